This design comes from an exercise in tuning for small area and a short achievable clock period on the open sky130 flow, not from production work. The RTL was checked by simulation tests, not by an equivalence proof against the original design. The runs stand in the order in which they began. Some may have run side by side, so a run need not build on the results above it, and the first need not be the original design. Some runs may be left out. An edit can pass the tests and still lose a function that they never use. Power and IR drop assume default switching activity.

==> flow/design.v <==
module arm_datapath(
	input CLK,
	input CLR,
	input [18:0] Ctrl,           
	input [31:0] MemDataOut,     
	output [31:0] MemAddress,    
	output [31:0] MemDataIn,     
	output [31:0] IR,            
	output [3:0] FlagsOut,       
	output Cond                  
);
wire FRLD  = Ctrl[18];
wire RFLD  = Ctrl[17];
wire IRLD  = Ctrl[16];
wire MARLD = Ctrl[15];
wire MDRLD = Ctrl[14];
wire [1:0] MA = Ctrl[11:10];
wire [1:0] MB = Ctrl[9:8];
wire MC = Ctrl[7];
wire MD = Ctrl[6];
wire ME = Ctrl[5];
wire [4:0] OPcu = Ctrl[4:0];
reg [31:0] IRq, MAR, MDR;
reg Zf, Nf, Cf, Vf;
assign IR = IRq;
assign MemAddress = MAR;
assign MemDataIn = MDR;
assign FlagsOut = {Zf, Nf, Cf, Vf};
wire [31:0] rq [0:15];
wire [31:0] res;
wire [31:0] resg = CLR ? 32'h00000000 : res;
wire [3:0] waddr = MC ? 4'hF : IRq[15:12];
wire [15:0] wdec = 16'h0001 << waddr;
wire [15:0] wen = CLR ? 16'hFFFF : (RFLD ? wdec : 16'h0000);
genvar g;
generate
	for (g = 0; g < 16; g = g + 1) begin : rf
		reg [31:0] q;
		always @(posedge CLK)
			if (wen[g]) q <= resg;
		assign rq[g] = q;
	end
endgenerate
wire [15:0] dRn = 16'h0001 << IRq[19:16];
wire [15:0] dRd = 16'h0001 << IRq[15:12];
wire [15:0] dRm = 16'h0001 << IRq[3:0];
wire [15:0] sel1 = ({16{MA == 2'd0}} & dRn) | ({16{MA == 2'd1}} & dRd) | ({16{MA == 2'd2}} & 16'h8000) | ({16{MA == 2'd3}} & 16'h0001);
reg [31:0] PA, PB;
integer i;
always @(*) begin
	PA = 32'h00000000;
	PB = 32'h00000000;
	for (i = 0; i < 16; i = i + 1) begin
		PA = PA | ({32{sel1[i]}} & rq[i]);
		PB = PB | ({32{dRm[i]}} & rq[i]);
	end
end
wire [2:0] cls = IRq[27:25];
wire isImmRot = (cls == 3'b001);
wire isShift  = (cls == 3'b000) && !IRq[4];
wire isBr     = (cls == 3'b101);
wire [4:0] sh = IRq[11:7];
wire [1:0] st = IRq[6:5];
wire [4:0] ramt = (st == 2'b00) ? (5'd0 - sh) : sh;
wire [31:0] r0 = PB;
wire [31:0] r1 = ramt[0] ? {r0[0],    r0[31:1]}  : r0;
wire [31:0] r2 = ramt[1] ? {r1[1:0],  r1[31:2]}  : r1;
wire [31:0] r3 = ramt[2] ? {r2[3:0],  r2[31:4]}  : r2;
wire [31:0] r4 = ramt[3] ? {r3[7:0],  r3[31:8]}  : r3;
wire [31:0] r5 = ramt[4] ? {r4[15:0], r4[31:16]} : r4;
reg [31:0] lomask, himask;
integer j;
always @(*) begin
	for (j = 0; j < 32; j = j + 1) begin
		lomask[j] = (j < sh);
		himask[31 - j] = (j < sh);
	end
end
wire [31:0] mzero = (st == 2'b00) ? lomask : (st == 2'b01) ? himask : 32'h00000000;
wire [31:0] mone  = (st == 2'b10) ? himask : 32'h00000000;
wire [31:0] shifted = (r5 & ~mzero) | mone;
wire [31:0] imm32 = {24'h000000, IRq[7:0]};
wire [3:0] rotimm = {IRq[10:8], 1'b0};
wire [31:0] immrot = (imm32 >> rotimm) | (imm32 << (6'd32 - {2'b00, rotimm}));
wire [31:0] K = isImmRot ? immrot :
                isBr ? {{6{IRq[23]}}, IRq[23:0], 2'b00} :
                {20'h00000, IRq[11:0]};
wire [31:0] SO = isShift ? shifted : K;
wire [31:0] A = PA;
wire [31:0] B = (MB == 2'd0) ? PB : (MB == 2'd1) ? SO : (MB == 2'd2) ? MDR : 32'h00000000;
wire [4:0] op = MD ? OPcu : {1'b0, IRq[24:21]};
wire Cin = Cf;
reg [31:0] Q;
reg ci, invS, cinv, arith;
reg [31:0] lres;
always @(*) begin
	Q = B; ci = 1'b0; invS = 1'b0; cinv = 1'b0; arith = 1'b0; lres = 32'h00000000;
	case (op)
		5'd0, 5'd8:          lres = A & B;
		5'd1, 5'd9:          lres = A ^ B;
		5'd2, 5'd10: begin Q = ~B; ci = 1'b1; cinv = 1'b1; arith = 1'b1; end
		5'd3:        begin Q = ~B; ci = 1'b0; invS = 1'b1; arith = 1'b1; end
		5'd4, 5'd11, 5'd18: begin arith = 1'b1; end
		5'd5:        begin ci = Cin; arith = 1'b1; end
		5'd6:        begin Q = ~B; ci = Cin; cinv = 1'b1; arith = 1'b1; end
		5'd7:        begin Q = ~B; ci = ~Cin; invS = 1'b1; arith = 1'b1; end
		5'd12:               lres = A | B;
		5'd13:               lres = B;
		5'd14:               lres = A & ~B;
		5'd15:               lres = ~B;
		5'd16:               lres = A;
		5'd17:       begin Q = 32'h00000004; arith = 1'b1; end
		default: ;
	endcase
end
wire [32:0] s = {1'b0, A} + {1'b0, Q} + {32'h00000000, ci};
assign res = arith ? (s[31:0] ^ {32{invS}}) : lres;
wire Cnew = arith & (s[32] ^ cinv);
wire Nnew = res[31];
wire Znew = (res == 32'h00000000);
wire Vnew = Cin ^ Cnew;
always @(posedge CLK) begin
	if (CLR | FRLD) begin
		Zf <= ~CLR & Znew;
		Nf <= ~CLR & Nnew;
		Cf <= ~CLR & Cnew;
		Vf <= ~CLR & Vnew;
	end
	if (CLR | IRLD)  IRq <= CLR ? 32'h00000000 : MemDataOut;
	if (CLR | MARLD) MAR <= resg;
	if (CLR | MDRLD) MDR <= CLR ? 32'h00000000 : (ME ? res : MemDataOut);
end
reg c;
always @(*) begin
	case (IRq[31:28])
		4'b0000: c = Zf;
		4'b0001: c = ~Zf;
		4'b0010: c = Cf;
		4'b0011: c = ~Cf;
		4'b0100: c = Nf;
		4'b0101: c = ~Nf;
		4'b0110: c = Vf;
		4'b0111: c = ~Vf;
		4'b1000: c = Cf & ~Zf;
		4'b1001: c = ~Cf | Zf;
		4'b1010: c = (Nf == Vf);
		4'b1011: c = (Nf != Vf);
		4'b1100: c = ~Zf & (Nf == Vf);
		4'b1101: c = Zf | (Nf != Vf);
		4'b1110: c = 1'b1;
		default: c = 1'b0;
	endcase
end
assign Cond = c;
endmodule
==> flow/run.sh <==
#!/bin/bash
# synth_recipe.tcl (not shown) runs the flow's synth.tcl, then flattens the netlist and writes it again
# the make line also repeats each setting of config.mk as NAME=value (left out here)
make -C /OpenROAD-flow-scripts/flow DESIGN_CONFIG=/design/flow/config.mk WORK_HOME=/design/flow/orfs CLKGATE_MAP_FILE= SYNTH_SCRIPT=/design/flow/synth_recipe.tcl finish
==> flow/config.mk <==
export PLATFORM = sky130hd
export DESIGN_NAME = arm_datapath
export DESIGN_NICKNAME = arm_datapath
export VERILOG_FILES = /design/flow/design.v
export SDC_FILE = /design/flow/constraint.sdc
export NUM_CORES = 4
export LEC_CHECK = 0
export CAP_MARGIN = 20
export CORE_MARGIN = 2
export CORE_UTILIZATION = 30
export SLEW_MARGIN = 20
==> flow/constraint.sdc <==
create_clock -name core_clock -period 12.0 [get_ports {CLK}]
set_input_delay 2.4000 -clock core_clock [delete_from_list [all_inputs] [get_ports {CLK}]]
set_output_delay 2.4000 -clock core_clock [all_outputs]
set_load 0.01 [all_outputs]
==> out/metrics.cfg, run 1 <==
[floorplanning]
dieArea_um2 = 125000
chipHeight_um = 354
initial_core_util = 0.302
floorplan.core_area_um2 = 122000
rows = 128
floorplan.die.width_um = 354
io-pin-count = 154

[power_and_ir_drop]
p_clk_frac = 0.260
total_power_w = 0.00892
power.sequential.fraction = 0.376
internal_power_w = 0.00545
power.share.combinational = 0.364
cellPowerDensity_nw_per_um2 = 207
irDropWorstVdd_mv = 0.107
net-switching-power_w = 0.00347
sw_frac_of_total = 0.389
pleak_nw = 15.2

[yosys]
synth.cells.most_frequent = edfxtp_1 (612), nor2_1 (220), mux2i_1 (216)
yosys.area.top_type_share = 0.501
synth.area.top_cells = edfxtp_1 (50%), mux2i_1 (5.9%), a22oi_1 (3.4%)
synth_cells = 3311
post_synth_instance_area_um2 = 36700
synth.ff_latch_count = 612
post-synth-top-count-cell = edfxtp_1
yosys_most_used_dff = edfxtp_1
avgSynthCellArea_um2 = 11.1
synth-edff-count = 612
syn_nets = 3438
ys.warnings.count = 1
asyncSetResetFlopFracSynth = 0
yosys.cell_types.count = 99
synth_seq_area_share = 0.501
synth_top_area_cell = edfxtp_1

[route]
route.final.wire_length_um = 173000
ant_nets = 0
vias = 33300
routed_via_density = 6.54
iteration_count_of_the_initial_detailed_routing_pass = 10
drt_first_iter_violations = 6364
dr.max_layer_used = met5
route.layer.met1.wl_um = 65200
drc = 0
route.detailed.wl_per_inst_um = 34.1
routed-wl-met3_um = 24200
met2_length_um = 72700

[status]
run_status = complete, no violations

[place]
dpl_worst_slack_ns = 1.73
dp_hpwl_um = 117000
placement.io_buffers = 151
routabilityCongestion = 1.00

[worst_setup_path]
category_of_the_critical_setup_timing_path = flip-flop to flip-flop
worstSetupStartpoint = IRq[1]$_SDFFCE_PP0P_
worstPathArrival_ns = 11.09
critical_path_peak_fanout = 22
crit_path_end_kind = flip-flop
cp.required_ns = 12.48
cp_slowest_cell = edfxtp_1
critPathLaunchType = flip-flop
cpPeakStageDelay_ns = 1.13
critical_path.reg2reg.startpoint = IRq[1]$_SDFFCE_PP0P_

[grt]
grt-ovfl-total = 0
grt_start_max_net_pins = 56
number_of_antenna_violations_at_the_first_check_in_global_routing = 7
grt_pass1_vias = 30900
global_route.usage.total = 0.266
grt_first_pass_wirelength_um = 240000

[final_layout]
drive_gt1_frac = 0.112
num-nets-final = 3536
area.growth.synth_to_final_pct = 17.4

[timing]
slew-limit-headroom = 0.213
post-route-period-util = 0.884
slew_viol_final = 0
final_hold_viol_count = 0
finalSetupViolCount = 0
worst-slew-pin-transition_ns = 1.18
tns_ns = 0
final.setup.worst_slack_ns = 1.39
timing.hold.ws_ns = 0.843
skew_ns = 0.0346
rsz0062_at_grt = no
finalWorstPathRequiredPeriod_ns = 10.61
fmax_ghz = 0.0943

[worst_hold_path]
min_from = Cf$_DFFE_PP_
min-delay-path-class = flip-flop to flip-flop

[clocking]
tritoncts_num_sinks = 612
clk-insertion-delay-late_ns = 0.66
ctsResizeCount = 0
cts_made_buffers = 71
cts_setup_buffers = 0
htreeDepth = 3
cts_hold_buffers = 0
register_clock_pin_slew_on_the_reported_worst_setup_and_hold_paths_ns = 0.06
cts.path.max_buffers = 3
cts_root_buffer = clkbuf_16
cts_tree = yes

[flow_run]
max_cap_violations = 0

-- layout by cell type, fill, tap and decap left out, types with 59 or more instances in the layout --
cell and instances:
clkdlybuf4s50_1 149, a221oi_1 94, a22oi_1 167, o22ai_1 78, a21oi_1 169, buf_4 137
ha_1 72, a22o_1 70, mux2i_1 215, nand2_1 148, edfxtp_1 612, a222oi_1 65
nand3_1 108, inv_1 59, a211oi_1 73, nor3_1 64, o21ai_0 133, clkbuf_16 72
nor2_1 207
-- state kept, by name, indices dropped and copies added (netlist names) --
name	cells
rf.q	512
IRq	32
MAR	32
MDR	32
Cf	1
Nf	1
Vf	1
Zf	1
-- cells by family after synthesis --
| logic type | after synthesis | synth area share |
|---|---|---|
| compound gates | 1176 | 0.235 |
| buf+inv | 330 | 0.0390 |
| mux | 244 | 0.0724 |
| fa+ha+maj | 74 | 0.0256 |
| xor+xnor | 68 | 0.0162 |
| simple gates | 807 | 0.111 |
| flops | 612 | 0.501 |
-- power groups by stage --
stage               sequential, W  clock, W  combinational (W)
finish                    0.00335   0.00232            0.00324
global placement          0.00338         0            0.00306
detailed placement        0.00338         0            0.00307
CTS                       0.00334   0.00233            0.00309
global route              0.00339   0.00242            0.00336
floorplan                 0.00326         0            0.00178
-- through the flow --
stage | util | std cells | area, µm²
finish | 0.354 | 5091 | 43100
global route | 0.354 | 5090 | 43100
CTS | 0.354 | 5086 | 43000
detailed placement | 0.334 | 4959 | 40500
global placement | 0.333 | 4959 | 40500
floorplan | - | 3311 | 36700
-- path summary, 6_finish.rpt --
check / to / depth (start not counted) / slack, ns
worst max-delay path: Zf$_DFFE_PP_ / 28 / 1.39
worst min-delay path: Vf$_DFFE_PP_ / 2 / 0.84
worst max register to register: Zf$_DFFE_PP_ / 28 / 1.39
worst min register to register: Vf$_DFFE_PP_ / 2 / 0.84
-- per-layer routing --
metal,up-vias,track usage
met5,-,0.00981
met1,16400,0.345
li1,13600,-
met4,6,0.144
met2,2710,0.390
met3,570,0.0880
-- final cells by class --
type / instances / area (µm²)
clock buffer: 80 / 1830
fill: 12000 / 78500
antenna: 3 / 7.51
clock inverter: 47 / 647
tap: 1625 / 2030
sequential: 612 / 18400
timing repair buffer: 294 / 2650
inverter: 61 / 229
multi-input combinational: 2369 / 17300
-- critical path: cells and delay by family (launching register included) --
family | cells | cell delay, ns
AND/OR/NAND/NOR | 11 | 3.91
XOR/XNOR | 1 | 0.11
buffers and inverters | 2 | 0.81
flip-flops | 1 | 1.13
AO/OA/AOI/OAI | 10 | 2.76
adder cells (fa/ha/maj) | 2 | 0.96
multiplexers | 2 | 0.77
==> inputs of run 2 (changes only) <==
--- a/flow/config.mk
+++ b/flow/config.mk
@@ -8,4 +8,5 @@
 export CAP_MARGIN = 20
 export CORE_MARGIN = 2
-export CORE_UTILIZATION = 30
+export CORE_UTILIZATION = 40
+export SETUP_SLACK_MARGIN = 5
 export SLEW_MARGIN = 20
==> out/metrics.cfg, run 2 <==
[floorplanning]
initial_core_util = 0.402  ; +0.100
rows = 111  ; -13%
floorplan.core_area_um2 = 91200  ; -25%
dieArea_um2 = 94200  ; -25%
io-pin-count = 154  ; unchanged
floorplan.die.width_um = 307  ; -13%
chipHeight_um = 307  ; -13%

[timing]
post-route-period-util = 0.633  ; -0.251
tns_ns = 0  ; unchanged
slew-limit-headroom = 0.266  ; +0.0534
timing.hold.ws_ns = 0.840  ; -0.00353 ns
rsz0062_at_grt = yes
finalWorstPathRequiredPeriod_ns = 7.59  ; -3.02 ns
slew_viol_final = 0  ; unchanged
skew_ns = 0.0452  ; +0.0106 ns
worst-slew-pin-transition_ns = 1.10  ; -0.0830 ns
final_hold_viol_count = 0  ; unchanged
fmax_ghz = 0.132  ; +40%
finalSetupViolCount = 0  ; unchanged

[yosys]
yosys.cell_types.count = 99  ; unchanged
synth-edff-count = 612  ; unchanged
avgSynthCellArea_um2 = 11.1  ; unchanged
synth_top_area_cell = edfxtp_1
synth.area.top_cells = edfxtp_1 (50%), mux2i_1 (5.9%), a22oi_1 (3.4%)
synth_seq_area_share = 0.501  ; unchanged
asyncSetResetFlopFracSynth = 0  ; unchanged
synth.ff_latch_count = 612  ; unchanged
ys.warnings.count = 1  ; unchanged
synth.cells.most_frequent = edfxtp_1 (612), nor2_1 (220), mux2i_1 (216)
yosys.area.top_type_share = 0.501  ; unchanged
post-synth-top-count-cell = edfxtp_1
synth_cells = 3311  ; unchanged
yosys_most_used_dff = edfxtp_1
syn_nets = 3438  ; unchanged
post_synth_instance_area_um2 = 36700  ; unchanged

[worst_setup_path]
r2r-end = Zf$_DFFE_PP_
critPathLaunchType = flip-flop
critical_path.reg2reg.startpoint = IRq[0]$_SDFFCE_PP0P_
reg2regPathDepth = 30  ; +7.1%
cpPeakStageDelay_ns = 0.57  ; -0.56 ns
critical_path_peak_fanout = 6  ; -73%
worstPathArrival_ns = 8.09  ; -3.00 ns
timing.reg2reg.setup_slack_ns = 4.41  ; +3.02 ns
cp_slowest_cell = mux4_2
crit_path_end_kind = flip-flop
critPathMostFrequentCell = buf_12
category_of_the_critical_setup_timing_path = flip-flop to flip-flop
cp.required_ns = 12.50  ; +0.02 ns

[power_and_ir_drop]
pleak_nw = 16.4  ; +8.3%
cellPowerDensity_nw_per_um2 = 203  ; -1.8%
irDropWorstVdd_mv = 0.0894  ; -17%

[route]
routed_via_density = 7.20  ; +10%
iteration_count_of_the_initial_detailed_routing_pass = 8  ; -2
route.final.wire_length_um = 179000  ; +3.0%
route.detailed.wl_per_inst_um = 37.2  ; +9.3%
drt_first_iter_violations = 5890  ; -7.4%
drc = 0  ; unchanged
vias = 34500  ; +3.7%
ant_nets = 0  ; unchanged

[grt]
grt_pass1_vias = 31800  ; +3.0%
global_route.usage.total = 0.367  ; +0.100
number_of_antenna_violations_at_the_first_check_in_global_routing = 2  ; -5
grt_first_pass_wirelength_um = 245000  ; +2.1%
grt_start_max_net_pins = 56  ; unchanged
grt-ovfl-total = 0  ; unchanged

[final_layout]
area.growth.synth_to_final_pct = 24.9
register_with_the_highest_flop_count = rf.q
finalCoreUtilization = 0.502  ; +0.148
largest_register_ffs = 512  ; unchanged
num-nets-final = 3683  ; +4.2%
layout_commonest_cell = edfxtp_1
layout.cells.most_common_list = edfxtp_1 (612), buf_4 (206), mux2i_1 (204)
drive_gt1_frac = 0.211  ; +0.0986

[clocking]
register_clock_pin_slew_on_the_reported_worst_setup_and_hold_paths_ns = 0.07  ; about the same
tritoncts_num_sinks = 612  ; unchanged
cts_root_buffer = clkbuf_16
htreeDepth = 3  ; unchanged
cts_made_buffers = 68  ; -4.2%
clk-insertion-delay-late_ns = 0.66  ; about the same
cts_hold_buffers = 0  ; unchanged
cts.path.max_buffers = 3  ; unchanged
cts_tree = yes

[status]
run_status = complete, no violations

[worst_hold_path]
min-delay-path-class = flip-flop to flip-flop
min_from = Cf$_DFFE_PP_
worstHoldEndpoint = Vf$_DFFE_PP_
worst_hold_path.num_cells = 2  ; unchanged

[place]
placement.io_buffers = 151  ; unchanged
dp_hpwl_um = 114000  ; -2.0%
routabilityCongestion = 1.04  ; +3.9%

[flow_run]
max_cap_violations = 0  ; unchanged

## run 2: cell counts after synthesis
Identical to the previous run, type by type.
## run 2: cells by family after synthesis
family | after synthesis | synth area share
compound gates | 1176 | 0.235
xor+xnor | 68 | 0.0162
fa+ha+maj | 74 | 0.0256
buf+inv | 330 | 0.0390
flops | 612 | 0.501
mux | 244 | 0.0724
simple gates | 807 | 0.111
## run 2: stage by stage
| step | setup slack (ns) | std cells | power, W | cell area [µm²] |
|---|---|---|---|---|
| 6_report | 4.41 | 4796 | 0.00932 | 45800 |
| 5_1_grt | 4.29 | 4793 | 0.00957 | 45800 |
| 4_1_cts | 4.55 | 4739 | 0.00890 | 44800 |
| 3_5_place_dp | 2.17 | 4500 | 0.00642 | 40000 |
| 3_3_place_gp | 2.27 | 4500 | 0.00642 | 39900 |
| 2_1_floorplan | 4.52 | 3311 | 0.00507 | 37000 |
## run 2: metal layers
metal	vias up	part of all wire	GRT usage
met3	703	0.14	0.105
met5	-	0.00031	0.00413
met1	16900	0.36	0.469
met4	2	0.080	0.242
li1	13900	-	-
met2	2926	0.42	0.540
## run 2: final cells by class
type	count	area, µm²
Sequential cell	612	18400
Tap cell	1186	1480
Antenna cell	3	7.51
Timing Repair Buffer	440	4550
Fill cell	8167	45400
Clock inverter	37	428
Clock buffer	84	1760
Inverter	61	236
Multi-Input combinational cell	2373	19000
## run 2: critical path, delay by kind of cell (launching register included)
| family | cells | cell delay (ns) |
|---|---|---|
| mux | 4 | 1.58 |
| buf+inv | 6 | 0.84 |
| flops | 1 | 0.35 |
| fa+ha+maj | 1 | 0.24 |
| xor+xnor | 1 | 0.09 |
| simple gates | 8 | 1.81 |
| compound gates | 10 | 2.48 |
## run 2: worst max-delay path by stage
stage / startpoint / slack [ns] / to / depth (start not counted)
floorplan: Ctrl[6] / 4.52 / Zf$_DFFE_PP_ / 28
global placement: Ctrl[11] / 2.27 / Zf$_DFFE_PP_ / 24
detailed placement: Ctrl[11] / 2.17 / Zf$_DFFE_PP_ / 24
CTS: IRq[0]$_SDFFCE_PP0P_ / 4.55 / Zf$_DFFE_PP_ / 28
global route: IRq[0]$_SDFFCE_PP0P_ / 4.29 / Zf$_DFFE_PP_ / 30
finish: IRq[0]$_SDFFCE_PP0P_ / 4.41 / Zf$_DFFE_PP_ / 30
## run 2: power breakdown
group          internal [W]  switching (W)  leakage, nW  total [W]
Clock               0.00119       0.000922         1.05    0.00211
Sequential          0.00303       0.000306         6.36    0.00334
Combinational       0.00144        0.00244         9.03    0.00387
## run 2: repair_timing
item                       CTS  global route
gates resized for setup    324            90
setup endpoints to repair  573           411
setup buffers              105            49
pin swaps                   79            52
cloned                      13             4
==> inputs of run 3 (changes only) <==
--- a/flow/design.v
+++ b/flow/design.v
@@ -62,6 +62,7 @@
 wire [4:0] sh = IRq[11:7];
 wire [1:0] st = IRq[6:5];
-wire [4:0] ramt = (st == 2'b00) ? (5'd0 - sh) : sh;
-wire [31:0] r0 = PB;
+wire [4:0] ramt = isImmRot ? {1'b0, IRq[10:8], 1'b0} :
+                  (st == 2'b00) ? (5'd0 - sh) : sh;
+wire [31:0] r0 = isImmRot ? {24'h000000, IRq[7:0]} : PB;
 wire [31:0] r1 = ramt[0] ? {r0[0],    r0[31:1]}  : r0;
 wire [31:0] r2 = ramt[1] ? {r1[1:0],  r1[31:2]}  : r1;
@@ -69,52 +70,52 @@
 wire [31:0] r4 = ramt[3] ? {r3[7:0],  r3[31:8]}  : r3;
 wire [31:0] r5 = ramt[4] ? {r4[15:0], r4[31:16]} : r4;
-reg [31:0] lomask, himask;
-integer j;
-always @(*) begin
-	for (j = 0; j < 32; j = j + 1) begin
-		lomask[j] = (j < sh);
-		himask[31 - j] = (j < sh);
-	end
-end
+wire [31:0] lomask = ~(32'hFFFFFFFF << sh);    
+wire [31:0] himask = ~(32'hFFFFFFFF >> sh);    
 wire [31:0] mzero = (st == 2'b00) ? lomask : (st == 2'b01) ? himask : 32'h00000000;
 wire [31:0] mone  = (st == 2'b10) ? himask : 32'h00000000;
-wire [31:0] shifted = (r5 & ~mzero) | mone;
-wire [31:0] imm32 = {24'h000000, IRq[7:0]};
-wire [3:0] rotimm = {IRq[10:8], 1'b0};
-wire [31:0] immrot = (imm32 >> rotimm) | (imm32 << (6'd32 - {2'b00, rotimm}));
-wire [31:0] K = isImmRot ? immrot :
-                isBr ? {{6{IRq[23]}}, IRq[23:0], 2'b00} :
-                {20'h00000, IRq[11:0]};
-wire [31:0] SO = isShift ? shifted : K;
+wire [31:0] K2 = isBr ? {{6{IRq[23]}}, IRq[23:0], 2'b00} : {20'h00000, IRq[11:0]};
+wire [31:0] keepv  = isShift ? ~mzero : {32{isImmRot}};
+wire [31:0] fillv = isShift ? mone : (isImmRot ? 32'h00000000 : K2);
+wire [31:0] SO = (r5 & keepv) | fillv;
 wire [31:0] A = PA;
-wire [31:0] B = (MB == 2'd0) ? PB : (MB == 2'd1) ? SO : (MB == 2'd2) ? MDR : 32'h00000000;
 wire [4:0] op = MD ? OPcu : {1'b0, IRq[24:21]};
 wire Cin = Cf;
-reg [31:0] Q;
-reg ci, invS, cinv, arith;
-reg [31:0] lres;
+reg invB, ci, invS, cinv, four;
+reg s_sum, s_and, s_xor, s_or, s_q, s_a;
 always @(*) begin
-	Q = B; ci = 1'b0; invS = 1'b0; cinv = 1'b0; arith = 1'b0; lres = 32'h00000000;
+	invB = 1'b0; ci = 1'b0; invS = 1'b0; cinv = 1'b0; four = 1'b0;
+	s_sum = 1'b0; s_and = 1'b0; s_xor = 1'b0; s_or = 1'b0; s_q = 1'b0; s_a = 1'b0;
 	case (op)
-		5'd0, 5'd8:          lres = A & B;
-		5'd1, 5'd9:          lres = A ^ B;
-		5'd2, 5'd10: begin Q = ~B; ci = 1'b1; cinv = 1'b1; arith = 1'b1; end
-		5'd3:        begin Q = ~B; ci = 1'b0; invS = 1'b1; arith = 1'b1; end
-		5'd4, 5'd11, 5'd18: begin arith = 1'b1; end
-		5'd5:        begin ci = Cin; arith = 1'b1; end
-		5'd6:        begin Q = ~B; ci = Cin; cinv = 1'b1; arith = 1'b1; end
-		5'd7:        begin Q = ~B; ci = ~Cin; invS = 1'b1; arith = 1'b1; end
-		5'd12:               lres = A | B;
-		5'd13:               lres = B;
-		5'd14:               lres = A & ~B;
-		5'd15:               lres = ~B;
-		5'd16:               lres = A;
-		5'd17:       begin Q = 32'h00000004; arith = 1'b1; end
+		5'd0, 5'd8:          s_and = 1'b1;
+		5'd1, 5'd9:          s_xor = 1'b1;
+		5'd2, 5'd10: begin invB = 1'b1; ci = 1'b1; cinv = 1'b1; s_sum = 1'b1; end
+		5'd3:        begin invB = 1'b1; ci = 1'b0; invS = 1'b1; s_sum = 1'b1; end
+		5'd4, 5'd11, 5'd18:  s_sum = 1'b1;
+		5'd5:        begin ci = Cin; s_sum = 1'b1; end
+		5'd6:        begin invB = 1'b1; ci = Cin; cinv = 1'b1; s_sum = 1'b1; end
+		5'd7:        begin invB = 1'b1; ci = ~Cin; invS = 1'b1; s_sum = 1'b1; end
+		5'd12:               s_or = 1'b1;
+		5'd13:               s_q = 1'b1;
+		5'd14:       begin invB = 1'b1; s_and = 1'b1; end
+		5'd15:       begin invB = 1'b1; s_q = 1'b1; end
+		5'd16:               s_a = 1'b1;
+		5'd17:       begin four = 1'b1; s_sum = 1'b1; end
 		default: ;
 	endcase
 end
-wire [32:0] s = {1'b0, A} + {1'b0, Q} + {32'h00000000, ci};
-assign res = arith ? (s[31:0] ^ {32{invS}}) : lres;
-wire Cnew = arith & (s[32] ^ cinv);
+wire m0 = (MB == 2'd0) & ~four;
+wire m1 = (MB == 2'd1) & ~four;
+wire m2 = (MB == 2'd2) & ~four;
+wire [31:0] Bsel = ({32{m0}} & PB) | ({32{m1}} & SO) | ({32{m2}} & MDR);
+wire [31:0] Q = (Bsel ^ {32{invB}}) | {29'h0, four, 2'b00};
+wire [33:0] s2 = {1'b0, A, 1'b1} + {1'b0, Q, ci};
+wire [31:0] sum = s2[32:1];
+assign res = ({32{s_sum}} & (sum ^ {32{invS}})) |
+             ({32{s_and}} & (A & Q)) |
+             ({32{s_xor}} & (A ^ Q)) |
+             ({32{s_or}}  & (A | Q)) |
+             ({32{s_q}}   & Q) |
+             ({32{s_a}}   & A);
+wire Cnew = s_sum & (s2[33] ^ cinv);
 wire Nnew = res[31];
 wire Znew = (res == 32'h00000000);
==> flow/flow/run.sh (new file) <==
#!/bin/bash
# Own flow: the standard layout, with one change in synthesis: ABC maps
# with flow/abc_map.script instead of ORFS's abc_speed.script. Everything else
# (Yosys passes, flattening, renaming, floorplan to finish) is the standard flow.
set -euo pipefail
W=$(pwd)
# ORFS synth.tcl with the ABC script swapped right after its preamble
sed "s#^source \$::env(SCRIPTS_DIR)/synth_preamble.tcl\$#&\nset abc_args [lreplace \$abc_args 1 1 $W/flow/abc_map.script]#" \
  "$FLOW_HOME/scripts/synth.tcl" > "$W/synth_mod.tcl"
grep -q "abc_map.script" "$W/synth_mod.tcl"
# synth_recipe.tcl sourcing the modified synth.tcl
sed "s#^source \$::env(SCRIPTS_DIR)/synth.tcl\$#source $W/synth_mod.tcl#" \
  "$W/synth_recipe.tcl" > "$W/own_synth.tcl"
grep -q "synth_mod.tcl" "$W/own_synth.tcl"
# standard.sh with the synthesis script replaced
sed "s#$W/synth_recipe.tcl#$W/own_synth.tcl#g" "$W/standard.sh" > "$W/own_standard.sh"
grep -q "own_synth.tcl" "$W/own_standard.sh"
bash "$W/own_standard.sh" > "$W/flow_make.log" 2>&1
==> flow/flow/abc_map.script (new file) <==
strash
&get -n
&st
&dch
&nf -a
&put
topo
stime -c
==> flow/standard.sh (new file) <==
#!/bin/bash
# synth_recipe.tcl (not shown) runs the flow's synth.tcl, then flattens the netlist and writes it again
# the make line also repeats each setting of config.mk as NAME=value (left out here)
make -C /OpenROAD-flow-scripts/flow DESIGN_CONFIG=/design/flow/config.mk WORK_HOME=/design/flow/orfs CLKGATE_MAP_FILE= SYNTH_SCRIPT=/design/flow/synth_recipe.tcl "${@:-finish}"
removed: flow/run.sh
==> out/metrics.cfg, run 3 <==
[status]
run_status = complete, no violations

[clocking]
htreeDepth = 3  ; unchanged
clk-insertion-delay-late_ns = 0.66  ; about the same
cts_tree = yes
cts.path.max_buffers = 3  ; unchanged
register_clock_pin_slew_on_the_reported_worst_setup_and_hold_paths_ns = 0.07  ; about the same
cts_root_buffer = clkbuf_16
cts_made_buffers = 67  ; -1.5%
tritoncts_num_sinks = 612  ; unchanged

[place]
routabilityCongestion = 1.03  ; -1.3%
dpl_worst_slack_ns = 2.02  ; -0.143 ns
placedCellCount = 4103  ; -8.8%
placement.io_buffers = 151  ; unchanged
dp_hpwl_um = 101000  ; -12%
dpl-instance-area_um2 = 36800  ; -7.9%

[route]
drc = 0  ; unchanged
routed_via_density = 7.17  ; -0.30%
route.detailed.wl_per_inst_um = 37.6  ; +0.95%
ant_nets = 0  ; unchanged
drt_first_iter_violations = 6667  ; +13%
route.final.wire_length_um = 170000  ; -4.6%
iteration_count_of_the_initial_detailed_routing_pass = 13  ; +5
vias = 32500  ; -5.8%

[floorplanning]
dieArea_um2 = 83000  ; -12%
chipHeight_um = 288  ; -6.1%
rows = 104  ; -6.3%
floorplan.core_area_um2 = 80200  ; -12%
io-pin-count = 154  ; unchanged
initial_core_util = 0.403  ; +0.000448
floorplan.die.width_um = 288  ; -6.1%

[final_layout]
area.growth.synth_to_final_pct = 39.3
register_with_the_highest_flop_count = rf.q
largest_register_ffs = 512  ; unchanged
drive_gt1_frac = 0.284  ; +0.0727
final_design_area_no_fill_um2 = 45000  ; -1.9%
layout_commonest_cell = edfxtp_1
num-nets-final = 3540  ; -3.9%
layout.cells.most_common_list = edfxtp_1 (612), a22oi_1 (315), buf_4 (297)
fin_cells = 4531  ; -5.5%
fillers = 6730  ; -18%

[worst_hold_path]
worstHoldEndpoint = Vf$_DFFE_PP_
worst_hold_path.num_cells = 2  ; unchanged
min_from = Cf$_DFFE_PP_
min-delay-path-class = flip-flop to flip-flop

[timing]
rsz0062_at_grt = yes
final.setup.worst_slack_ns = 4.16  ; -0.243 ns
final_hold_viol_count = 0  ; unchanged
tns_ns = 0  ; unchanged
post-route-period-util = 0.653  ; +0.0203
finalSetupViolCount = 0  ; unchanged
skew_ns = 0.0492  ; +0.00399 ns
worst-slew-pin-transition_ns = 1.21  ; +0.113 ns
finalWorstPathRequiredPeriod_ns = 7.84  ; +0.243 ns
fmax_ghz = 0.128  ; -3.1%
slew-limit-headroom = 0.191  ; -0.0755
slew_viol_final = 0  ; unchanged

[yosys]
ys.warnings.count = 1  ; unchanged
yosys.cell_types.count = 61  ; -38%
synth_top_area_cell = edfxtp_1
yosys_most_used_dff = edfxtp_1
syn_nets = 2902  ; -16%
avgSynthCellArea_um2 = 11.6  ; +4.7%
synth-edff-count = 612  ; unchanged
asyncSetResetFlopFracSynth = 0  ; unchanged
synth_cells = 2780  ; -16%
yosys.area.top_type_share = 0.569  ; +0.0686
synth_seq_area_share = 0.569  ; +0.0686
post_synth_instance_area_um2 = 32300  ; -12%
post-synth-top-count-cell = edfxtp_1
synth.ff_latch_count = 612  ; unchanged
synth.area.top_cells = edfxtp_1 (57%), a22oi_1 (7.7%), a21oi_1 (2.9%)
synth.cells.most_frequent = edfxtp_1 (612), a22oi_1 (333), nand2_1 (228)

[power_and_ir_drop]
cellPowerDensity_nw_per_um2 = 199  ; -2.0%
p_clk_frac = 0.234  ; +0.007
power.share.combinational = 0.400  ; -0.016
net-switching-power_w = 0.00349  ; -4.6%
pleak_nw = 15.2  ; -7.4%
internal_power_w = 0.00547  ; -3.4%
irDropWorstVdd_mv = 0.0963  ; +7.6%
sw_frac_of_total = 0.390  ; -0.00313
power.sequential.fraction = 0.366  ; +0.008

[worst_setup_path]
reg2regPathDepth = 36  ; +20%
cp.required_ns = 12.51  ; about the same
path_buf_inv = 6  ; unchanged
cp_slowest_cell = edfxtp_1
category_of_the_critical_setup_timing_path = flip-flop to flip-flop
critical_path.reg2reg.startpoint = IRq[2]$_SDFFCE_PP0P_
r2r-end = Zf$_DFFE_PP_
timing.reg2reg.setup_slack_ns = 4.16  ; -0.24 ns
worstPathArrival_ns = 8.34  ; +0.25 ns
critPathLaunchType = flip-flop
crit_path_end_kind = flip-flop
critical_path_s_top_delay_family = compound AO/OA/AOI/OAI gates
critical_path_peak_fanout = 8  ; +2
cpPeakStageDelay_ns = 0.53  ; -0.04 ns

[grt]
grt_start_max_net_pins = 73  ; +30%
grt_first_pass_wirelength_um = 229000  ; -6.8%
global_route.usage.total = 0.391  ; +0.0241
number_of_antenna_violations_at_the_first_check_in_global_routing = 5  ; +3
grt_pass1_vias = 30400  ; -4.5%
grt-ovfl-total = 0  ; unchanged

[flow_run]
max_cap_violations = 0  ; unchanged

==> run 3: changes by cell type after synthesis, sizes merged, moves of 60 or more <==
cell / change
inv: -60
nand2: +80
clkbuf: -178
mux2i: -211
nand4: +62
nand3: -69
o22ai: -75
clkinv: +72
a22oi: +166
buf: -87
==> run 3: how the worst max path moves through the flow <==
stage / start / cells past startpoint / slack (ns) / endpoint
6_report: IRq[2]$_SDFFCE_PP0P_ / 36 / 4.16 / Zf$_DFFE_PP_
5_1_grt: IRq[2]$_SDFFCE_PP0P_ / 34 / 4.07 / Zf$_DFFE_PP_
4_1_cts: IRq[2]$_SDFFCE_PP0P_ / 37 / 4.54 / Zf$_DFFE_PP_
3_5_place_dp: Ctrl[6] / 25 / 2.02 / Zf$_DFFE_PP_
3_3_place_gp: Ctrl[6] / 25 / 2.08 / Zf$_DFFE_PP_
2_1_floorplan: Ctrl[6] / 22 / 4.43 / Zf$_DFFE_PP_
==> run 3: power by group through the flow <==
stage / logic [W] / clock network, W / registers [W]
floorplan: 0.00141 / 0 / 0.00323
global placement: 0.00251 / 0 / 0.00328
detailed placement: 0.00254 / 0 / 0.00329
CTS: 0.00299 / 0.00211 / 0.00325
global route: 0.00370 / 0.00219 / 0.00331
finish: 0.00358 / 0.00210 / 0.00328
==> run 3: worst reg2reg max path: cells and delay by family (launching register included) <==
family / cells / cell delay [ns]
adders and majority gates: 1 / 0.33
AOI/OAI and AO/OA: 19 / 3.23
and+or+nand+nor: 9 / 2.24
buffers and inverters: 6 / 1.16
xor gates and xnor gates: 1 / 0.22
DFF: 1 / 0.53
==> run 3: area by class of cell <==
type,instances,area (µm²),share of cell area
Clock buffer,73,1700,0.0378
Clock inverter,47,544,0.0121
Timing Repair Buffer,568,5860,0.130
Antenna cell,2,5.00,0.000111
Inverter,73,278,0.00618
Sequential cell,612,18400,0.409
Multi-Input combinational cell,2096,16900,0.375
Tap cell,1060,1330,0.0295
==> run 3: timing repair <==
item | in CTS | in global routing
setup endpoints to repair | 580 | 468
resized for setup | 430 | 268
pin swaps | 126 | 113
buffers inserted | 184 | 97
hold buffers | 0 | 0
gates cloned | 12 | 13
==> run 3: metal layers <==
layer / routed length (µm) / track usage / vias up
li1: - / - / 13000
met4: 14200 / 0.263 / 6
met5: 42 / 0 / -
met3: 23500 / 0.115 / 703
met1: 58800 / 0.484 / 15900
met2: 73800 / 0.591 / 2836
==> run 3: kinds of logic (layout without fill, tap and decap cells) <==
logic type,count (synthesis),after routing,share of synthesized area
other,0,2,0
XOR/XNOR,91,91,0.0247
flip-flops,612,612,0.569
buffers and inverters,77,761,0.00942
AO/OA/AOI/OAI,1153,1157,0.253
multiplexers,9,9,0.00295
adder cells (fa/ha/maj),69,69,0.0270
AND/OR/NAND/NOR,769,770,0.113
==> run 3: per-stage QoR <==
stage               utilization  power [W]  hold WS [ns]
global route              0.561    0.00920         0.903
floorplan                     -    0.00464         0.684
global placement          0.459    0.00578         0.810
finish                    0.561    0.00896         0.837
detailed placement        0.459    0.00583         0.813
CTS                       0.532    0.00835         0.844
==> inputs of run 4 (changes only) <==
--- a/flow/design.v
+++ b/flow/design.v
@@ -81,22 +81,23 @@
 wire [4:0] op = MD ? OPcu : {1'b0, IRq[24:21]};
 wire Cin = Cf;
-reg invB, ci, invS, cinv, four;
-reg s_sum, s_and, s_xor, s_or, s_q, s_a;
+reg invA, ci, invS, cinv, four;
+reg s_sum, s_and, s_xor, s_or, s_bic, s_mov, s_mvn, s_a;
 always @(*) begin
-	invB = 1'b0; ci = 1'b0; invS = 1'b0; cinv = 1'b0; four = 1'b0;
-	s_sum = 1'b0; s_and = 1'b0; s_xor = 1'b0; s_or = 1'b0; s_q = 1'b0; s_a = 1'b0;
+	invA = 1'b0; ci = 1'b0; invS = 1'b0; cinv = 1'b0; four = 1'b0;
+	s_sum = 1'b0; s_and = 1'b0; s_xor = 1'b0; s_or = 1'b0;
+	s_bic = 1'b0; s_mov = 1'b0; s_mvn = 1'b0; s_a = 1'b0;
 	case (op)
 		5'd0, 5'd8:          s_and = 1'b1;
 		5'd1, 5'd9:          s_xor = 1'b1;
-		5'd2, 5'd10: begin invB = 1'b1; ci = 1'b1; cinv = 1'b1; s_sum = 1'b1; end
-		5'd3:        begin invB = 1'b1; ci = 1'b0; invS = 1'b1; s_sum = 1'b1; end
+		5'd2, 5'd10: begin invA = 1'b1; ci = 1'b0; invS = 1'b1; s_sum = 1'b1; end
+		5'd3:        begin invA = 1'b1; ci = 1'b1; cinv = 1'b1; s_sum = 1'b1; end
 		5'd4, 5'd11, 5'd18:  s_sum = 1'b1;
 		5'd5:        begin ci = Cin; s_sum = 1'b1; end
-		5'd6:        begin invB = 1'b1; ci = Cin; cinv = 1'b1; s_sum = 1'b1; end
-		5'd7:        begin invB = 1'b1; ci = ~Cin; invS = 1'b1; s_sum = 1'b1; end
+		5'd6:        begin invA = 1'b1; ci = ~Cin; invS = 1'b1; s_sum = 1'b1; end
+		5'd7:        begin invA = 1'b1; ci = Cin; cinv = 1'b1; s_sum = 1'b1; end
 		5'd12:               s_or = 1'b1;
-		5'd13:               s_q = 1'b1;
-		5'd14:       begin invB = 1'b1; s_and = 1'b1; end
-		5'd15:       begin invB = 1'b1; s_q = 1'b1; end
+		5'd13:               s_mov = 1'b1;
+		5'd14:               s_bic = 1'b1;
+		5'd15:               s_mvn = 1'b1;
 		5'd16:               s_a = 1'b1;
 		5'd17:       begin four = 1'b1; s_sum = 1'b1; end
@@ -107,17 +108,24 @@
 wire m1 = (MB == 2'd1) & ~four;
 wire m2 = (MB == 2'd2) & ~four;
-wire [31:0] Bsel = ({32{m0}} & PB) | ({32{m1}} & SO) | ({32{m2}} & MDR);
-wire [31:0] Q = (Bsel ^ {32{invB}}) | {29'h0, four, 2'b00};
-wire [33:0] s2 = {1'b0, A, 1'b1} + {1'b0, Q, ci};
+wire [31:0] B = ({32{m0}} & PB) | ({32{m1}} & SO) | ({32{m2}} & MDR);
+wire [31:0] Q = B | {29'h0, four, 2'b00};
+wire [31:0] P = A ^ {32{invA}};
+wire [33:0] s2 = {1'b0, P, 1'b1} + {1'b0, Q, ci};
 wire [31:0] sum = s2[32:1];
-assign res = ({32{s_sum}} & (sum ^ {32{invS}})) |
-             ({32{s_and}} & (A & Q)) |
-             ({32{s_xor}} & (A ^ Q)) |
-             ({32{s_or}}  & (A | Q)) |
-             ({32{s_q}}   & Q) |
-             ({32{s_a}}   & A);
+wire [31:0] lres = ({32{s_and}} & (A & B)) |
+                   ({32{s_xor}} & (A ^ B)) |
+                   ({32{s_or}}  & (A | B)) |
+                   ({32{s_bic}} & (A & ~B)) |
+                   ({32{s_mov}} & B) |
+                   ({32{s_mvn}} & ~B) |
+                   ({32{s_a}}   & A);
+assign res = ({32{s_sum}} & (sum ^ {32{invS}})) | lres;
 wire Cnew = s_sum & (s2[33] ^ cinv);
 wire Nnew = res[31];
-wire Znew = (res == 32'h00000000);
+wire [31:0] t  = P ^ Q;
+wire [31:0] kf = {P[30:0] | Q[30:0], ci};
+wire [31:0] kr = {P[30:0] & Q[30:0], ci};
+wire zsum = invS ? &(t ^ kr) : &(~(t ^ kf));
+wire Znew = s_sum ? zsum : (lres == 32'h00000000);
 wire Vnew = Cin ^ Cnew;
 always @(posedge CLK) begin
==> out/metrics.cfg, run 4 <==
[status]
run_status = complete, no violations

[clocking]
clk-insertion-delay-late_ns = 0.67  ; about the same
htreeDepth = 3  ; unchanged
cts_hold_buffers = 0  ; unchanged
tritoncts_num_sinks = 612  ; unchanged
register_clock_pin_slew_on_the_reported_worst_setup_and_hold_paths_ns = 0.06  ; about the same
cts_made_buffers = 68  ; +1.5%
cts.path.max_buffers = 3  ; unchanged
cts_tree = yes
cts_root_buffer = clkbuf_16

[final_layout]
num-nets-final = 3856  ; +8.9%
drive_gt1_frac = 0.225  ; -0.0584
fin_cells = 4826  ; +6.5%
finalCoreUtilization = 0.538  ; -0.0231
largest_register_ffs = 512  ; unchanged
fillers = 7251  ; +7.7%
area.growth.synth_to_final_pct = 33.7
register_with_the_highest_flop_count = rf.q
layout.cells.most_common_list = edfxtp_1 (612), a22oi_1 (299), buf_4 (253)
layout_commonest_cell = edfxtp_1

[yosys]
synth-edff-count = 612  ; unchanged
yosys_most_used_dff = edfxtp_1
synth_seq_area_share = 0.529  ; -0.0403
synth.ff_latch_count = 612  ; unchanged
synth_top_area_cell = edfxtp_1
ys.warnings.count = 1  ; unchanged
synth.area.top_cells = edfxtp_1 (53%), a22oi_1 (6.5%), ha_1 (5.9%)
post_synth_instance_area_um2 = 34700  ; +7.6%
synth_cells = 3023  ; +8.7%
asyncSetResetFlopFracSynth = 0  ; unchanged
syn_nets = 3271  ; +13%
post-synth-top-count-cell = edfxtp_1
yosys.cell_types.count = 59  ; -3.3%
yosys.area.top_type_share = 0.529  ; -0.0403
avgSynthCellArea_um2 = 11.5  ; -1.0%
synth.cells.most_frequent = edfxtp_1 (612), a22oi_1 (303), nand2_1 (242)

[worst_hold_path]
min-delay-path-class = flip-flop to flip-flop

[route]
route.detailed.wl_per_inst_um = 36.8  ; -2.1%
drt_first_iter_violations = 7290  ; +9.3%
routed_via_density = 7.12  ; -0.79%
vias = 34300  ; +5.7%
drc = 0  ; unchanged
ant_nets = 0  ; unchanged
route.final.wire_length_um = 178000  ; +4.3%
iteration_count_of_the_initial_detailed_routing_pass = 11  ; -2

[place]
placedCellCount = 4430  ; +8.0%
routabilityCongestion = 1.03  ; +0.13%
dp_hpwl_um = 103000  ; +2.2%
placement.io_buffers = 151  ; unchanged

[timing]
tns_ns = 0  ; unchanged
finalWorstPathRequiredPeriod_ns = 7.11  ; -0.724 ns
slew-limit-headroom = 0.289  ; +0.0983
finalSetupViolCount = 0  ; unchanged
timing.hold.ws_ns = 0.866  ; +0.0294 ns
slew_viol_final = 0  ; unchanged
skew_ns = 0.0727  ; +0.0235 ns
fmax_ghz = 0.141  ; +10%
worst-slew-pin-transition_ns = 1.06  ; -0.154 ns
rsz0062_at_grt = yes
final_hold_viol_count = 0  ; unchanged
post-route-period-util = 0.593  ; -0.0603

[floorplanning]
floorplan.die.width_um = 299  ; +3.7%
io-pin-count = 154  ; unchanged
rows = 108  ; +3.8%
floorplan.core_area_um2 = 86300  ; +7.7%
initial_core_util = 0.402  ; about the same
chipHeight_um = 299  ; +3.7%
dieArea_um2 = 89200  ; +7.5%

[grt]
grt-ovfl-total = 0  ; unchanged
global_route.usage.total = 0.378  ; -0.0126
grt_pass1_vias = 31700  ; +4.4%
grt_first_pass_wirelength_um = 239000  ; +4.3%
number_of_antenna_violations_at_the_first_check_in_global_routing = 5  ; unchanged
grt_start_max_net_pins = 65  ; -11%

[worst_setup_path]
crit_path_end_kind = flip-flop
worstPathArrival_ns = 7.50  ; -0.84 ns
cp.required_ns = 12.39  ; -0.12 ns
cp_slowest_cell = and4b_4
critPathLaunchType = flip-flop
critical_path_peak_fanout = 8  ; unchanged
cpPeakStageDelay_ns = 0.49  ; -0.04 ns
category_of_the_critical_setup_timing_path = flip-flop to flip-flop

[power_and_ir_drop]
total_power_w = 0.00891  ; -0.59%
pleak_nw = 16.0  ; +4.9%
cellPowerDensity_nw_per_um2 = 192  ; -3.8%
irDropWorstVdd_mv = 0.117  ; +21%

[flow_run]
max_cap_violations = 0  ; unchanged

## run 4: cell types whose count changed after synthesis, sizes merged, moves of 23 or more
| cell | before | now |
|---|---|---|
| ha | 68 | 163 |
| nor2 | 218 | 195 |
| a211oi | 83 | 54 |
| fa | 1 | 32 |
| a22oi | 333 | 303 |
| a221oi | 49 | 26 |
| or2 | 7 | 34 |
| clkinv | 73 | 141 |
| a222oi | 76 | 125 |
## run 4: cell families (layout without fill, tap and decap cells)
group / after synthesis / count (layout) / share of synthesized area
buffers and inverters: 145 / 770 / 0.0161
other: 0 / 8 / 0
xor gates and xnor gates: 106 / 106 / 0.0267
adders and majority gates: 195 / 195 / 0.0772
AOI/OAI and AO/OA: 1125 / 1129 / 0.230
muxes: 12 / 12 / 0.00360
DFF: 612 / 612 / 0.529
and+or+nand+nor: 828 / 839 / 0.117
## run 4: critical path: cells and delay by family, from the launching register on
kind            cells  cell delay, ns
simple gates        4            0.92
fa+ha+maj           1            0.41
compound gates     19            3.61
flops               1            0.42
xor+xnor            1            0.14
buf+inv             8            1.35
## run 4: layer usage
metal	part of all wire	global-route usage	wire, µm	up-vias
met3	0.17	0.134	29400	766
met2	0.40	0.539	71700	3321
met1	0.36	0.499	63200	16500
met5	0	0	0	-
met4	0.075	0.211	13400	0
li1	-	-	-	13700
## run 4: power breakdown
part / internal (W) / leakage [nW] / switching, W
clock: 0.00126 / 1.12 / 0.000955
combinational: 0.00121 / 8.48 / 0.00224
sequential: 0.00295 / 6.37 / 0.000279
total: 0.00543 / 16.0 / 0.00348
## run 4: path summary, 6_finish.rpt
| check | from | endpoint | slack (ns) | cells past startpoint |
|---|---|---|---|---|
| worst max-delay path | IRq[2]$_SDFFCE_PP0P_ | rf[7].q[27]$_DFFE_PP_ | 4.89 | 33 |
| worst min-delay path | Cf$_DFFE_PP_ | Vf$_DFFE_PP_ | 0.87 | 2 |
| worst max register to register | IRq[2]$_SDFFCE_PP0P_ | rf[7].q[27]$_DFFE_PP_ | 4.89 | 33 |
| worst min register to register | Cf$_DFFE_PP_ | Vf$_DFFE_PP_ | 0.87 | 2 |
## run 4: layout make-up
cell class	instances	area, µm²	share of cell area
Clock inverter	48	622	0.0134
Timing Repair Buffer	504	5340	0.115
Sequential cell	612	18400	0.396
Antenna cell	8	20.0	0.000431
Clock buffer	77	1740	0.0374
Tap cell	1155	1450	0.0311
Inverter	141	548	0.0118
Multi-Input combinational cell	2281	18400	0.395
## run 4: what timing repair did
item | CTS | global route
pin swaps | 75 | 66
buffers inserted | 142 | 87
hold endpoints to repair | 0 | 0
resized for setup | 290 | 201
setup endpoints to repair | 562 | 394
gates cloned | 24 | 9
## run 4: stage by stage
step | setup slack, ns | instance area [µm²]
after floorplan | 4.70 | 35400
after global placement | 2.29 | 39300
after detailed placement | 2.26 | 39300
after CTS | 5.00 | 44600
after global routing | 4.81 | 46400
final | 4.89 | 46400
==> inputs of run 5 (changes only) <==
--- a/flow/design.v
+++ b/flow/design.v
@@ -111,6 +111,7 @@
 wire [31:0] Q = B | {29'h0, four, 2'b00};
 wire [31:0] P = A ^ {32{invA}};
-wire [33:0] s2 = {1'b0, P, 1'b1} + {1'b0, Q, ci};
-wire [31:0] sum = s2[32:1];
+wire [31:0] sum;
+wire co;
+alu_adder ADD(.P(P), .Q(Q), .ci(ci), .sum(sum), .co(co));
 wire [31:0] lres = ({32{s_and}} & (A & B)) |
                    ({32{s_xor}} & (A ^ B)) |
@@ -121,5 +122,5 @@
                    ({32{s_a}}   & A);
 assign res = ({32{s_sum}} & (sum ^ {32{invS}})) | lres;
-wire Cnew = s_sum & (s2[33] ^ cinv);
+wire Cnew = s_sum & (co ^ cinv);
 wire Nnew = res[31];
 wire [31:0] t  = P ^ Q;
@@ -163,2 +164,7 @@
 assign Cond = c;
 endmodule
+module alu_adder(input [31:0] P, input [31:0] Q, input ci, output [31:0] sum, output co);
+	wire [33:0] s2 = {1'b0, P, 1'b1} + {1'b0, Q, ci};
+	assign sum = s2[32:1];
+	assign co = s2[33];
+endmodule
==> flow/flow/run.sh (replaced) <==
#!/bin/bash
set -euo pipefail
W=$(pwd)
# ORFS synth.tcl with the ABC script swapped right after its preamble, and a
# first ABC run on alu_adder alone with the speed script
sed -e "s#^source \$::env(SCRIPTS_DIR)/synth_preamble.tcl\$#&\nset abc_args_fast \$abc_args\nset abc_args [lreplace \$abc_args 1 1 $W/flow/abc_map.script]#" \
    -e "s#^  log_cmd abc {\*}\$abc_args\$#  log_cmd abc {*}\$abc_args_fast alu_adder\n&#" \
  "$FLOW_HOME/scripts/synth.tcl" > "$W/synth_mod.tcl"
grep -q "abc_map.script" "$W/synth_mod.tcl"
grep -q "abc_args_fast alu_adder" "$W/synth_mod.tcl"
# synth_recipe.tcl sourcing the modified synth.tcl
sed "s#^source \$::env(SCRIPTS_DIR)/synth.tcl\$#source $W/synth_mod.tcl#" \
  "$W/synth_recipe.tcl" > "$W/own_synth.tcl"
grep -q "synth_mod.tcl" "$W/own_synth.tcl"
# standard.sh with the synthesis script replaced
sed "s#$W/synth_recipe.tcl#$W/own_synth.tcl#g" "$W/standard.sh" > "$W/own_standard.sh"
grep -q "own_synth.tcl" "$W/own_standard.sh"
bash "$W/own_standard.sh" > "$W/flow_make.log" 2>&1
--- a/flow/config.mk
+++ b/flow/config.mk
@@ -8,5 +8,6 @@
 export CAP_MARGIN = 20
 export CORE_MARGIN = 2
-export CORE_UTILIZATION = 40
+export CORE_UTILIZATION = 55
 export SETUP_SLACK_MARGIN = 5
 export SLEW_MARGIN = 20
+export SYNTH_HIERARCHICAL = 1
==> out/metrics.cfg, run 5 <==
[clocking]
cts_hold_buffers = 0  ; unchanged
register_clock_pin_slew_on_the_reported_worst_setup_and_hold_paths_ns = 0.06  ; about the same
cts_tree = yes
htreeDepth = 3  ; unchanged
cts_made_buffers = 67  ; -1.5%
cts_root_buffer = clkbuf_16
cts.path.max_buffers = 3  ; unchanged
tritoncts_num_sinks = 612  ; unchanged
clk-insertion-delay-late_ns = 0.66  ; about the same

[yosys]
syn_nets = 3350  ; +2.4%
post-synth-top-count-cell = edfxtp_1
yosys.area.top_type_share = 0.524  ; -0.00547
synth.ff_latch_count = 612  ; unchanged
yosys.cell_types.count = 77  ; +31%
avgSynthCellArea_um2 = 11.3  ; -1.5%
post_synth_instance_area_um2 = 35100  ; +1.0%
synth_cells = 3102  ; +2.6%
synth.area.top_cells = edfxtp_1 (52%), ha_1 (6.9%), a22oi_1 (5.9%)
synth_top_area_cell = edfxtp_1
asyncSetResetFlopFracSynth = 0  ; unchanged
synth.cells.most_frequent = edfxtp_1 (612), a22oi_1 (276), nand2_1 (238)
yosys_most_used_dff = edfxtp_1
synth_seq_area_share = 0.524  ; -0.00547
synth-edff-count = 612  ; unchanged
ys.warnings.count = 7  ; +6

[grt]
grt_util_met3 = 0.179  ; +0.0454
global_route.usage.total = 0.479  ; +0.101
grt_pass1_vias = 32300  ; +2.1%
groute.layer.met1.usage = 0.589  ; +0.0905
globalRouteMet2Util = 0.700  ; +0.161
grt_first_pass_wirelength_um = 228000  ; -4.6%
top_usage_layer = met2
grt-ovfl-total = 0  ; unchanged
grt_start_max_net_pins = 73  ; +12%
number_of_antenna_violations_at_the_first_check_in_global_routing = 3  ; -2

[floorplanning]
io-pin-count = 154  ; unchanged
chipHeight_um = 257  ; -14%
dieArea_um2 = 65900  ; -26%
floorplan.die.width_um = 257  ; -14%
initial_core_util = 0.556  ; +0.154
rows = 92  ; -15%
floorplan.core_area_um2 = 63100  ; -27%

[timing]
slew_viol_final = 0  ; unchanged
timing.hold.ws_ns = 1.09  ; +0.224 ns
tns_ns = 0  ; unchanged
finalSetupViolCount = 0  ; unchanged
fmax_ghz = 0.142  ; +1.1%
skew_ns = 0.0398  ; -0.0329 ns
post-route-period-util = 0.586  ; -0.00626
finalWorstPathRequiredPeriod_ns = 7.04  ; -0.0751 ns
slew-limit-headroom = 0.271  ; -0.0182
final_hold_viol_count = 0  ; unchanged
rsz0062_at_grt = yes
worst-slew-pin-transition_ns = 1.09  ; +0.0384 ns

[worst_setup_path]
cp.required_ns = 12.37  ; -0.02 ns
critical_path.reg2reg.startpoint = IRq[0]$_SDFFCE_PP0P_
reg2regPathDepth = 30  ; -9.1%
crit_path_end_kind = flip-flop
worstSetupStartpoint = Ctrl[10]
worstPathArrival_ns = 7.41  ; -0.09 ns
r2r-end = rf[3].q[29]$_DFFE_PP_
critPathLaunchType = primary input
timing.reg2reg.setup_slack_ns = 4.98  ; +0.09 ns
critical_path_peak_fanout = 30  ; +22
category_of_the_critical_setup_timing_path = primary input to flip-flop

[worst_hold_path]
min_from = Cf$_DFFE_PP_
worstHoldEndpoint = Vf$_DFFE_PP_
min-delay-path-class = flip-flop to flip-flop
worst_hold_path.num_cells = 2  ; unchanged

[route]
route.final.wire_length_um = 164000  ; -7.6%
drc = 0  ; unchanged
vias = 34500  ; +0.37%
ant_nets = 0  ; unchanged
iteration_count_of_the_initial_detailed_routing_pass = 13  ; +2
drt_first_iter_violations = 7339  ; +0.67%
routed_via_density = 7.75  ; +8.9%
route.detailed.wl_per_inst_um = 36.9  ; +0.27%

[place]
dp_hpwl_um = 100000  ; -2.8%
routabilityCongestion = 1.11  ; +7.4%
placedCellCount = 4181  ; -5.6%
placement.io_buffers = 151  ; unchanged

[final_layout]
num-nets-final = 3796  ; -1.6%
largest_register_ffs = 512  ; unchanged
register_with_the_highest_flop_count = rf.q
drive_gt1_frac = 0.184  ; -0.0416
layout_commonest_cell = edfxtp_1
area.growth.synth_to_final_pct = 26.5
layout.cells.most_common_list = edfxtp_1 (612), a22oi_1 (276), nand2_1 (232)
fin_cells = 4448  ; -7.8%
fillers = 4618  ; -36%

[status]
run_status = complete, no violations

[flow_run]
max_cap_violations = 0  ; unchanged

[power_and_ir_drop]
irDropWorstVdd_mv = 0.209  ; +79%
pleak_nw = 15.6  ; -2.5%
cellPowerDensity_nw_per_um2 = 195  ; +1.9%

run 5: cell count changes after synthesis, moves of 25 or more:
cell,change
nor2_1,+30
a22oi_1,-27
xnor2_1,-25
fa_1,-31
xor2_1,+52
clkinv_1,-35
ha_1,+31
a21oi_1,+43
run 5: repair_timing:
action                     CTS  global route
setup buffers               65            73
pin swaps                   49            64
setup endpoints to repair  580           503
gates cloned                 4             2
gates resized for setup    264           212
run 5: worst max-delay path by stage:
stage                                   to  slack, ns  cells past startpoint
floorplan                MAR[22]$_DFFE_PP_       4.97                     17
global placement         MAR[28]$_DFFE_PP_       2.63                     19
detailed placement   rf[0].q[29]$_DFFE_PP_       2.58                     19
CTS                  rf[9].q[15]$_DFFE_PP_       4.94                     26
global route        rf[15].q[29]$_DFFE_PP_       4.91                     25
finish               rf[3].q[29]$_DFFE_PP_       4.96                     25
run 5: modules after synthesis (local to each module, per instance):
module / copies in the design / area, µm²
arm_datapath: 1 / 33400
alu_adder: 1 / 1710
run 5: power by group:
| group | switching [W] | total, W | internal, W |
|---|---|---|---|
| clock | 0.000934 | 0.00209 | 0.00115 |
| sequential | 0.000258 | 0.00317 | 0.00291 |
| combinational | 0.00224 | 0.00342 | 0.00118 |
run 5: area by class of cell:
cell class                      count  area [µm²]  share of cell area
Timing Repair Buffer              383        3970              0.0894
Sequential cell                   612       18400               0.414
Clock buffer                       77        1710              0.0386
Inverter                          109         420             0.00947
Multi-Input combinational cell   2375       18400               0.414
Clock inverter                     44         463              0.0104
Antenna cell                        2        5.00            0.000113
Tap cell                          846        1060              0.0238
run 5: layer usage:
layer | routed length (µm) | share of wire
met1 | 53900 | 0.33
met2 | 68800 | 0.42
met3 | 27200 | 0.17
met4 | 13900 | 0.085
met5 | 217 | 0.0013
run 5: logic make-up (layout without fill, tap and decap cells):
logic type	Yosys count	after routing	share of synthesized area
AO/OA/AOI/OAI	1189	1190	0.241
XOR/XNOR	133	133	0.0332
adder cells (fa/ha/maj)	195	195	0.0697
buffers and inverters	118	613	0.0131
flip-flops	612	612	0.524
multiplexers	8	8	0.00246
other	0	2	0
AND/OR/NAND/NOR	847	849	0.117
run 5: worst max-delay path, cell delays in order:
cell and delay [ns]:
clkbuf_2 0.17, or3b_4 0.48, buf_12 0.16, o22ai_4 0.19, buf_8 0.42, nand2_1 0.15
nand4_1 0.20, nor2_4 0.07, buf_12 0.15, xor2_4 0.16, fa_1 0.48, a21o_1 0.21
nand4_1 0.14, nand2_1 0.14, o21ai_4 0.30, o41ai_4 0.11, buf_4 0.18, a211oi_4 0.23
a211oi_2 0.07, xor2_1 0.16, xor2_1 0.20, a21oi_4 0.21, buf_12 0.16, nor2_4 0.05
buf_12 0.18
run 5: metrics by stage:
stage / total power, W / setup WS [ns] / utilization / instance area, µm²
4_1_cts: 0.00823 / 4.94 / 0.680 / 42900
3_3_place_gp: 0.00584 / 2.63 / 0.618 / 39000
2_1_floorplan: 0.00473 / 4.97 / - / 35400
3_5_place_dp: 0.00591 / 2.58 / 0.618 / 39000
5_1_grt: 0.00888 / 4.91 / 0.704 / 44400
6_report: 0.00868 / 4.96 / 0.704 / 44400
==> inputs of run 6 (changes only) <==
--- a/flow/design.v
+++ b/flow/design.v
@@ -29,14 +29,15 @@
 wire [31:0] rq [0:15];
 wire [31:0] res;
-wire [31:0] resg = CLR ? 32'h00000000 : res;
 wire [3:0] waddr = MC ? 4'hF : IRq[15:12];
 wire [15:0] wdec = 16'h0001 << waddr;
-wire [15:0] wen = CLR ? 16'hFFFF : (RFLD ? wdec : 16'h0000);
+wire [15:0] rload = (CLR | ~RFLD) ? 16'h0000 : wdec;
+wire [15:0] rhold = CLR ? 16'h0000 : (RFLD ? ~wdec : 16'hFFFF);
 genvar g;
 generate
 	for (g = 0; g < 16; g = g + 1) begin : rf
 		reg [31:0] q;
-		always @(posedge CLK)
-			if (wen[g]) q <= resg;
+		wire [31:0] qn;
+		holdload HL(.q(q), .d(res), .hold(rhold[g]), .load(rload[g]), .n(qn));
+		always @(posedge CLK) q <= qn;
 		assign rq[g] = q;
 	end
@@ -98,5 +99,5 @@
 		5'd12:               s_or = 1'b1;
 		5'd13:               s_mov = 1'b1;
-		5'd14:               s_bic = 1'b1;
+		5'd14:       begin invA = 1'b1; s_bic = 1'b1; end
 		5'd15:               s_mvn = 1'b1;
 		5'd16:               s_a = 1'b1;
@@ -111,23 +112,29 @@
 wire [31:0] Q = B | {29'h0, four, 2'b00};
 wire [31:0] P = A ^ {32{invA}};
+wire [31:0] pp = P ^ Q;
+wire [31:0] gg = P & Q;
+wire [31:0] oo = P | Q;
 wire [31:0] sum;
 wire co;
-alu_adder ADD(.P(P), .Q(Q), .ci(ci), .sum(sum), .co(co));
-wire [31:0] lres = ({32{s_and}} & (A & B)) |
-                   ({32{s_xor}} & (A ^ B)) |
-                   ({32{s_or}}  & (A | B)) |
-                   ({32{s_bic}} & (A & ~B)) |
-                   ({32{s_mov}} & B) |
-                   ({32{s_mvn}} & ~B) |
-                   ({32{s_a}}   & A);
+alu_adder ADD(.p(pp), .g(gg), .ci(ci), .sum(sum), .co(co));
+wire [31:0] lres = ({32{s_and}} & gg) |
+                   ({32{s_xor}} & pp) |
+                   ({32{s_or}}  & oo) |
+                   ({32{s_bic}} & ~oo) |
+                   ({32{s_mov}} & Q) |
+                   ({32{s_mvn}} & ~Q) |
+                   ({32{s_a}}   & P);
 assign res = ({32{s_sum}} & (sum ^ {32{invS}})) | lres;
 wire Cnew = s_sum & (co ^ cinv);
 wire Nnew = res[31];
-wire [31:0] t  = P ^ Q;
-wire [31:0] kf = {P[30:0] | Q[30:0], ci};
-wire [31:0] kr = {P[30:0] & Q[30:0], ci};
-wire zsum = invS ? &(t ^ kr) : &(~(t ^ kf));
+wire [31:0] kf = {oo[30:0], ci};
+wire [31:0] kr = {gg[30:0], ci};
+wire zsum = invS ? &(pp ^ kr) : &(~(pp ^ kf));
 wire Znew = s_sum ? zsum : (lres == 32'h00000000);
 wire Vnew = Cin ^ Cnew;
+wire [31:0] IRn, MARn, MDRn;
+holdload HLIR(.q(IRq), .d(MemDataOut), .hold(~CLR & ~IRLD), .load(~CLR & IRLD), .n(IRn));
+holdload HLMAR(.q(MAR), .d(res), .hold(~CLR & ~MARLD), .load(~CLR & MARLD), .n(MARn));
+holdload HLMDR(.q(MDR), .d(ME ? res : MemDataOut), .hold(~CLR & ~MDRLD), .load(~CLR & MDRLD), .n(MDRn));
 always @(posedge CLK) begin
 	if (CLR | FRLD) begin
@@ -137,7 +144,7 @@
 		Vf <= ~CLR & Vnew;
 	end
-	if (CLR | IRLD)  IRq <= CLR ? 32'h00000000 : MemDataOut;
-	if (CLR | MARLD) MAR <= resg;
-	if (CLR | MDRLD) MDR <= CLR ? 32'h00000000 : (ME ? res : MemDataOut);
+	IRq <= IRn;
+	MAR <= MARn;
+	MDR <= MDRn;
 end
 reg c;
@@ -164,7 +171,26 @@
 assign Cond = c;
 endmodule
-module alu_adder(input [31:0] P, input [31:0] Q, input ci, output [31:0] sum, output co);
-	wire [33:0] s2 = {1'b0, P, 1'b1} + {1'b0, Q, ci};
-	assign sum = s2[32:1];
-	assign co = s2[33];
+module alu_adder(input [31:0] p, input [31:0] g, input ci, output [31:0] sum, output co);
+	reg [32:0] G, Pp, Gn, Pn;
+	integer k, i;
+	always @(*) begin
+		G = {g, ci};
+		Pp = {p, 1'b0};
+		for (k = 1; k < 33; k = k * 2) begin
+			Gn = G;
+			Pn = Pp;
+			for (i = 0; i < 33; i = i + 1)
+				if (i >= k) begin
+					Gn[i] = G[i] | (Pp[i] & G[i-k]);
+					Pn[i] = Pp[i] & Pp[i-k];
+				end
+			G = Gn;
+			Pp = Pn;
+		end
+	end
+	assign sum = p ^ G[31:0];
+	assign co = G[32];
 endmodule
+module holdload(input [31:0] q, input [31:0] d, input hold, input load, output [31:0] n);
+	assign n = (q & {32{hold}}) | (d & {32{load}});
+endmodule
--- a/flow/config.mk
+++ b/flow/config.mk
@@ -9,4 +9,6 @@
 export CORE_MARGIN = 2
 export CORE_UTILIZATION = 55
+export CTS_CLUSTER_DIAMETER = 80
+export CTS_CLUSTER_SIZE = 25
 export SETUP_SLACK_MARGIN = 5
 export SLEW_MARGIN = 20
==> out/metrics.cfg, run 6 <==
[yosys]
yosys.area.top_type_share = 0.372  ; -0.152
synth.area.top_cells = dfxtp_1 (37%), a22o_1 (16%), a22oi_1 (6.8%)
ys.warnings.count = 8  ; +1
synth_cells = 3558  ; +15%
synth-edff-count = 4  ; -99%
syn_nets = 3680  ; +9.9%
synth.ff_latch_count = 612  ; unchanged
post_synth_instance_area_um2 = 32700  ; -6.7%
synth_seq_area_share = 0.376  ; -0.148
yosys.cell_types.count = 80  ; +3.9%
synth.cells.most_frequent = a22o_1 (613), dfxtp_1 (608), a22oi_1 (297)
synth_top_area_cell = dfxtp_1
asyncSetResetFlopFracSynth = 0  ; unchanged
post-synth-top-count-cell = a22o_1
yosys_most_used_dff = dfxtp_1
avgSynthCellArea_um2 = 9.20  ; -19%

[final_layout]
largest_register_ffs = 512  ; unchanged
fillers = 4465  ; -3.3%
area.growth.synth_to_final_pct = 24.2
num-nets-final = 4087  ; +7.7%
finalCoreUtilization = 0.690  ; -0.0135
drive_gt1_frac = 0.154  ; -0.0292
layout.cells.most_common_list = a22o_1 (613), dfxtp_1 (607), a22oi_1 (297)
layout_commonest_cell = a22o_1
fin_cells = 4756  ; +6.9%
register_with_the_highest_flop_count = rf.q

[grt]
number_of_antenna_violations_at_the_first_check_in_global_routing = 6  ; +3
grt_start_max_net_pins = 66  ; -9.6%
grt_first_pass_wirelength_um = 254000  ; +12%
grt_pass1_vias = 37500  ; +16%
global_route.usage.total = 0.564  ; +0.0853
grt-ovfl-total = 0  ; unchanged

[timing]
post-route-period-util = 0.594  ; +0.00760
final.setup.worst_slack_ns = 4.87  ; -0.0912 ns
fmax_ghz = 0.140  ; -1.3%
slew_viol_final = 0  ; unchanged
finalSetupViolCount = 0  ; unchanged
skew_ns = 0.0399  ; +0.0000987 ns
slew-limit-headroom = 0.0829  ; -0.188
finalWorstPathRequiredPeriod_ns = 7.13  ; +0.0912 ns
tns_ns = 0  ; unchanged
final_hold_viol_count = 0  ; unchanged
rsz0062_at_grt = yes
worst-slew-pin-transition_ns = 1.37  ; +0.279 ns

[worst_setup_path]
crit_path_end_kind = flip-flop
timing.reg2reg.setup_slack_ns = 4.87  ; -0.11 ns
cp.required_ns = 12.49  ; +0.12 ns
critPathLaunchType = flip-flop
critical_path_s_top_delay_family = compound AO/OA/AOI/OAI gates
critical_path_peak_fanout = 32  ; +6.7%
r2r-end = Zf$_DFFE_PP_
path_buf_inv = 4  ; -3
worstSetupStartpoint = IRq[3]$_DFF_P_
cpPeakStageDelay_ns = 0.59  ; +0.11 ns
category_of_the_critical_setup_timing_path = flip-flop to flip-flop
worstPathArrival_ns = 7.62  ; +0.21 ns
cp_num_cells = 24  ; -4.0%
crit_path_cell_trace = buf_6, nor4bb_4, buf_8, a222oi_1, nand4_1, nor4_4, a2111oi_1, a31oi_2, mux2i_2, a211oi_1, a221oi_1, o21ai_2, nand2_1, ha_4, clkbuf_2, a22oi_1, o21ai_0, a21oi_1, o21ai_0, a211oi_1, nand4_1, or4_1, nor4b_2, buf_4
reg2regPathDepth = 24  ; -20%
endpoint = Zf$_DFFE_PP_
critical_path.reg2reg.startpoint = IRq[3]$_DFF_P_
cp_slowest_cell = or4_1

[power_and_ir_drop]
irDropWorstVdd_mv = 0.144  ; -31%
cellPowerDensity_nw_per_um2 = 126  ; -35%
pleak_nw = 14.5  ; -7.1%

[clocking]
tritoncts_num_sinks = 612  ; unchanged
cts.path.max_buffers = 3  ; unchanged
htreeDepth = 2  ; -1
register_clock_pin_slew_on_the_reported_worst_setup_and_hold_paths_ns = 0.10  ; +0.04 ns
cts_root_buffer = clkbuf_16
cts_tree = yes
cts_hold_buffers = 0  ; unchanged
cts_made_buffers = 34  ; -49%
clk-insertion-delay-late_ns = 0.63  ; -0.03 ns

[floorplanning]
rows = 89  ; -3.3%
chipHeight_um = 248  ; -3.4%
dieArea_um2 = 61500  ; -6.6%
floorplan.die.width_um = 248  ; -3.4%
initial_core_util = 0.556  ; -0.000730
floorplan.core_area_um2 = 58900  ; -6.6%
io-pin-count = 154  ; unchanged

[place]
routabilityCongestion = 1.04  ; -6.1%
dpl_worst_slack_ns = 2.22  ; -0.361 ns
placedCellCount = 4577  ; +9.5%
dp_hpwl_um = 110000  ; +9.6%
placement.io_buffers = 151  ; unchanged

[route]
ant_nets = 0  ; unchanged
vias = 40500  ; +17%
drc = 0  ; unchanged
route.final.wire_length_um = 183000  ; +12%
route.detailed.wl_per_inst_um = 38.5  ; +4.4%
iteration_count_of_the_initial_detailed_routing_pass = 22  ; +9
drt_first_iter_violations = 10700  ; +46%
routed_via_density = 8.51  ; +9.9%

[worst_hold_path]
min-delay-path-class = flip-flop to flip-flop

[status]
run_status = complete, no violations

[flow_run]
max_cap_violations = 0  ; unchanged

run 6: changes by cell type in the layout (fill, tap and decap cells not counted), sizes merged, moves of 36 or more:
cell / before / now
a22o: 4 / 613
dfxtp: 0 / 608
edfxtp: 612 / 4
ha: 194 / 69
clkinv: 131 / 72
xor2: 97 / 42
clkbuf: 81 / 41
o21ai: 196 / 232
run 6: routing by layer:
metal	vias to the layer above	routed length, µm	GRT usage
met5	-	386	0.0207
met4	18	21400	0.476
met3	1636	31600	0.282
met2	4416	70100	0.763
met1	18800	59900	0.657
li1	15600	-	-
run 6: worst min path at each step:
stage | startpoint | endpoint | slack, ns | cells past startpoint
5_1_grt | MAR[3]$_DFF_P_ | MAR[3]$_DFF_P_ | 0.51 | 1
2_1_floorplan | rf[5].q[14]$_DFF_P_ | rf[5].q[14]$_DFF_P_ | 0.47 | 1
4_1_cts | MAR[2]$_DFF_P_ | MAR[2]$_DFF_P_ | 0.49 | 1
6_report | MAR[28]$_DFF_P_ | MAR[28]$_DFF_P_ | 0.49 | 1
3_5_place_dp | MAR[1]$_DFF_P_ | MAR[1]$_DFF_P_ | 0.47 | 1
3_3_place_gp | MAR[0]$_DFF_P_ | MAR[0]$_DFF_P_ | 0.46 | 1
run 6: area by class of cell:
class,count,area (µm²),area share
Multi-Input combinational cell,2850,22300,0.549
Sequential cell,612,12300,0.302
Tap cell,773,967,0.0238
Antenna cell,6,15.0,0.000369
Clock buffer,38,886,0.0218
Inverter,88,348,0.00855
Timing Repair Buffer,379,3660,0.0900
Clock inverter,10,169,0.00415
run 6: timing repair:
item,CTS,global route
setup endpoints to repair,580,528
gates resized for setup,189,194
buffers inserted,64,58
pin swaps,32,54
gates cloned,2,0
run 6: logic make-up (layout without fill, tap and decap cells):
group                      count (synthesis)  after routing  synth area share
AOI/OAI and AO/OA                       1828           1828             0.424
xor gates and xnor gates                 102            102            0.0273
adders and majority gates                 69             69            0.0264
buffers and inverters                     98            515            0.0120
DFF                                      612            612             0.376
muxes                                     44             44            0.0148
other                                      0              6                 0
and+or+nand+nor                          805            807             0.120
run 6: report_power, final:
group          internal (W)  total (W)  switching [W]  leakage [nW]
Combinational      0.000526    0.00168        0.00115          9.00
Sequential          0.00208    0.00213      0.0000516          4.96
Clock              0.000559    0.00133       0.000767         0.513
Total               0.00316    0.00513        0.00197          14.5
run 6: Yosys stat by module, one instance, submodules excluded:
module	cells inside	cell area, µm²	times used
arm_datapath	2703	25800	1
holdload	32	280	19
alu_adder	247	1560	1
run 6: stage by stage:
stage / power, W / cell area [µm²] / hold WS (ns)
after floorplan: 0.00296 / 33300 / 0.473
after global placement: 0.00354 / 36900 / 0.465
after detailed placement: 0.00356 / 36900 / 0.472
after CTS: 0.00489 / 39300 / 0.495
after global routing: 0.00521 / 40700 / 0.513
final: 0.00513 / 40700 / 0.491

-- re-timing with driven ports --
How much do the figures lean on ideal ports? The routed layouts below were timed once more, with nothing changed but the port constraints.
Step 1: set_driving_cell puts a clkbuf_16 on CLK and a buf_2 on each other input, an assumption about the parent block.
Step 2 times the ports against the registers' clock, not the clock port: input delays grow and output delays shrink by t, the midpoint of the rising clock arrivals with the driver on.
Slacks: no drivers / after step 1 / after step 2; pairs: no drivers / after step 1.
run | shift t [ns] | setup WS [ns] | worst setup path at the end | slew at the worst register clock pin (ns) | cell pins on the clock port's net
run 1 | 0.718 | 1.392 / 1.392 / 1.392 | register to register | 0.07 / 0.07 | 1
run 2 | 0.702 | 4.408 / 4.408 / 3.823 | input to register | 0.07 / 0.07 | 1
run 3 | 0.701 | 4.165 / 4.165 / 3.571 | input to register | 0.07 / 0.07 | 1
run 4 | 0.698 | 4.889 / 4.889 / 4.248 | input to register | 0.07 / 0.07 | 1
run 5 | 0.704 | 4.964 / 4.951 / 4.247 | input to register | 0.07 / 0.07 | 1
run 6 | 0.680 | 4.873 / 4.873 / 4.200 | input to register | 0.10 / 0.10 | 1
After both steps every run listed still meets setup and hold. The setup slack of run 5, which loses most, moves by -0.013 ns with the drivers and by -0.717 ns with both steps.
